This is an optimization exercise on Yosys and OpenROAD, whose aim is small area, not a production implementation. In this exercise RTL edits were held to simulation tests only and were not proved equivalent to the original. Runs are listed by start time; runs that overlapped did not see each other's results, and the first one shown may already differ from the original design. The series may have gaps, and a smaller design here may also do less where the tests do not look. Power and IR drop assume default switching activity.

## design/flow/config.mk

```make
export PLATFORM = sky130hd
export DESIGN_NAME = msi_main
export DESIGN_NICKNAME = msi_main
export VERILOG_FILES = /design/flow/design.v
export SDC_FILE = /design/flow/constraint.sdc
export NUM_CORES = 4
export LEC_CHECK = 0
export CAP_MARGIN = 20
export CORE_MARGIN = 2
export CORE_UTILIZATION = 25
export PLACE_DENSITY = 0.4
export SLEW_MARGIN = 20
```

## design/flow/constraint.sdc

```tcl
create_clock -name core_clock -period 9.0 [get_ports {clk}]
set_input_delay 1.8000 -clock core_clock [delete_from_list [all_inputs] [get_ports {clk}]]
set_output_delay 1.8000 -clock core_clock [all_outputs]
set_load 0.01 [all_outputs]
```

## design/flow/design.v

```verilog
module FSM_MSI_CPU_requests_controller(
	input [1:0] state_in,
	input cpu_write_hit, cpu_read_hit,
	input cpu_write_miss, cpu_read_miss,
	output reg write_back_block_next, 
	output reg [1:0] state_next,bus_next
	);
	parameter INVALID=2'b00, MODIFIED=2'b01, SHARED=2'b10;
	parameter BUS_INVALIDATE=2'b00, BUS_WRITE_MISS=2'b01, BUS_READ_MISS=2'b10, BUS_NONE=2'b11;
	wire cpu_write = cpu_write_hit | cpu_write_miss; 
	wire cpu_read = cpu_read_hit | cpu_read_miss;
	always@(*)begin
		state_next = 2'b11; 
		bus_next = BUS_NONE;
		write_back_block_next = 0;
		case(state_in)
			INVALID:begin
				case({cpu_write,cpu_read})
					2'b01: begin
						state_next = SHARED;
						bus_next = BUS_READ_MISS;
						write_back_block_next = 0;
					end
					2'b10: begin
						state_next = MODIFIED;
						bus_next = BUS_WRITE_MISS;
						write_back_block_next = 0;
					end
					default:begin
						state_next = 2'b11; 
						bus_next = 2'b11;
						write_back_block_next = 0;
					end
				endcase
			end
			MODIFIED:begin
				case({cpu_write_hit,cpu_read_hit,cpu_write_miss,cpu_read_miss})
					4'b0001:begin						
						state_next = SHARED;
						bus_next = BUS_READ_MISS;
						write_back_block_next = 1;
					end
					4'b0010:begin
						state_next = MODIFIED;
						bus_next = BUS_WRITE_MISS;
						write_back_block_next =1;					
					end
					4'b0100,4'b1000:begin
						state_next = MODIFIED;
						bus_next = BUS_NONE;
						write_back_block_next = 0;
					end
					default:begin
						state_next = 2'b11; 
						bus_next = 2'b11;
						write_back_block_next = 0;
					end
				endcase			
			end
			SHARED:begin
				case({cpu_write_hit,cpu_read_hit,cpu_write_miss,cpu_read_miss})
					4'b0001:begin
						state_next = SHARED;
						bus_next = BUS_READ_MISS;
						write_back_block_next = 0;
					end
					4'b0010:begin
						state_next = MODIFIED;
						bus_next = BUS_WRITE_MISS;
						write_back_block_next = 0;
					end
					4'b0100:begin
						state_next = SHARED;
						bus_next = BUS_NONE;
						write_back_block_next = 0;
					end
					4'b1000:begin
						state_next = MODIFIED;
						bus_next = BUS_INVALIDATE;
						write_back_block_next = 0;
					end
					default:begin
						state_next = 2'b11; 
						bus_next = 2'b11;
						write_back_block_next = 0;
					end
				endcase
			end
			default:begin
				state_next = 2'b11; 
				bus_next = 2'b11;
				write_back_block_next = 0;
			end
		endcase
	end
endmodule
module FSM_MSI_BUS_requests_controller(
	input [1:0] state_in,
	input bus_write_miss, 
	input bus_read_miss, 
	input bus_invalidate,
	output reg abort_mem_access_next,
	output reg write_back_block_next,
	output reg [1:0] state_next
	);
	parameter INVALID=2'b00, MODIFIED=2'b01, SHARED=2'b10;
	always@(*)begin
		state_next = state_in;
		write_back_block_next = 0;
		abort_mem_access_next = 0;
		case(state_in)
			MODIFIED:begin
				case({bus_write_miss,bus_read_miss})
					2'b01:begin
						state_next = SHARED;
						write_back_block_next = 1;
						abort_mem_access_next = 1;
					end
					2'b10:begin
						state_next = INVALID;
						write_back_block_next = 1;
						abort_mem_access_next = 1;
					end
					default: begin
						state_next = state_in; 
					 	write_back_block_next = 0;
					 	abort_mem_access_next = 0;
					end
				endcase
			end
			SHARED:begin
				case({bus_invalidate,bus_write_miss,bus_read_miss})
					3'b001:begin
						state_next = SHARED;
						write_back_block_next = 0;
						abort_mem_access_next = 0;
					end
					3'b010,3'b100:begin
						state_next = INVALID;
						write_back_block_next = 0;
						abort_mem_access_next = 0;
					end
					default:begin
					 	write_back_block_next = 0;
					 	abort_mem_access_next = 0;
					 	state_next = state_in;
					end
				endcase
			end
			default:begin
				state_next = state_in;
				write_back_block_next = 0;
				abort_mem_access_next = 0;
			end
		endcase
	end
endmodule
module cache_directlyMapped_32x21bits(
	input clk,rst,core,
	input read, 
	input write,
	input [15:0] write_data,
	input [8:0] mem_address,
	input [1:0] bus_requests, 
	input [8:0] bus_request_mem_address, 
	input bus_data_found, 
	input [15:0] bus_data_delivery, 
	input [15:0] mem_data_delivery,
	output [15:0] data_out_cpu, 
	output cpu_write_back,bus_write_back, 
	output [8:0] address_out_mem_cpu,address_out_mem_bus,
	output [15:0] data_out_mem_cpu,data_out_mem_bus, 
	output bus_reply_abort_mem_access, 
	output [15:0] bus_reply_data_found, 
	output [8:0] ask_mem_address, 
	output [1:0] bus_reply 
	);
	integer i; 
	parameter INVALID=2'b00, MODIFIED=2'b01, SHARED=2'b10;
	parameter BUS_INVALIDATE=2'b00, BUS_WRITE_MISS=2'b01, BUS_READ_MISS=2'b10;
	reg [21:0] cache [0:31]; 
	wire [4:0] cache_index = mem_address[4:0]; 
	wire [3:0] mem_tag = mem_address[8:5];
	wire [4:0] cache_tag_attending_bus = {1'b0, bus_request_mem_address[8:5]}; 
	wire [4:0] cache_index_attending_bus = bus_request_mem_address[4:0];
	wire [1:0] coherency_state_attending_bus = cache[cache_index_attending_bus][21:20];
	wire [1:0] coherency_state_attending_cpu = cache[cache_index][21:20]; 
	wire [3:0] tag = cache[cache_index][19:16];
	wire [15:0] data = cache[cache_index][15:0];
	wire write_hit  = (write & ~read) & ( mem_tag == tag) & coherency_state_attending_cpu!=INVALID; 
	wire write_miss = (write & ~read) & ((mem_tag != tag) | coherency_state_attending_cpu==INVALID);
	wire read_hit   = (~write & read) & ( mem_tag == tag) & coherency_state_attending_cpu!=INVALID;
	wire read_miss  = (~write & read) & ((mem_tag != tag) | coherency_state_attending_cpu==INVALID);
	wire cpu_match = (coherency_state_attending_cpu!=INVALID?1'b1:1'b0) & (tag==mem_tag? 1'b1:1'b0); 
	wire bus_resquest_match = (cache[cache_index_attending_bus][21:20]!=INVALID?1'b1:1'b0) & ({1'b0, cache[cache_index_attending_bus][19:16]}==cache_tag_attending_bus? 1'b1:1'b0);
	wire cpu_controler_write_back, bus_controler_write_back, bus_controler_abort_mem_access;
	wire [1:0] state_next_cpu,state_next_bus; 
	assign data_out_cpu = read_hit == 1'b1 ? data : (bus_data_found == 1 ? bus_data_delivery : mem_data_delivery);
	assign cpu_write_back = cpu_controler_write_back;
	assign bus_write_back = bus_controler_write_back;
	assign address_out_mem_cpu = {cache[cache_index][19:16],cache_index};
	assign address_out_mem_bus =  {cache[cache_index_attending_bus][19:16],cache_index_attending_bus};
	assign data_out_mem_cpu = cache[cache_index][15:0];
	assign data_out_mem_bus = cache[cache_index_attending_bus][15:0];
	assign bus_reply_abort_mem_access = bus_resquest_match == 1 ? bus_controler_abort_mem_access : 1'b0;
	assign bus_reply_data_found = cache[cache_index_attending_bus][15:0]; 
	assign ask_mem_address = mem_address;
	FSM_MSI_CPU_requests_controller _CTRL_R_(
		.state_in(coherency_state_attending_cpu),
		.cpu_write_hit(write_hit),.cpu_read_hit(read_hit),
		.cpu_write_miss(write_miss),.cpu_read_miss(read_miss),
		.write_back_block_next(cpu_controler_write_back), 
		.state_next(state_next_cpu), 
		.bus_next(bus_reply) 
	);
	FSM_MSI_BUS_requests_controller _CTRL_B_(
		.state_in(coherency_state_attending_bus),
		.bus_write_miss(bus_requests==BUS_WRITE_MISS?1'b1:1'b0), 
		.bus_read_miss(bus_requests==BUS_READ_MISS?1'b1:1'b0), 
		.bus_invalidate(bus_requests==BUS_INVALIDATE?1'b1:1'b0),	
		.abort_mem_access_next(bus_controler_abort_mem_access), 
		.write_back_block_next(bus_controler_write_back), 
		.state_next(state_next_bus) 
	);
	always@(posedge clk)begin
		if (rst) begin
			for(i=0;i<32;i=i+1) begin
				cache[i] <= 22'b0;
			end
		end else begin
			cache[cache_index][21:20] <= state_next_cpu; 
			cache[cache_index][19:16] <= mem_tag;
			if (bus_resquest_match==1'b1)begin
				cache[cache_index_attending_bus][21:20] <= state_next_bus; 
			end
			if(write==1'b1)begin
				cache[cache_index][15:0] <= write_data;
			end
			if (bus_data_found==1'b1 && read_miss == 1'b1)begin
				cache[cache_index][15:0] <= bus_data_delivery;
			end 
			else if (bus_data_found==1'b0 && read_miss == 1'b1)begin
				cache[cache_index][15:0] <= mem_data_delivery;
			end
		end
	end
endmodule
module msi_main(
	input clk,
	input rst,
	input core1_write,
	input [8:0] core1_mem_adress,
	input [15:0] core1_write_data,
	input core2_write,
	input [8:0] core2_mem_adress,
	input [15:0] core2_write_data,
	input [15:0] mem_readed1, mem_readed2,
	output [15:0] cache1_data_out_cpu, cache2_data_out_cpu,
	output cache1_write_back_cpu, cache1_write_back_bus, cache2_write_back_cpu, cache2_write_back_bus,
	output [8:0] cache1_address_out_mem_cpu, cache1_address_out_mem_bus, cache2_address_out_mem_cpu, cache2_address_out_mem_bus,
	output [15:0] cache1_data_out_mem_cpu, cache1_data_out_mem_bus, cache2_data_out_mem_cpu, cache2_data_out_mem_bus
);
	wire core1_read = ~core1_write, core2_read = ~core2_write;
	wire [1:0] cache1_bus_reply,cache2_bus_reply;
	wire [8:0] cache1_ask_mem_address,cache2_ask_mem_address;
	wire cache1_bus_reply_data_found, cache2_bus_reply_data_found;
	wire [15:0] cache1_bus_reply_data_delivery, cache2_bus_reply_data_delivery; 
	cache_directlyMapped_32x21bits _CORE1_CACHE_(
		.clk(clk),.rst(rst),.core(1'b0),
		.read(core1_read),
		.write(core1_write),
		.write_data(core1_write_data),
		.mem_address(core1_mem_adress),
		.bus_requests(cache2_bus_reply),
		.bus_request_mem_address(cache2_ask_mem_address),
		.bus_data_found(cache2_bus_reply_data_found),
		.bus_data_delivery(cache2_bus_reply_data_delivery),
		.mem_data_delivery(mem_readed1),
		.cpu_write_back(cache1_write_back_cpu), 
		.bus_write_back(cache1_write_back_bus),
		.data_out_cpu(cache1_data_out_cpu),
		.data_out_mem_cpu(cache1_data_out_mem_cpu),
		.data_out_mem_bus(cache1_data_out_mem_bus),
		.address_out_mem_cpu(cache1_address_out_mem_cpu),
		.address_out_mem_bus(cache1_address_out_mem_bus),
		.bus_reply_abort_mem_access(cache1_bus_reply_data_found),
		.bus_reply_data_found(cache1_bus_reply_data_delivery),
		.ask_mem_address(cache1_ask_mem_address),
		.bus_reply(cache1_bus_reply)
	);
	cache_directlyMapped_32x21bits _CORE2_CACHE_(
		.clk(clk),.rst(rst),.core(1'b1),
		.read(core2_read),
		.write(core2_write),
		.write_data(core2_write_data),
		.mem_address(core2_mem_adress),
		.bus_requests(cache1_bus_reply),
		.bus_request_mem_address(cache1_ask_mem_address),
		.bus_data_found(cache1_bus_reply_data_found),
		.bus_data_delivery(cache1_bus_reply_data_delivery),
		.mem_data_delivery(mem_readed2),
		.cpu_write_back(cache2_write_back_cpu), 
		.bus_write_back(cache2_write_back_bus), 
		.data_out_cpu(cache2_data_out_cpu),
		.data_out_mem_cpu(cache2_data_out_mem_cpu),
		.data_out_mem_bus(cache2_data_out_mem_bus),
		.address_out_mem_cpu(cache2_address_out_mem_cpu),
		.address_out_mem_bus(cache2_address_out_mem_bus),
		.bus_reply_abort_mem_access(cache2_bus_reply_data_found),
		.bus_reply_data_found(cache2_bus_reply_data_delivery),
		.ask_mem_address(cache2_ask_mem_address),
		.bus_reply(cache2_bus_reply)
	);
endmodule
```

## design/flow/run.sh

```bash
#!/bin/bash
# synth_recipe.tcl (not shown) runs the flow's synth.tcl, then flattens the netlist and writes it again
# the make line also repeats each setting of config.mk as NAME=value (left out here)
make -C /OpenROAD-flow-scripts/flow DESIGN_CONFIG=/design/flow/config.mk WORK_HOME=/design/flow/orfs CLKGATE_MAP_FILE= SYNTH_SCRIPT=/design/flow/synth_recipe.tcl finish
```

==> results of run 1 <==
==> report_power, final <==
part	internal [uW]	total, uW	switching [uW]
clock network	4030	7090	3060
logic	1000	2910	1910
registers	7530	7720	190
total	12600	17700	5160
==> registers in the layout (all words and copies together), names as in the netlist <==
name,cells
_CORE1_CACHE_.cache,704
_CORE2_CACHE_.cache,704
==> synth_stat cells (all sizes together), types with 10 or more instances <==
cell     number  area share
edfxtp     1408        0.52
o21ai       582       0.036
mux4        576        0.16
nand2       567       0.027
a21oi       554       0.039
clkbuf      444       0.020
buf         334       0.025
mux2i       289       0.035
and3        236       0.018
o22ai       191       0.015
a22oi       158       0.015
a22o        133       0.014
a21o        127       0.012
nand2b      117      0.0090
nor2         85      0.0039
nand3        82      0.0057
nor4         72      0.0058
inv          60      0.0028
o31ai        48      0.0044
nand4        41      0.0031
o211ai       34      0.0068
o32ai        33      0.0035
and2         32      0.0025
nor4b        30      0.0032
or3          26      0.0020
or4          21      0.0020
nand4b       19      0.0020
nand4bb      12      0.0017
ha           10      0.0015
==> cells by family after synthesis <==
family	count (synthesis)	share of synthesized area
buf+inv	838	0.0486
fa+ha+maj	12	0.00178
mux	865	0.195
compound gates	1874	0.146
xor+xnor	4	0.000430
flops	1408	0.518
simple gates	1387	0.0902
==> layout make-up <==
type | count | area share
Antenna cell | 33 | 0.000859
Clock buffer | 225 | 0.0497
Clock inverter | 90 | 0.00748
Inverter | 60 | 0.00234
Multi-Input combinational cell | 4142 | 0.375
Sequential cell | 1408 | 0.440
Tap cell | 4325 | 0.0563
Timing Repair Buffer | 757 | 0.0691
==> worst paths after layout <==
path | from | endpoint | slack (ns) | depth (start not counted)
min | _CORE2_CACHE_.cache[27][20]$_DFFE_PP_ | _CORE2_CACHE_.cache[16][20]$_DFFE_PP_ | 1.48 | 5
max reg2reg | _CORE2_CACHE_.cache[14][16]$_SDFFCE_PN0P_ | _CORE2_CACHE_.cache[26][7]$_SDFFCE_PN0P_ | 3.56 | 10
max | core2_mem_adress[3] | cache2_data_out_cpu[3] | 0.13 | 21
min reg2reg | _CORE2_CACHE_.cache[27][20]$_DFFE_PP_ | _CORE2_CACHE_.cache[16][20]$_DFFE_PP_ | 1.48 | 5
==> cell usage in the layout, fill, tap and decap left out, types with 12 or more instances in the layout <==
cell type / synthesis / routed
a21oi_1: 453 / 445
nor4b_2: 0 / 25
clkdlybuf4s50_1: 0 / 200
buf_12: 0 / 26
a22oi_1: 158 / 157
diode_2: 0 / 33
o21ai_1: 135 / 131
buf_4: 60 / 506
nand2_2: 17 / 17
nand3_1: 71 / 70
dlymetal6s2s_1: 0 / 13
nand4b_1: 19 / 19
a21oi_2: 101 / 109
o211ai_4: 16 / 16
nor2_1: 85 / 78
clkbuf_1: 443 / 40
nand2b_1: 117 / 96
and3_1: 236 / 234
o31ai_1: 48 / 42
or3_1: 26 / 24
and2_1: 31 / 30
nor4_1: 69 / 59
or4_1: 20 / 17
clkinv_2: 0 / 29
clkinv_1: 0 / 39
nand4_1: 41 / 41
a21o_1: 127 / 127
mux4_2: 576 / 576
inv_1: 60 / 60
o211ai_2: 15 / 15
edfxtp_1: 1408 / 1408
mux2i_1: 289 / 287
nand2b_2: 0 / 21
o22ai_1: 190 / 188
clkbuf_16: 0 / 185
o32ai_1: 33 / 33
a22o_1: 133 / 133
nand2_1: 548 / 548
nand4bb_1: 12 / 12
o21ai_0: 443 / 443
==> worst register-to-register path, stage by stage (launching register included) <==
cell and delay, ns:
edfxtp_1 0.51, mux2i_1 0.20, o22ai_1 0.12, nor4_1 0.52, a21oi_1 0.15, or4_4 0.61, or4_4 0.86, buf_4 0.48
nand2_2 0.15, buf_4 0.53, nand2b_2 0.81
==> metal layers <==
layer / GRT usage / vias up
li1: - / 25800
met5: 0 / -
met4: 0.119 / 12
met1: 0.325 / 33900
met2: 0.383 / 3655
met3: 0.0503 / 729
==> through the flow <==
stage / setup slack [ns] / area (sq um) / TNS (ns) / power (uW)
after CTS: 0.00714 / 95800 / 0 / 17800
after global routing: -0.0690 / 96100 / -0.201 / 18100
final: 0.131 / 96200 / 0 / 17700
after detailed placement: -0.200 / 90300 / -2.49 / 10700
after global placement: -0.235 / 90200 / -3.02 / 10700
after floorplan: 1.01 / 81600 / 0 / 9170
==> what timing repair did <==
action                     in CTS  in global routing
gates cloned                    0                  0
setup endpoints to repair      21                 32
pin swaps                       0                  2
hold buffers                    0                  0
buffers inserted                0                  2
resized for setup              11                 41
==> summary.txt, run 1 <==
Synthesis
  • EDFF count, synth: 1408
  • Post-Synthesis Cells: approximately 6400
  • Post-synth ARST share: 0
  • Cell Area, Synth: 0.0816 sq mm
  • YS warnings: 3
  • Sequential fraction of the synthesis area: 0.518
  • Synth Area per Inst: 12.8 sq um
  • Post-synthesis register bit count: 1408
  • Net count after synthesis: approximately 6500
  • Synth cell types: 69
  • Main synth FF type: edfxtp_1

STA
  • Final Hold Vio Count: 0
  • Period Utilization, post-route: 0.985
  • Slew @ Worst Pin: ~1.3 ns
  • Unrepaired setup endpoints after global routing: true
  • Worst Clk Skew: 0.101 ns
  • Final setup fails: 0
  • Slew Viols, Final: 0
  • Fmax: approximately 110 MHz
  • Fin Hold WS: 1.48 ns
  • Min Tclk post-route: 8.87 ns
  • Slew Limit Headroom: 0.151

Floorplan
  • Initial Util: 0.251
  • DIE HEIGHT: 575 um
  • Boundary Pins: 222
  • FP Rows: ~210
  • Area of the core: 0.325 sq mm
  • Die width: 575 um
  • Die area: around 0.33 sq mm

Cells and area
  • Non-filler cells, final: 11000
  • Register area: ~0.042 sq mm
  • Nets: between 6000 and 7000
  • Multi-input logic area: 0.0360 sq mm
  • # fillers: 32700
  • Layout cells sized above 1: 0.248
  • Final Util: 0.296
  • Syn-to-layout area delta: 17.9%

Place
  • PortBufs: 221
  • Detail Placement HPWL: 282000 um
  • Routability congestion estimate: 0.925
  • Dpl cells: 10700

Routing
  • Routed WL: roughly 420000 um
  • Residual DRC: 0
  • DR WL/cell: 37.9 um
  • Metal2 WL: ~190000 um
  • DRT iter0 DRCs: 9133
  • Vias: 64100
  • WL met1: between 150000 and 200000 um
  • Met3 wire length: 35900 um
  • DRT antenna net count: 0
  • 1st-pass router iterations: 8
  • Vias/cell: roughly 5.8
  • Top sig layer: met5

Clocking
  • CTS tree: built
  • Clock Pin Slew Worst Setup and Hold Paths: about 0.05 ns
  • CTS Sinks: 1408
  • Max Root-Sink Buffers: 4
  • Clk Tree Root Cell: clkbuf_16
  • Cts bufs inserted: 180
  • H-tree Lvls: 4
  • Clk Latency, worst-skew pair: 0.90 ns

Worst setup path
  • Worst Setup End Kind: primary output
  • Crit-path cells: clkdlybuf4s50_1 -> buf_4 -> buf_4 -> or4b_1 -> o22ai_1 -> nor4_1 -> and3_1 -> or4_4 -> nor3_4 -> maj3_1 -> o21ai_0 -> ha_1 -> nand2b_1 -> nor2_1 -> o21ai_2 -> buf_12 -> nor3_4 -> buf_8 -> o21ai_1 -> mux2i_1 -> clkdlybuf4s50_1
  • Critical path fanouts, max: 17
  • Slowest stage delay, CP: 0.62 ns
  • Startpoint types: input pin
  • Critical Path RT: 7.20 ns
  • Crit-path slowest cell: or4_4
  • Arr. time, crit path: 7.07 ns
  • Buf/Inv on CP: 6
  • Setup Crit Path Kind: in2out
  • Family with the most delay on the worst path: simple AND/OR/NAND/NOR gates

Global route
  • GR Overflow Total: 0
  • Initial antenna violation count: 27
  • Number of global-route vias before repair: between 60000 and 70000
  • Largest net degree at the start of global routing: between 100 and 150
  • First-pass GRT wire length: 562000 um
  • Total global-route track usage: 0.246

Power and ir drop
  • Cell area power density: about 180 mW/mm^2
  • Max VDD drop: 142 uV
  • LEAKAGE: 0.0332 uW

Hold path
  • Tightest Hold Check Type: reg2reg

Status
  • Status: complete, no violations

Flow run
  • Max_cap viols: 0
==> run 2, diff against run 1 <==
==> design/flow/design.v (replaced) <==
module FSM_MSI_CPU_requests_controller(
	input valid, modified, hit, write,
	output write_back,
	output modified_next
	);
	assign write_back = valid & modified & ~hit;
	assign modified_next = write | (modified & hit);
endmodule
module FSM_MSI_BUS_requests_controller(
	input valid, modified, tag_match,
	input bus_write, bus_hit, bus_own_m,
	output write_back, supply, match,
	output valid_next, modified_next
	);
	wire own_m = valid & modified;
	assign write_back = own_m & ~bus_hit;            
	assign supply = write_back & tag_match;
	assign match = valid & tag_match;
	assign valid_next = ~(bus_write & (~bus_hit | (~modified & ~bus_own_m)));
	assign modified_next = modified & bus_hit;
endmodule
module cache_directlyMapped_32x21bits(
	input clk, rst,
	input write,
	input [15:0] write_data,
	input [8:0] mem_address,
	input [15:0] mem_data_delivery,
	input bus_write,
	input [8:0] bus_address,
	input bus_hit,               
	input bus_own_m,             
	input bus_data_found,        
	input [15:0] bus_data_delivery,
	output hit, own_m,
	output [15:0] data_out_cpu,
	output cpu_write_back, bus_write_back,
	output [8:0] address_out_mem_cpu, address_out_mem_bus,
	output [15:0] data_out_mem_cpu, data_out_mem_bus,
	output supply
	);
	reg        v  [0:31];
	reg        m  [0:31];
	reg [3:0]  tg [0:31];
	reg [15:0] dt [0:31];
	wire [4:0] idx = mem_address[4:0];
	wire [3:0] tag = mem_address[8:5];
	wire [4:0] bidx = bus_address[4:0];
	wire [3:0] btag = bus_address[8:5];
	wire [31:0] csel = 32'd1 << idx;
	wire [31:0] bsel = 32'd1 << bidx;
	wire [31:0] col [0:21];    
	genvar g, gb;
	generate for (g = 0; g < 32; g = g + 1) begin : rd
		assign col[0][g] = v[g];
		assign col[1][g] = m[g];
		for (gb = 0; gb < 4; gb = gb + 1) begin : t
			assign col[2 + gb][g] = tg[g][gb];
		end
		for (gb = 0; gb < 16; gb = gb + 1) begin : d
			assign col[6 + gb][g] = dt[g][gb];
		end
	end endgenerate
	wire [21:0] c_line, b_line;
	generate for (gb = 0; gb < 22; gb = gb + 1) begin : sel
		line_select32 c_sel(.sel(csel), .d(col[gb]), .q(c_line[gb]));
		line_select32 b_sel(.sel(bsel), .d(col[gb]), .q(b_line[gb]));
	end endgenerate
	wire        c_v = c_line[0], c_m = c_line[1];
	wire        b_v = b_line[0], b_m = b_line[1];
	wire [3:0]  c_tg = c_line[5:2], b_tg = b_line[5:2];
	wire [15:0] c_dt = c_line[21:6], b_dt = b_line[21:6];
	assign hit = c_v & (c_tg == tag);
	assign own_m = c_v & c_m;
	wire c_m_next, b_v_next, b_m_next, b_match;
	FSM_MSI_CPU_requests_controller _CTRL_R_(
		.valid(c_v), .modified(c_m), .hit(hit), .write(write),
		.write_back(cpu_write_back), .modified_next(c_m_next));
	FSM_MSI_BUS_requests_controller _CTRL_B_(
		.valid(b_v), .modified(b_m), .tag_match(b_tg == btag),
		.bus_write(bus_write), .bus_hit(bus_hit), .bus_own_m(bus_own_m),
		.write_back(bus_write_back), .supply(supply), .match(b_match),
		.valid_next(b_v_next), .modified_next(b_m_next));
	assign data_out_cpu = hit ? c_dt : (bus_data_found ? bus_data_delivery : mem_data_delivery);
	wire [15:0] d_next = write ? write_data : data_out_cpu;
	assign address_out_mem_cpu = {c_tg, idx};
	assign address_out_mem_bus = {b_tg, bidx};
	assign data_out_mem_cpu = c_dt;
	assign data_out_mem_bus = b_dt;
	integer i;
	always @(posedge clk) begin
		if (rst) begin
			for (i = 0; i < 32; i = i + 1)
				v[i] <= 1'b0;
		end else begin
			v[idx] <= 1'b1;
			if (b_match)
				v[bidx] <= b_v_next;    
		end
		m[idx] <= c_m_next;
		if (b_match)
			m[bidx] <= b_m_next;
		tg[idx] <= tag;
		dt[idx] <= d_next;
	end
endmodule
module line_select32(
	input [31:0] sel,
	input [31:0] d,
	output q
	);
	wire [10:0] n;
	genvar g;
	generate for (g = 0; g < 10; g = g + 1) begin : grp
		aoi222 a(.a1(sel[3*g]), .a2(d[3*g]), .b1(sel[3*g+1]), .b2(d[3*g+1]),
		         .c1(sel[3*g+2]), .c2(d[3*g+2]), .y(n[g]));
	end endgenerate
	aoi22 last(.a1(sel[30]), .a2(d[30]), .b1(sel[31]), .b2(d[31]), .y(n[10]));
	assign q = ~&n;
endmodule
module aoi222(input a1, a2, b1, b2, c1, c2, output y);
	assign y = ~((a1 & a2) | (b1 & b2) | (c1 & c2));
endmodule
module aoi22(input a1, a2, b1, b2, output y);
	assign y = ~((a1 & a2) | (b1 & b2));
endmodule
module msi_main(
	input clk,
	input rst,
	input core1_write,
	input [8:0] core1_mem_adress,
	input [15:0] core1_write_data,
	input core2_write,
	input [8:0] core2_mem_adress,
	input [15:0] core2_write_data,
	input [15:0] mem_readed1, mem_readed2,
	output [15:0] cache1_data_out_cpu, cache2_data_out_cpu,
	output cache1_write_back_cpu, cache1_write_back_bus, cache2_write_back_cpu, cache2_write_back_bus,
	output [8:0] cache1_address_out_mem_cpu, cache1_address_out_mem_bus, cache2_address_out_mem_cpu, cache2_address_out_mem_bus,
	output [15:0] cache1_data_out_mem_cpu, cache1_data_out_mem_bus, cache2_data_out_mem_cpu, cache2_data_out_mem_bus
);
	wire c1_hit, c2_hit, c1_own_m, c2_own_m;
	wire c1_supply, c2_supply;
	wire [15:0] c1_bus_data, c2_bus_data;
	cache_directlyMapped_32x21bits _CORE1_CACHE_(
		.clk(clk), .rst(rst),
		.write(core1_write), .write_data(core1_write_data), .mem_address(core1_mem_adress),
		.mem_data_delivery(mem_readed1),
		.bus_write(core2_write), .bus_address(core2_mem_adress),
		.bus_hit(c2_hit), .bus_own_m(c2_own_m),
		.bus_data_found(c2_supply), .bus_data_delivery(c2_bus_data),
		.hit(c1_hit), .own_m(c1_own_m),
		.data_out_cpu(cache1_data_out_cpu),
		.cpu_write_back(cache1_write_back_cpu), .bus_write_back(cache1_write_back_bus),
		.address_out_mem_cpu(cache1_address_out_mem_cpu), .address_out_mem_bus(cache1_address_out_mem_bus),
		.data_out_mem_cpu(cache1_data_out_mem_cpu), .data_out_mem_bus(c1_bus_data),
		.supply(c1_supply)
	);
	cache_directlyMapped_32x21bits _CORE2_CACHE_(
		.clk(clk), .rst(rst),
		.write(core2_write), .write_data(core2_write_data), .mem_address(core2_mem_adress),
		.mem_data_delivery(mem_readed2),
		.bus_write(core1_write), .bus_address(core1_mem_adress),
		.bus_hit(c1_hit), .bus_own_m(c1_own_m),
		.bus_data_found(c1_supply), .bus_data_delivery(c1_bus_data),
		.hit(c2_hit), .own_m(c2_own_m),
		.data_out_cpu(cache2_data_out_cpu),
		.cpu_write_back(cache2_write_back_cpu), .bus_write_back(cache2_write_back_bus),
		.address_out_mem_cpu(cache2_address_out_mem_cpu), .address_out_mem_bus(cache2_address_out_mem_bus),
		.data_out_mem_cpu(cache2_data_out_mem_cpu), .data_out_mem_bus(c2_bus_data),
		.supply(c2_supply)
	);
	assign cache1_data_out_mem_bus = c1_bus_data;
	assign cache2_data_out_mem_bus = c2_bus_data;
endmodule
==> design/flow/flow/run.sh (new file) <==
#!/bin/bash
# Own layout flow around the standard ORFS flow:
#  - synthesis is the standard one, except that ABC maps with flow/abc_area.script
#    (choice computation and delay-aware mapping with area recovery, without the
#    buffering and up-sizing of ORFS's speed script; placement repairs slew and timing);
#  - the port buffers use a small buffer instead of the default delay cell;
#  - clock tree synthesis uses small clock buffers and no dummy loads.
# Make output goes to synth.log and standard.log here; every ORFS step keeps its own log
# under orfs/logs/.
set -euo pipefail
here=$(pwd)
rm -rf "$here/scripts_own"
cp -r "$FLOW_HOME/scripts" "$here/scripts_own"
cp "$here/flow/abc_area.script" "$here/scripts_own/abc_area.script"
SCRIPTS_DIR="$here/scripts_own" ABC_AREA=1 bash standard.sh synth > synth.log 2>&1
export BUFFER_PORTS_ARGS="-buffer_cell sky130_fd_sc_hd__buf_2"
export CTS_ARGS="-sink_clustering_enable -repair_clock_nets -dont_use_dummy_load -buf_list sky130_fd_sc_hd__clkbuf_8 -sink_clustering_size 14 -sink_clustering_max_diameter 50"
bash standard.sh > standard.log 2>&1
==> design/flow/flow/abc_area.script (new file) <==
&get -n
&st
&dch
&nf
&put
==> design/flow/standard.sh (new file) <==
#!/bin/bash
# synth_recipe.tcl (not shown) runs the flow's synth.tcl, then flattens the netlist and writes it again
# the make line also repeats each setting of config.mk as NAME=value (left out here)
make -C /OpenROAD-flow-scripts/flow DESIGN_CONFIG=/design/flow/config.mk WORK_HOME=/design/flow/orfs CLKGATE_MAP_FILE= SYNTH_SCRIPT=/design/flow/synth_recipe.tcl "${@:-finish}"
--- a/design/flow/config.mk
+++ b/design/flow/config.mk
@@ -7,6 +7,9 @@
 export LEC_CHECK = 0
 export CAP_MARGIN = 20
 export CORE_MARGIN = 2
-export CORE_UTILIZATION = 25
-export PLACE_DENSITY = 0.4
+export CORE_UTILIZATION = 30
+export PLACE_DENSITY = 0.45
+export SETUP_SLACK_MARGIN = 0.1
 export SLEW_MARGIN = 20
+export SYNTH_HIERARCHICAL = 1
+export SYNTH_MINIMUM_KEEP_SIZE = 0
removed: design/flow/run.sh
==> summary.txt, run 2 <==
Status
  • Status: complete, no violations (unchanged)

Cells and area
  • Most frequent cells in the layout: 1344 x edfxtp_1, 880 x a222oi_1, 349 x buf_4, 220 x buf_2, 192 x nor2_2 (was 1408 x edfxtp_1, 576 x mux4_2, 548 x nand2_1, 506 x buf_4, 445 x a21oi_1)
  • Most common cell after layout, fill and taps aside: edfxtp_1 (unchanged)
  • Post-route cell area: 0.0691 sq mm (was 0.0962 sq mm)
  • # fillers: 18600 (was 32700)
  • Layout cells sized above 1: 0.227 (was 0.248)
  • Largest regs: _CORE1_CACHE_.dt: 512 flops, _CORE2_CACHE_.dt: 512 flops (was _CORE1_CACHE_.cache: 704 flops, _CORE2_CACHE_.cache: 704 flops)
  • Syn-to-layout area delta: 18.1% (was 17.9%)
  • Nets: 4446 (was 6645)

Clocking
  • Cts bufs inserted: 167 (was 180)
  • H-tree Lvls: 4 (unchanged)
  • Clock Pin Slew Worst Setup and Hold Paths: 0.06 ns (was 0.05 ns)
  • CTS Sinks: 1408 (unchanged)
  • Max Root-Sink Buffers: 3 (was 4)
  • Clk Latency, worst-skew pair: 1.00 ns (was 0.90 ns)
  • Clk Tree Root Cell: clkbuf_8 (was clkbuf_16)
  • CTS tree: built (unchanged)

Worst setup path
  • Arr. time, crit path: 6.94 ns (was 7.07 ns)
  • Reg2reg setup slack: 4.03 ns (was 3.56 ns)
  • Worst Setup End Kind: primary output (unchanged)
  • Startpoint types: input pin (unchanged)
  • FF-to-FF Start: _CORE2_CACHE_.tg[20][2]$_DFFE_PP_ (was _CORE2_CACHE_.cache[14][16]$_SDFFCE_PN0P_)
  • Setup Crit Path Kind: in2out (unchanged)
  • FF-to-FF path depth: 11 (was 10)
  • Critical Path RT: 7.20 ns (about the same)
  • Capturing point of the worst reg2reg path: _CORE1_CACHE_.dt[29][9]$_DFFE_PP_ (was _CORE2_CACHE_.cache[26][7]$_SDFFCE_PN0P_)
  • Critical path fanouts, max: 26 (was 17)

Global route
  • Number of global-route vias before repair: 43900 (was 62600)
  • Total global-route track usage: 0.268 (was 0.246)
  • Largest net degree at the start of global routing: 67 (was 115)
  • GR Overflow Total: 0 (unchanged)
  • Initial antenna violation count: 53 (was 27)
  • First-pass GRT wire length: 369000 um (was 562000 um)

Place
  • Detail Placement HPWL: 190000 um (was 282000 um)
  • DP Area: 0.0663 sq mm (was 0.0903 sq mm)
  • Routability congestion estimate: 0.948 (was 0.925)
  • PortBufs: 221 (unchanged)

Routing
  • 1st-pass router iterations: 14 (was 8)
  • Routed WL: 277000 um (was 418000 um)
  • Vias: 47200 (was 64100)
  • DR WL/cell: 39.1 um (was 37.9 um)
  • Vias/cell: 6.67 (was 5.81)
  • Residual DRC: 0 (unchanged)
  • DRT antenna net count: 0 (unchanged)
  • DRT iter0 DRCs: 11100 (was 9133)

Synthesis
  • Post-synth ARST share: 0 (unchanged)
  • Post-Synthesis Cells: 3638 (was 6388)
  • Synth Area per Inst: 16.1 sq um (was 12.8 sq um)
  • Dominant cells by area after synthesis: edfxtp_1 69%, a222oi_1 15%, dfxtp_1 2.2% (was edfxtp_1 52%, mux4_2 16%, mux2i_1 3.5%)
  • YS warnings: 7 (was 3)
  • Synth cell types: 31 (was 69)
  • Area leader, netlist: edfxtp_1 (unchanged)
  • Sequential fraction of the synthesis area: 0.712 (was 0.518)
  • Cell Area, Synth: 0.0585 sq mm (was 0.0816 sq mm)
  • EDFF count, synth: 1344 (was 1408)
  • Most frequent cells after synthesis: 1344 x edfxtp_1, 880 x a222oi_1, 228 x nor2_1 (was 1408 x edfxtp_1, 576 x mux4_2, 548 x nand2_1)
  • Main synth FF type: edfxtp_1 (unchanged)
  • Synth top area share: 0.690 (was 0.518)
  • Count leader, synth: edfxtp_1 (unchanged)
  • Post-synthesis register bit count: 1408 (unchanged)
  • Net count after synthesis: 3724 (was 6484)

STA
  • Slew Viols, Final: 0 (unchanged)
  • Slew @ Worst Pin: 1.15 ns (was 1.27 ns)
  • Min Tclk post-route: 8.74 ns (was 8.87 ns)
  • Final setup fails: 0 (unchanged)
  • Final Hold Vio Count: 0 (unchanged)
  • Fmax: 114 MHz (was 113 MHz)
  • Period Utilization, post-route: 0.971 (was 0.985)
  • Slew Limit Headroom: 0.232 (was 0.151)
  • Worst Clk Skew: 0.191 ns (was 0.101 ns)
  • Unrepaired setup endpoints after global routing: false (was true)
  • Post-route setup TNS: 0 ns (unchanged)

Hold path
  • Hold Path End: _CORE2_CACHE_.v[14]$_DFF_P_ (was _CORE2_CACHE_.cache[16][20]$_DFFE_PP_)
  • Hold path depth: 2 (was 5)
  • HP Start: _CORE2_CACHE_.v[14]$_DFF_P_ (was _CORE2_CACHE_.cache[27][20]$_DFFE_PP_)
  • Tightest Hold Check Type: reg2reg (unchanged)

Power and ir drop
  • Total Power: 12600 uW (was 17700 uW)
  • NetSw: 3350 uW (was 5160 uW)
  • Comb pwr share: 0.107 (was 0.164)
  • Int Pwr: 9250 uW (was 12600 uW)
  • Max VDD drop: 148 uV (was 142 uV)
  • Cell area power density: 182 mW/mm^2 (was 184 mW/mm^2)
  • Clock share of power: 0.310 (was 0.400)
  • Switching Fraction: 0.266 (was 0.291)
  • LEAKAGE: 0.0214 uW (was 0.0332 uW)
  • Sequential Power Share: 0.583 (was 0.436)

Flow run
  • Max_cap viols: 0 (unchanged)

Floorplan
  • FP Rows: 162 (was 209)
  • Die width: 446 um (was 575 um)
  • Initial Util: 0.301 (was 0.251)
  • DIE HEIGHT: 446 um (was 575 um)
  • Die area: 0.199 sq mm (was 0.331 sq mm)
  • Area of the core: 0.194 sq mm (was 0.325 sq mm)
  • Boundary Pins: 222 (unchanged)
## run 2: changes by cell type in the layout (fill, tap and decap cells not counted), moves of 185 or more
cell             previous run  this run
o22ai_1                   188         0
clkdlybuf4s50_1           200         0
and3_1                    234         2
a21oi_1                   445         0
mux4_2                    576         0
o21ai_0                   443       130
a222oi_1                    0       880
nand2_1                   548       106
clkbuf_16                 185         0
buf_2                       2       220
nor2_2                      2       192
mux2i_1                   287         0
## run 2: cells by family after synthesis
| family | count (synthesis) | synth area share |
|---|---|---|
| flip-flops | 1408 | 0.712 |
| AO/OA/AOI/OAI | 1292 | 0.197 |
| AND/OR/NAND/NOR | 834 | 0.0736 |
| XOR/XNOR | 16 | 0.00240 |
| multiplexers | 64 | 0.0123 |
| buffers and inverters | 24 | 0.00282 |
## run 2: stage by stage
stage	hold WS, ns	util	worst slack [ns]	std cells
after floorplan	0.482	-	0.256	3638
after global placement	0.502	0.341	0.0170	6729
after detailed placement	0.506	0.341	0.0249	6729
after CTS	0.523	0.353	0.279	6896
after global routing	0.548	0.355	0.104	7059
final	0.531	0.356	0.264	7074
## run 2: modules after synthesis (local to each module, per instance), a selection
module | cells inside | copies in the design | flip-flops and latches
line_select32 | 4 | 88 | 0
aoi222 | 1 | 880 | 0
cache_directlyMapped_32x21bits | 1150 | 2 | 704
FSM_MSI_CPU_requests_controller | 2 | 2 | 0
FSM_MSI_BUS_requests_controller | 7 | 2 | 0
aoi22 | 1 | 88 | 0
## run 2: worst max path at each step
stage	from	to	cells after the start
after floorplan	core1_mem_adress[0]	cache1_data_out_cpu[8]	12
after global placement	core1_mem_adress[0]	cache1_data_out_cpu[5]	15
after detailed placement	core1_mem_adress[0]	cache1_data_out_cpu[15]	15
after CTS	core1_mem_adress[3]	cache1_data_out_cpu[15]	17
after global routing	core2_mem_adress[0]	cache2_data_out_cpu[14]	14
final	core2_mem_adress[2]	cache2_data_out_cpu[14]	14
## run 2: repair_timing
action,in CTS,in global routing
resized for setup,2,3
buffers inserted,0,3
hold buffers,0,0
hold endpoints to repair,0,0
setup endpoints to repair,3,10
## run 2: final cells by class
class,instances,area [sq um],area share
antenna,174,435,0.00630
clock buffer,167,2300,0.0333
inverter,4,15.0,0.000217
multi-input combinational,2206,17800,0.257
sequential,1408,41600,0.603
tap,2542,3180,0.0460
timing repair buffer,573,3780,0.0547
## run 2: power by group through the flow
stage | Combinational [uW] | Clock [uW] | Sequential (uW)
floorplan | 456 | 0 | 7480
global placement | 1310 | 0 | 7490
detailed placement | 1310 | 0 | 7490
CTS | 1310 | 3960 | 7350
global route | 1360 | 4200 | 7350
finish | 1350 | 3900 | 7350
## run 2: worst max-delay path, cell delays in order
cell	delay (ns)
buf_2	0.52
or3b_1	0.65
nor2_2	0.30
a222oi_1	0.43
nand4_1	0.39
or3_1	0.52
xor2_1	0.16
nor4_1	0.57
nor3b_2	0.33
buf_4	0.36
nor2b_1	0.08
a221oi_1	0.49
nor2_1	0.08
buf_2	0.16
## run 2: per-layer routing
layer  global-route usage  wire length [um]  vias to the layer above
met1                0.354            106000                    24200
met4                0.169             19100                        6
met5                    0                38                        -
li1                     -                 -                    18900
met2                0.404            123000                     3480
met3               0.0514             28600                      560
==> run 3, diff against run 2 <==
==> design/flow/config.mk (replaced) <==
export PLATFORM = sky130hd
export DESIGN_NAME = msi_main
export DESIGN_NICKNAME = msi_main
export VERILOG_FILES = /design/flow/design.v
export SDC_FILE = /design/flow/constraint.sdc
export NUM_CORES = 4
export LEC_CHECK = 0
export CAP_MARGIN = 0
export CELL_PAD_IN_SITES_DETAIL_PLACEMENT = 1
export CELL_PAD_IN_SITES_GLOBAL_PLACEMENT = 2
export CORE_MARGIN = 2
export CORE_UTILIZATION = 30
export PLACE_DENSITY = 0.45
export SETUP_SLACK_MARGIN = 0.1
export SLEW_MARGIN = 0
export SYNTH_HIERARCHICAL = 1
export SYNTH_MINIMUM_KEEP_SIZE = 0
==> summary.txt, run 3 <==
Clocking
  • CTS tree: built (unchanged)
  • # hold bufs at CTS: 0 (unchanged)
  • Cts repair resizes: 0 (was 2)
  • Max Root-Sink Buffers: 3 (unchanged)
  • Post-CTS Setup Inserts: 0 (unchanged)
  • Clk Tree Root Cell: clkbuf_8 (unchanged)
  • CTS Sinks: 1408 (unchanged)
  • Clk Latency, worst-skew pair: 0.98 ns (was 1.00 ns)
  • Cts bufs inserted: 186 (was 167)
  • H-tree Lvls: 4 (unchanged)
  • Clock Pin Slew Worst Setup and Hold Paths: 0.04 ns (was 0.06 ns)

Worst setup path
  • CP startpoint: core1_mem_adress[4] (was core2_mem_adress[2])
  • Startpoint types: input pin (unchanged)
  • Critical path fanouts, max: 32 (was 26)
  • FF-to-FF Start: _CORE1_CACHE_.tg[21][0]$_DFFE_PP_ (was _CORE2_CACHE_.tg[20][2]$_DFFE_PP_)
  • Crit path to: cache1_data_out_cpu[9] (was cache2_data_out_cpu[14])
  • Crit-path slowest cell: a221oi_1 (was or3b_1)
  • Reg2reg setup slack: 3.96 ns (was 4.03 ns)
  • Arr. time, crit path: 7.07 ns (was 6.94 ns)
  • Worst Setup End Kind: primary output (unchanged)
  • FF-to-FF path depth: 13 (was 11)
  • Slowest stage delay, CP: 0.56 ns (was 0.65 ns)
  • Setup Crit Path Kind: in2out (unchanged)
  • CP most frequent cell: buf_4 (was buf_2)
  • Capturing point of the worst reg2reg path: _CORE1_CACHE_.dt[3][11]$_DFFE_PP_ (was _CORE1_CACHE_.dt[29][9]$_DFFE_PP_)
  • Crit-path cells: buf_2 -> buf_4 -> nand3b_1 -> nor2_2 -> buf_4 -> a222oi_1 -> nand4_1 -> or3_1 -> xor2_1 -> nor4_2 -> nor3b_2 -> buf_12 -> nor2b_1 -> a221oi_1 -> buf_4 -> nor2_1 -> buf_2 (was buf_2 -> or3b_1 -> nor2_2 -> a222oi_1 -> nand4_1 -> or3_1 -> xor2_1 -> nor4_1 -> nor3b_2 -> buf_4 -> nor2b_1 -> a221oi_1 -> nor2_1 -> buf_2)
  • Critical Path RT: 7.20 ns (about the same)

Flow run
  • Max_cap viols: 0 (unchanged)

Synthesis
  • Sequential fraction of the synthesis area: 0.712 (unchanged)
  • Cell Area, Synth: 0.0585 sq mm (unchanged)
  • Main synth FF type: edfxtp_1 (unchanged)
  • Synth cell types: 31 (unchanged)
  • EDFF count, synth: 1344 (unchanged)
  • Area leader, netlist: edfxtp_1 (unchanged)
  • Post-synth ARST share: 0 (unchanged)
  • Post-Synthesis Cells: 3638 (unchanged)
  • Most frequent cells after synthesis: 1344 x edfxtp_1, 880 x a222oi_1, 228 x nor2_1 (unchanged)
  • Synth top area share: 0.690 (unchanged)
  • Count leader, synth: edfxtp_1 (unchanged)
  • Net count after synthesis: 3724 (unchanged)
  • Synth Area per Inst: 16.1 sq um (unchanged)
  • Dominant cells by area after synthesis: edfxtp_1 69%, a222oi_1 15%, dfxtp_1 2.2% (unchanged)
  • YS warnings: 7 (unchanged)
  • Post-synthesis register bit count: 1408 (unchanged)

Cells and area
  • # fillers: 19800 (was 18600)
  • Nets: 4522 (was 4446)
  • Layout cells sized above 1: 0.236 (was 0.227)
  • Multi-input logic area: 0.0177 sq mm (was 0.0178 sq mm)
  • Most frequent cells in the layout: 1344 x edfxtp_1, 880 x a222oi_1, 397 x buf_4, 219 x buf_2, 191 x nor2_2 (was 1344 x edfxtp_1, 880 x a222oi_1, 349 x buf_4, 220 x buf_2, 192 x nor2_2)
  • Largest regs: _CORE1_CACHE_.dt: 512 flops, _CORE2_CACHE_.dt: 512 flops (unchanged)
  • Syn-to-layout area delta: 19.0% (was 18.1%)
  • Register area: 0.0416 sq mm (unchanged)
  • Most common cell after layout, fill and taps aside: edfxtp_1 (unchanged)
  • Final Util: 0.358 (was 0.356)
  • Non-filler cells, final: 7056 (was 7074)

STA
  • Fmax: 113 MHz (was 114 MHz)
  • Slew Limit Headroom: 0.143 (was 0.232)
  • Post-route setup TNS: 0 ns (unchanged)
  • Slew @ Worst Pin: 1.28 ns (was 1.15 ns)
  • Slew Viols, Final: 0 (unchanged)
  • Min Tclk post-route: 8.87 ns (was 8.74 ns)
  • Setup WS post-layout: 0.128 ns (was 0.264 ns)
  • Final setup fails: 0 (unchanged)
  • Worst Clk Skew: 0.121 ns (was 0.191 ns)
  • Final Hold Vio Count: 0 (unchanged)
  • Period Utilization, post-route: 0.986 (was 0.971)
  • Unrepaired setup endpoints after global routing: false (unchanged)

Status
  • Status: complete, no violations (unchanged)

Power and ir drop
  • Int Pwr: 9440 uW (was 9250 uW)
  • Sequential Power Share: 0.568 (was 0.583)
  • NetSw: 3500 uW (was 3350 uW)
  • Clock share of power: 0.323 (was 0.310)
  • Cell area power density: 186 mW/mm^2 (was 182 mW/mm^2)
  • Switching Fraction: 0.271 (was 0.266)
  • Max VDD drop: 121 uV (was 148 uV)
  • LEAKAGE: 0.0218 uW (was 0.0214 uW)
  • Comb pwr share: 0.109 (was 0.107)

Floorplan
  • Area of the core: 0.194 sq mm (unchanged)
  • Die area: 0.199 sq mm (unchanged)
  • Boundary Pins: 222 (unchanged)
  • FP Rows: 162 (unchanged)
  • DIE HEIGHT: 446 um (unchanged)
  • Initial Util: 0.301 (unchanged)
  • Die width: 446 um (unchanged)

Place
  • Routability congestion estimate: 0.908 (was 0.948)
  • Detail Placement HPWL: 218000 um (was 190000 um)
  • Pre-CTS setup slack: 0.179 ns (was 0.0249 ns)
  • PortBufs: 221 (unchanged)
  • Dpl cells: 6790 (was 6729)

Global route
  • GR Overflow Total: 0 (unchanged)
  • Total global-route track usage: 0.305 (was 0.268)
  • Largest net degree at the start of global routing: 67 (unchanged)
  • First-pass GRT wire length: 415000 um (was 369000 um)
  • Initial antenna violation count: 90 (was 53)
  • Number of global-route vias before repair: 47400 (was 43900)

Routing
  • DRT iter0 DRCs: 9305 (was 11100)
  • Vias/cell: 6.73 (was 6.67)
  • Routed WL: 311000 um (was 277000 um)
  • DRT antenna net count: 0 (unchanged)
  • Vias: 47500 (was 47200)
  • 1st-pass router iterations: 11 (was 14)
  • DR WL/cell: 44.1 um (was 39.1 um)
  • Residual DRC: 0 (unchanged)

Hold path
  • Tightest Hold Check Type: reg2reg (unchanged)
## run 3: cell counts after synthesis
Identical to the previous run, type by type.
## run 3: worst min path at each step
stage | start | endpoint | cells after the start
finish | _CORE1_CACHE_.v[7]$_DFF_P_ | _CORE1_CACHE_.v[7]$_DFF_P_ | 2
global route | _CORE1_CACHE_.v[17]$_DFF_P_ | _CORE1_CACHE_.v[17]$_DFF_P_ | 2
CTS | _CORE1_CACHE_.v[7]$_DFF_P_ | _CORE1_CACHE_.v[7]$_DFF_P_ | 2
detailed placement | _CORE1_CACHE_.v[17]$_DFF_P_ | _CORE1_CACHE_.v[17]$_DFF_P_ | 2
global placement | _CORE2_CACHE_.v[25]$_DFF_P_ | _CORE2_CACHE_.v[25]$_DFF_P_ | 2
floorplan | _CORE1_CACHE_.v[0]$_DFF_P_ | _CORE1_CACHE_.v[0]$_DFF_P_ | 2
## run 3: metal layers
| metal | up-vias | wire length (um) | global-route usage | part of all wire |
|---|---|---|---|---|
| li1 | 18900 | - | - | - |
| met3 | 504 | 27900 | 0.0590 | 0.090 |
| met4 | 10 | 15800 | 0.154 | 0.051 |
| met2 | 2930 | 136000 | 0.451 | 0.44 |
| met1 | 25100 | 131000 | 0.425 | 0.42 |
| met5 | - | 66 | 0 | 0.00021 |
## run 3: cells by family (layout without fill, tap and decap cells)
logic type | after synthesis | count (layout) | synth area share
flip-flops | 1408 | 1408 | 0.712
AO/OA/AOI/OAI | 1292 | 1292 | 0.197
AND/OR/NAND/NOR | 834 | 834 | 0.0736
multiplexers | 64 | 64 | 0.0123
buffers and inverters | 24 | 820 | 0.00282
XOR/XNOR | 16 | 16 | 0.00240
other | 0 | 80 | 0
## run 3: per-module statistics from Yosys, one instance, submodules excluded, excerpt
module,cell area (sq um),flops+latches,cells inside
aoi222,10.0,0,1
cache_directlyMapped_32x21bits,23400,704,1150
line_select32,23.8,0,4
FSM_MSI_BUS_requests_controller,36.3,0,7
aoi22,7.51,0,1
FSM_MSI_CPU_requests_controller,16.3,0,2
## run 3: metrics by stage
stage	area, sq um	hold WS (ns)	power (uW)
after floorplan	58500	0.482	7940
after global placement	66800	0.500	8870
after detailed placement	66800	0.510	8890
after CTS	69400	0.525	13000
after global routing	69500	0.562	13300
final	69600	0.527	12900
## run 3: worst max-delay path: cells and delay by family
family,cells,cell delay (ns)
AO/OA/AOI/OAI,2,1.06
XOR/XNOR,1,0.18
AND/OR/NAND/NOR,8,2.55
buffers and inverters,6,1.42
## run 3: power groups by stage
stage / sequential (uW) / combinational, uW / clock [uW]
after global routing: 7360 / 1440 / 4500
final: 7350 / 1410 / 4180
after floorplan: 7480 / 456 / 0
after global placement: 7490 / 1380 / 0
after CTS: 7350 / 1400 / 4300
after detailed placement: 7490 / 1390 / 0
## run 3: layout make-up
cell class	instances	area share
sequential	1408	0.598
multi-input combinational	2206	0.254
timing repair buffer	630	0.0626
tap	2542	0.0457
clock buffer	186	0.0368
antenna	80	0.00288
inverter	4	0.000216
==> run 4, diff against run 3 <==
--- a/design/flow/flow/run.sh
+++ b/design/flow/flow/run.sh
@@ -14,5 +14,5 @@
 cp "$here/flow/abc_area.script" "$here/scripts_own/abc_area.script"
 SCRIPTS_DIR="$here/scripts_own" ABC_AREA=1 bash standard.sh synth > synth.log 2>&1
 export BUFFER_PORTS_ARGS="-buffer_cell sky130_fd_sc_hd__buf_2"
-export CTS_ARGS="-sink_clustering_enable -repair_clock_nets -dont_use_dummy_load -buf_list sky130_fd_sc_hd__clkbuf_8 -sink_clustering_size 14 -sink_clustering_max_diameter 50"
+export CTS_ARGS="-sink_clustering_enable -repair_clock_nets -dont_use_dummy_load -buf_list sky130_fd_sc_hd__clkbuf_16 -sink_clustering_size 30 -sink_clustering_max_diameter 80"
 bash standard.sh > standard.log 2>&1
==> design/flow/config.mk (replaced) <==
export PLATFORM = sky130hd
export DESIGN_NAME = msi_main
export DESIGN_NICKNAME = msi_main
export VERILOG_FILES = /design/flow/design.v
export SDC_FILE = /design/flow/constraint.sdc
export NUM_CORES = 4
export LEC_CHECK = 0
export CAP_MARGIN = 20
export CORE_MARGIN = 2
export CORE_UTILIZATION = 30
export PLACE_DENSITY = 0.45
export SETUP_SLACK_MARGIN = 0.1
export SLEW_MARGIN = 20
export SYNTH_HIERARCHICAL = 1
export SYNTH_MINIMUM_KEEP_SIZE = 0
==> summary.txt, run 4 <==
Global route
  • Total global-route track usage: 0.266 (was 0.305)
  • Number of global-route vias before repair: 43200 (was 47400)
  • Initial antenna violation count: 52 (was 90)
  • First-pass GRT wire length: 367000 um (was 415000 um)
  • GR Overflow Total: 0 (unchanged)
  • Largest net degree at the start of global routing: 67 (unchanged)

Power and ir drop
  • Max VDD drop: 140 uV (was 121 uV)
  • Switching Fraction: 0.258 (was 0.271)
  • NetSw: 3290 uW (was 3500 uW)
  • Int Pwr: 9450 uW (was 9440 uW)
  • Cell area power density: 184 mW/mm^2 (was 186 mW/mm^2)
  • Clock share of power: 0.318 (was 0.323)
  • Comb pwr share: 0.106 (was 0.109)
  • LEAKAGE: 0.0213 uW (was 0.0218 uW)
  • Sequential Power Share: 0.576 (was 0.568)

Place
  • Detail Placement HPWL: 190000 um (was 218000 um)
  • Pre-CTS setup slack: 0.0249 ns (was 0.179 ns)
  • PortBufs: 221 (unchanged)
  • Routability congestion estimate: 0.948 (was 0.908)

Floorplan
  • FP Rows: 162 (unchanged)
  • Initial Util: 0.301 (unchanged)
  • Die width: 446 um (unchanged)
  • Boundary Pins: 222 (unchanged)
  • DIE HEIGHT: 446 um (unchanged)
  • Die area: 0.199 sq mm (unchanged)
  • Area of the core: 0.194 sq mm (unchanged)

STA
  • Post-route setup TNS: 0 ns (unchanged)
  • Unrepaired setup endpoints after global routing: false (unchanged)
  • Fmax: 113 MHz (about the same)
  • Slew Viols, Final: 0 (unchanged)
  • Final setup fails: 0 (unchanged)
  • Slew Limit Headroom: 0.214 (was 0.143)
  • Fin Hold WS: 0.534 ns (was 0.527 ns)
  • Final Hold Vio Count: 0 (unchanged)
  • Slew @ Worst Pin: 1.18 ns (was 1.28 ns)
  • Min Tclk post-route: 8.84 ns (was 8.87 ns)
  • Worst Clk Skew: 0.136 ns (was 0.121 ns)
  • Period Utilization, post-route: 0.982 (was 0.986)
  • Setup WS post-layout: 0.162 ns (was 0.128 ns)

Worst setup path
  • Critical path fanouts, max: 26 (was 32)
  • Slowest stage delay, CP: 0.79 ns (was 0.56 ns)
  • Critical Path RT: 7.20 ns (about the same)
  • Worst Setup End Kind: primary output (unchanged)
  • Startpoint types: input pin (unchanged)
  • CP most frequent cell: buf_4 (unchanged)
  • Setup Crit Path Kind: in2out (unchanged)
  • Crit-path slowest cell: nor2_2 (was a221oi_1)
  • Arr. time, crit path: 7.04 ns (was 7.07 ns)
  • Crit-path cells: buf_2 -> buf_4 -> nand3b_1 -> nor2_2 -> a222oi_1 -> nand4_1 -> or3_1 -> xor2_1 -> nor4_2 -> buf_4 -> nor3b_2 -> buf_4 -> nor2b_1 -> a221oi_1 -> nor2_1 -> buf_2 (was buf_2 -> buf_4 -> nand3b_1 -> nor2_2 -> buf_4 -> a222oi_1 -> nand4_1 -> or3_1 -> xor2_1 -> nor4_2 -> nor3b_2 -> buf_12 -> nor2b_1 -> a221oi_1 -> buf_4 -> nor2_1 -> buf_2)

Cells and area
  • Multi-input logic area: 0.0178 sq mm (was 0.0177 sq mm)
  • Nets: 4373 (was 4522)
  • Most common cell after layout, fill and taps aside: edfxtp_1 (unchanged)
  • Register area: 0.0416 sq mm (unchanged)
  • Syn-to-layout area delta: 18.2% (was 19.0%)
  • Largest regs: _CORE1_CACHE_.dt: 512 flops, _CORE2_CACHE_.dt: 512 flops (unchanged)
  • Layout cells sized above 1: 0.214 (was 0.236)
  • # fillers: 18600 (was 19800)
  • Most frequent cells in the layout: 1344 x edfxtp_1, 880 x a222oi_1, 349 x buf_4, 221 x buf_2, 192 x nor2_2 (was 1344 x edfxtp_1, 880 x a222oi_1, 397 x buf_4, 219 x buf_2, 191 x nor2_2)

Synthesis
  • EDFF count, synth: 1344 (unchanged)
  • Cell Area, Synth: 0.0585 sq mm (unchanged)
  • Count leader, synth: edfxtp_1 (unchanged)
  • Synth cell types: 31 (unchanged)
  • Post-synthesis mux area share: 0.0123 (unchanged)
  • Synth top area share: 0.690 (unchanged)
  • YS warnings: 7 (unchanged)
  • Simple-gate area share of the yosys netlist: 0.0736 (unchanged)
  • Post-synthesis adder-cell area fraction: 0 (unchanged)
  • Synth Area per Inst: 16.1 sq um (unchanged)
  • Post-synth ARST share: 0 (unchanged)
  • Most frequent cells after synthesis: 1344 x edfxtp_1, 880 x a222oi_1, 228 x nor2_1 (unchanged)
  • Post-synthesis register bit count: 1408 (unchanged)
  • Sequential fraction of the synthesis area: 0.712 (unchanged)
  • Dominant cells by area after synthesis: edfxtp_1 69%, a222oi_1 15%, dfxtp_1 2.2% (unchanged)
  • Largest family of logic cells by synthesized area: compound AO/OA/AOI/OAI gates (unchanged)
  • Post-Synthesis Cells: 3638 (unchanged)
  • Net count after synthesis: 3724 (unchanged)
  • Main synth FF type: edfxtp_1 (unchanged)
  • XOR/XNOR share of the synthesized area: 0.00240 (unchanged)
  • Area leader, netlist: edfxtp_1 (unchanged)
  • Area fraction in compound gates after synthesis: 0.197 (unchanged)

Clocking
  • Cts bufs inserted: 94 (was 186)
  • CTS Sinks: 1408 (unchanged)
  • # hold bufs at CTS: 0 (unchanged)
  • Max Root-Sink Buffers: 3 (unchanged)
  • H-tree Lvls: 3 (was 4)
  • Clk Latency, worst-skew pair: 0.81 ns (was 0.98 ns)
  • Clk Tree Root Cell: clkbuf_16 (was clkbuf_8)
  • Clock Pin Slew Worst Setup and Hold Paths: 0.06 ns (was 0.04 ns)
  • CTS tree: built (unchanged)

Hold path
  • Tightest Hold Check Type: reg2reg (unchanged)

Flow run
  • Max_cap viols: 0 (unchanged)

Status
  • Status: complete, no violations (unchanged)

Routing
  • Vias: 46900 (was 47500)
  • DR WL/cell: 39.3 um (was 44.1 um)
  • Routed WL: 275000 um (was 311000 um)
  • DRT antenna net count: 0 (unchanged)
  • Residual DRC: 0 (unchanged)
  • 1st-pass router iterations: 11 (unchanged)
  • Vias/cell: 6.70 (was 6.73)
  • DRT iter0 DRCs: 11500 (was 9305)
-- run 4: cell count changes in the layout (fill, tap and decap cells not counted), moves of 2 or more --
cell and delta:
diode_2 +94, clkbuf_8 -186, buf_4 -48, clkbuf_16 +94, buf_2 +2, a221oi_1 -17
a221oi_2 +17, buf_12 -12
-- run 4: metrics by stage --
step / cells / power (uW) / utilization / instance area [sq um]
after detailed placement: 6729 / 8800 / 0.341 / 66300
final: 7001 / 12700 / 0.356 / 69200
after floorplan: 3638 / 7940 / - / 58500
after global placement: 6729 / 8800 / 0.341 / 66300
after CTS: 6823 / 12800 / 0.353 / 68700
after global routing: 6989 / 13000 / 0.356 / 69100
-- run 4: timing repair --
action	CTS	global route
setup buffers	0	3
setup endpoints to repair	9	7
gates resized for setup	2	3
pin swaps	0	0
-- run 4: final timing paths --
path                                     startpoint                                 to  slack [ns]  cells after the start
hold reg to reg         _CORE1_CACHE_.v[22]$_DFF_P_        _CORE1_CACHE_.v[22]$_DFF_P_        0.53                      2
setup / recovery                core1_mem_adress[4]             cache1_data_out_cpu[9]        0.16                     16
hold / removal          _CORE1_CACHE_.v[22]$_DFF_P_        _CORE1_CACHE_.v[22]$_DFF_P_        0.53                      2
setup reg to reg  _CORE2_CACHE_.tg[18][2]$_DFFE_PP_  _CORE1_CACHE_.dt[11][9]$_DFFE_PP_        4.01                     11
-- run 4: layout make-up --
class / count / share of cell area
Inverter: 4 / 0.000217
Sequential cell: 1408 / 0.602
Antenna cell: 174 / 0.00630
Clock buffer: 94 / 0.0340
Timing Repair Buffer: 573 / 0.0546
Tap cell: 2542 / 0.0460
Multi-Input combinational cell: 2206 / 0.257
-- run 4: worst max-delay path: cells and delay by family --
| kind | cells | cell delay, ns |
|---|---|---|
| and+or+nand+nor | 8 | 2.84 |
| buffers and inverters | 5 | 1.51 |
| AOI/OAI and AO/OA | 2 | 0.70 |
| xor gates and xnor gates | 1 | 0.14 |
-- run 4: power groups by stage --
| stage | Combinational (uW) | Sequential (uW) | Clock, uW |
|---|---|---|---|
| 2_1_floorplan | 456 | 7480 | 0 |
| 3_3_place_gp | 1310 | 7490 | 0 |
| 3_5_place_dp | 1310 | 7490 | 0 |
| 4_1_cts | 1310 | 7340 | 4110 |
| 5_1_grt | 1360 | 7350 | 4320 |
| 6_report | 1350 | 7340 | 4050 |
-- run 4: layer usage --
metal / share of wire / vias to the layer above / track usage / routed length [um]
met5: 0.00019 / - / 0 / 53
met4: 0.067 / 8 / 0.154 / 18400
met3: 0.11 / 468 / 0.0524 / 29000
met2: 0.45 / 3366 / 0.406 / 123000
met1: 0.38 / 24300 / 0.351 / 105000
li1: - / 18800 / - / -
-- run 4: modules after synthesis, one instance, submodules excluded, a selection --
module / cell area (sq um) / cells inside / copies in the design
cache_directlyMapped_32x21bits: 23400 / 1150 / 2
FSM_MSI_BUS_requests_controller: 36.3 / 7 / 2
line_select32: 23.8 / 4 / 88
FSM_MSI_CPU_requests_controller: 16.3 / 2 / 2
aoi222: 10.0 / 1 / 880
aoi22: 7.51 / 1 / 88
-- run 4: cell families (layout without fill, tap and decap cells) --
family,count (synthesis),after routing
simple gates,834,834
compound gates,1292,1292
flops,1408,1408
xor+xnor,16,16
mux,64,64
other cells,0,174
buf+inv,24,671
==> run 5, diff against run 4 <==
--- a/design/flow/flow/run.sh
+++ b/design/flow/flow/run.sh
@@ -14,5 +14,5 @@
 cp "$here/flow/abc_area.script" "$here/scripts_own/abc_area.script"
 SCRIPTS_DIR="$here/scripts_own" ABC_AREA=1 bash standard.sh synth > synth.log 2>&1
 export BUFFER_PORTS_ARGS="-buffer_cell sky130_fd_sc_hd__buf_2"
-export CTS_ARGS="-sink_clustering_enable -repair_clock_nets -dont_use_dummy_load -buf_list sky130_fd_sc_hd__clkbuf_16 -sink_clustering_size 30 -sink_clustering_max_diameter 80"
+export CTS_ARGS="-sink_clustering_enable -repair_clock_nets -dont_use_dummy_load -buf_list sky130_fd_sc_hd__clkbuf_8 -sink_clustering_size 18 -sink_clustering_max_diameter 55"
 bash standard.sh > standard.log 2>&1
==> summary.txt, run 5 <==
Clocking
  • Max Root-Sink Buffers: 3 (unchanged)
  • Clk Tree Root Cell: clkbuf_8 (was clkbuf_16)
  • CTS Sinks: 1408 (unchanged)
  • H-tree Lvls: 4 (was 3)
  • Clk Latency, worst-skew pair: 0.97 ns (was 0.81 ns)
  • Clock Pin Slew Worst Setup and Hold Paths: 0.08 ns (was 0.06 ns)
  • Cts bufs inserted: 139 (was 94)
  • CTS tree: built (unchanged)

Synthesis
  • Area fraction in compound gates after synthesis: 0.197 (unchanged)
  • Post-Synthesis Cells: 3638 (unchanged)
  • YS warnings: 7 (unchanged)
  • Post-synth ARST share: 0 (unchanged)
  • Cell Area, Synth: 0.0585 sq mm (unchanged)
  • Simple-gate area share of the yosys netlist: 0.0736 (unchanged)
  • Count leader, synth: edfxtp_1 (unchanged)
  • Synth top area share: 0.690 (unchanged)
  • Net count after synthesis: 3724 (unchanged)
  • Post-synthesis adder-cell area fraction: 0 (unchanged)
  • Synth Area per Inst: 16.1 sq um (unchanged)
  • Area leader, netlist: edfxtp_1 (unchanged)
  • Post-synthesis register bit count: 1408 (unchanged)
  • Most frequent cells after synthesis: 1344 x edfxtp_1, 880 x a222oi_1, 228 x nor2_1 (unchanged)
  • XOR/XNOR share of the synthesized area: 0.00240 (unchanged)
  • EDFF count, synth: 1344 (unchanged)
  • Dominant cells by area after synthesis: edfxtp_1 69%, a222oi_1 15%, dfxtp_1 2.2% (unchanged)
  • Post-synthesis mux area share: 0.0123 (unchanged)
  • Largest family of logic cells by synthesized area: compound AO/OA/AOI/OAI gates (unchanged)
  • Main synth FF type: edfxtp_1 (unchanged)
  • Sequential fraction of the synthesis area: 0.712 (unchanged)
  • Synth cell types: 31 (unchanged)

Routing
  • DR WL/cell: 39.0 um (was 39.3 um)
  • Vias: 47100 (was 46900)
  • DRT antenna net count: 0 (unchanged)
  • Residual DRC: 0 (unchanged)
  • DRT iter0 DRCs: 11200 (was 11500)
  • 1st-pass router iterations: 14 (was 11)
  • Routed WL: 276000 um (was 275000 um)
  • Vias/cell: 6.66 (was 6.70)

STA
  • Unrepaired setup endpoints after global routing: true (was false)
  • Fmax: 115 MHz (was 113 MHz)
  • Worst Clk Skew: 0.147 ns (was 0.136 ns)
  • Post-route setup TNS: 0 ns (unchanged)
  • Final Hold Vio Count: 0 (unchanged)
  • Slew Limit Headroom: 0.215 (was 0.214)
  • Min Tclk post-route: 8.72 ns (was 8.84 ns)
  • Slew Viols, Final: 0 (unchanged)
  • Period Utilization, post-route: 0.969 (was 0.982)
  • Slew @ Worst Pin: 1.17 ns (was 1.18 ns)
  • Final setup fails: 0 (unchanged)

Floorplan
  • Die area: 0.199 sq mm (unchanged)
  • FP Rows: 162 (unchanged)
  • Area of the core: 0.194 sq mm (unchanged)
  • Initial Util: 0.301 (unchanged)
  • Boundary Pins: 222 (unchanged)
  • Die width: 446 um (unchanged)
  • DIE HEIGHT: 446 um (unchanged)

Place
  • DP Area: 0.0663 sq mm (unchanged)
  • Detail Placement HPWL: 190000 um (unchanged)
  • PortBufs: 221 (unchanged)
  • Routability congestion estimate: 0.948 (unchanged)

Cells and area
  • Most common cell after layout, fill and taps aside: edfxtp_1 (unchanged)
  • Syn-to-layout area delta: 17.6% (was 18.2%)
  • Multi-input logic area: 0.0178 sq mm (unchanged)
  • Nets: 4418 (was 4373)
  • # fillers: 18600 (about the same)
  • Post-route cell area: 0.0688 sq mm (was 0.0692 sq mm)
  • Largest regs: _CORE1_CACHE_.dt: 512 flops, _CORE2_CACHE_.dt: 512 flops (unchanged)
  • Most frequent cells in the layout: 1344 x edfxtp_1, 880 x a222oi_1, 349 x buf_4, 221 x buf_2, 192 x nor2_2 (unchanged)
  • Layout cells sized above 1: 0.222 (was 0.214)
  • Register area: 0.0416 sq mm (unchanged)

Worst setup path
  • FF-to-FF Start: _CORE2_CACHE_.tg[18][2]$_DFFE_PP_ (unchanged)
  • Arr. time, crit path: 6.92 ns (was 7.04 ns)
  • Setup Crit Path Kind: in2out (unchanged)
  • Worst Setup End Kind: primary output (unchanged)
  • Capturing point of the worst reg2reg path: _CORE1_CACHE_.dt[19][9]$_DFFE_PP_ (was _CORE1_CACHE_.dt[11][9]$_DFFE_PP_)
  • Startpoint types: input pin (unchanged)
  • Critical path fanouts, max: 26 (unchanged)
  • FF-to-FF path depth: 11 (unchanged)
  • Reg2reg setup slack: 4.07 ns (was 4.01 ns)
  • Critical Path RT: 7.20 ns (about the same)

Power and ir drop
  • LEAKAGE: 0.0212 uW (was 0.0213 uW)
  • Cell area power density: 178 mW/mm^2 (was 184 mW/mm^2)
  • Max VDD drop: 132 uV (was 140 uV)

Hold path
  • Hold path depth: 2 (unchanged)
  • HP Start: _CORE2_CACHE_.v[9]$_DFF_P_ (was _CORE1_CACHE_.v[22]$_DFF_P_)
  • Tightest Hold Check Type: reg2reg (unchanged)
  • Hold Path End: _CORE2_CACHE_.v[9]$_DFF_P_ (was _CORE1_CACHE_.v[22]$_DFF_P_)

Global route
  • Largest net degree at the start of global routing: 67 (unchanged)
  • Total global-route track usage: 0.267 (was 0.266)
  • First-pass GRT wire length: 368000 um (was 367000 um)
  • Number of global-route vias before repair: 43600 (was 43200)
  • GR Overflow Total: 0 (unchanged)
  • Initial antenna violation count: 54 (was 52)

Status
  • Status: complete, no violations (unchanged)

Flow run
  • Max_cap viols: 0 (unchanged)
==> run 5: cell counts after synthesis <==
No cell type changed its count.
==> run 5: where the power goes <==
group          internal, uW  switching, uW
Combinational           306           1040
Sequential             7300           42.2
Clock                  1370           2200
Total                  8980           3280
==> run 5: layout make-up <==
type,instances,share of cell area
clock buffer,139,0.0278
sequential,1408,0.605
antenna,204,0.00742
tap,2542,0.0462
inverter,4,0.000218
multi-input combinational,2206,0.258
timing repair buffer,573,0.0549
==> run 5: modules after synthesis, one instance, submodules excluded, excerpt <==
module,flops+latches,cells inside
line_select32,0,4
aoi222,0,1
cache_directlyMapped_32x21bits,704,1150
FSM_MSI_BUS_requests_controller,0,7
aoi22,0,1
FSM_MSI_CPU_requests_controller,0,2
==> run 5: metal layers <==
| metal | track usage | vias to the layer above | part of all wire |
|---|---|---|---|
| met1 | 0.351 | 24300 | 0.38 |
| met2 | 0.401 | 3358 | 0.44 |
| met3 | 0.0542 | 547 | 0.10 |
| met5 | 0 | - | 0.00020 |
| met4 | 0.170 | 8 | 0.070 |
| li1 | - | 18900 | - |
==> run 5: worst max-delay path by stage <==
stage                   startpoint                       to  slack [ns]
6_report       core2_mem_adress[2]  cache2_data_out_cpu[14]        0.28
5_1_grt        core1_mem_adress[2]  cache1_data_out_cpu[15]        0.09
4_1_cts        core1_mem_adress[3]  cache1_data_out_cpu[15]        0.28
3_5_place_dp   core1_mem_adress[0]  cache1_data_out_cpu[15]        0.02
3_3_place_gp   core1_mem_adress[0]   cache1_data_out_cpu[5]        0.02
2_1_floorplan  core1_mem_adress[0]   cache1_data_out_cpu[8]        0.26
==> run 5: logic make-up after synthesis <==
family	count (synthesis)
compound gates	1292
xor+xnor	16
buf+inv	24
flops	1408
mux	64
simple gates	834
==> run 5: timing repair <==
item / CTS / global route
cloned: 0 / 0
hold buffers: 0 / 0
endpoints found under the setup margin: 3 / 9
setup buffers: 0 / 3
gates resized for setup: 2 / 3
endpoints found under the hold margin: 0 / 0
==> run 5: stage by stage <==
step	utilization	setup slack (ns)	instances	total power, uW	hold WS (ns)
after floorplan	-	0.256	3638	7940	0.482
after detailed placement	0.341	0.0249	6729	8800	0.506
after global placement	0.341	0.0170	6729	8800	0.502
after CTS	0.351	0.279	6868	12300	0.527
after global routing	0.354	0.0874	7062	12600	0.553
final	0.354	0.276	7076	12300	0.530
==> run 5: worst max-delay path, cell delays in order <==
cell	delay, ns
buf_2	0.52
or3b_1	0.65
nor2_2	0.30
a222oi_1	0.45
nand4_1	0.34
or3_1	0.47
xor2_1	0.16
nor4_1	0.62
nor3b_2	0.33
buf_4	0.37
nor2b_1	0.09
a221oi_1	0.49
nor2_1	0.08
buf_2	0.16
==> run 6, diff against run 5 <==
--- a/design/flow/flow/run.sh
+++ b/design/flow/flow/run.sh
@@ -14,5 +14,5 @@
 cp "$here/flow/abc_area.script" "$here/scripts_own/abc_area.script"
 SCRIPTS_DIR="$here/scripts_own" ABC_AREA=1 bash standard.sh synth > synth.log 2>&1
 export BUFFER_PORTS_ARGS="-buffer_cell sky130_fd_sc_hd__buf_2"
-export CTS_ARGS="-sink_clustering_enable -repair_clock_nets -dont_use_dummy_load -buf_list sky130_fd_sc_hd__clkbuf_8 -sink_clustering_size 18 -sink_clustering_max_diameter 55"
+export CTS_ARGS="-sink_clustering_enable -repair_clock_nets -dont_use_dummy_load -buf_list sky130_fd_sc_hd__clkbuf_4 -sink_clustering_size 10 -sink_clustering_max_diameter 40"
 bash standard.sh > standard.log 2>&1
==> summary.txt, run 6 <==
Status
  • Status: complete, no violations (unchanged)

Global route
  • Total global-route track usage: 0.268 (was 0.267)
  • Largest net degree at the start of global routing: 67 (unchanged)
  • Initial antenna violation count: 55 (was 54)
  • First-pass GRT wire length: 371000 um (was 368000 um)
  • Number of global-route vias before repair: 44500 (was 43600)
  • GR Overflow Total: 0 (unchanged)

Floorplan
  • DIE HEIGHT: 446 um (unchanged)
  • FP Rows: 162 (unchanged)
  • Die area: 0.199 sq mm (unchanged)
  • Area of the core: 0.194 sq mm (unchanged)
  • Die width: 446 um (unchanged)
  • Boundary Pins: 222 (unchanged)
  • Initial Util: 0.301 (unchanged)

STA
  • Slew Viols, Final: 0 (unchanged)
  • Final setup fails: 0 (unchanged)
  • Min Tclk post-route: 8.75 ns (was 8.72 ns)
  • Fmax: 114 MHz (was 115 MHz)
  • Setup WS post-layout: 0.247 ns (was 0.276 ns)
  • Slew Limit Headroom: 0.246 (was 0.215)
  • Worst Clk Skew: 0.254 ns (was 0.147 ns)
  • Period Utilization, post-route: 0.973 (was 0.969)
  • Slew @ Worst Pin: 1.13 ns (was 1.17 ns)
  • Post-route setup TNS: 0 ns (unchanged)
  • Unrepaired setup endpoints after global routing: false (was true)
  • Final Hold Vio Count: 0 (unchanged)

Place
  • Detail Placement HPWL: 190000 um (unchanged)
  • PortBufs: 221 (unchanged)
  • Pre-CTS setup slack: 0.0249 ns (unchanged)
  • Routability congestion estimate: 0.948 (unchanged)

Synthesis
  • Main synth FF type: edfxtp_1 (unchanged)
  • Post-synth ARST share: 0 (unchanged)
  • Post-synthesis register bit count: 1408 (unchanged)
  • Area leader, netlist: edfxtp_1 (unchanged)
  • Synth Area per Inst: 16.1 sq um (unchanged)
  • Count leader, synth: edfxtp_1 (unchanged)
  • YS warnings: 7 (unchanged)
  • Net count after synthesis: 3724 (unchanged)
  • EDFF count, synth: 1344 (unchanged)
  • Post-Synthesis Cells: 3638 (unchanged)
  • Synth top area share: 0.690 (unchanged)
  • Sequential fraction of the synthesis area: 0.712 (unchanged)
  • Synth cell types: 31 (unchanged)
  • Most frequent cells after synthesis: 1344 x edfxtp_1, 880 x a222oi_1, 228 x nor2_1 (unchanged)
  • Dominant cells by area after synthesis: edfxtp_1 69%, a222oi_1 15%, dfxtp_1 2.2% (unchanged)
  • Cell Area, Synth: 0.0585 sq mm (unchanged)

Clocking
  • H-tree Lvls: 4 (unchanged)
  • CTS Sinks: 1408 (unchanged)
  • Clock Pin Slew Worst Setup and Hold Paths: 0.07 ns (was 0.08 ns)
  • Cts bufs inserted: 239 (was 139)
  • Max Root-Sink Buffers: 3 (unchanged)
  • CTS tree: built (unchanged)
  • Clk Latency, worst-skew pair: 1.38 ns (was 0.97 ns)
  • Clk Tree Root Cell: clkbuf_4 (was clkbuf_8)

Cells and area
  • Syn-to-layout area delta: 17.3% (was 17.6%)
  • Most frequent cells in the layout: 1344 x edfxtp_1, 880 x a222oi_1, 349 x buf_4, 239 x clkbuf_4, 221 x buf_2 (was 1344 x edfxtp_1, 880 x a222oi_1, 349 x buf_4, 221 x buf_2, 192 x nor2_2)
  • Nets: 4518 (was 4418)
  • Layout cells sized above 1: 0.240 (was 0.222)
  • Largest regs: _CORE1_CACHE_.dt: 512 flops, _CORE2_CACHE_.dt: 512 flops (unchanged)
  • Most common cell after layout, fill and taps aside: edfxtp_1 (unchanged)

Hold path
  • Tightest Hold Check Type: reg2reg (unchanged)

Power and ir drop
  • LEAKAGE: 0.0213 uW (was 0.0212 uW)
  • Comb pwr share: 0.111 (was 0.110)
  • Int Pwr: 8810 uW (was 8980 uW)
  • Cell area power density: 177 mW/mm^2 (was 178 mW/mm^2)
  • NetSw: 3320 uW (was 3280 uW)
  • Clock share of power: 0.283 (was 0.291)
  • Switching Fraction: 0.274 (was 0.268)
  • Sequential Power Share: 0.606 (was 0.599)
  • Max VDD drop: 109 uV (was 132 uV)

Routing
  • Routed WL: 277000 um (was 276000 um)
  • Vias: 47700 (was 47100)
  • 1st-pass router iterations: 14 (unchanged)
  • Vias/cell: 6.65 (was 6.66)
  • DRT iter0 DRCs: 11100 (was 11200)
  • Residual DRC: 0 (unchanged)
  • DRT antenna net count: 0 (unchanged)
  • DR WL/cell: 38.6 um (was 39.0 um)

Worst setup path
  • Critical path fanouts, max: 26 (unchanged)
  • Slowest stage delay, CP: 0.78 ns (was 0.65 ns)
  • Setup Crit Path Kind: in2out (unchanged)
  • Crit-path slowest cell: nor2_2 (was or3b_1)
  • CP most frequent cell: buf_4 (was buf_2)
  • Crit-path cells: buf_2 -> buf_4 -> nand3b_1 -> nor2_2 -> a222oi_1 -> nand4_1 -> or3_1 -> xor2_1 -> nor4_2 -> buf_4 -> nor3b_2 -> buf_4 -> nor2b_1 -> a221oi_2 -> nor2_1 -> buf_2 (was buf_2 -> or3b_1 -> nor2_2 -> a222oi_1 -> nand4_1 -> or3_1 -> xor2_1 -> nor4_1 -> nor3b_2 -> buf_4 -> nor2b_1 -> a221oi_1 -> nor2_1 -> buf_2)
  • Worst Setup End Kind: primary output (unchanged)
  • Startpoint types: input pin (unchanged)
  • Critical Path RT: 7.20 ns (about the same)
  • Arr. time, crit path: 6.95 ns (was 6.92 ns)

Flow run
  • Max_cap viols: 0 (unchanged)
run 6: changes by cell type in the layout (fill, tap and decap cells not counted):
cell      delta
or3b_1       -1
clkbuf_8   -139
diode_2      -8
clkbuf_4   +239
or3b_2       +1
run 6: timing repair:
action / in CTS / in global routing
pin swaps: 0 / 0
resized for setup: 2 / 4
buffers inserted: 0 / 3
cloned: 0 / 0
hold buffers: 0 / 0
setup endpoints to repair: 9 / 5
run 6: routing by layer:
layer | GRT usage | wire, um
met5 | 0 | 27
met2 | 0.402 | 122000
met1 | 0.351 | 105000
met3 | 0.0583 | 29800
met4 | 0.173 | 19500
run 6: layout make-up:
cell class,count,area (sq um)
fill,18700,126000
sequential,1408,41600
multi-input combinational,2206,17800
timing repair buffer,573,3780
tap,2542,3180
clock buffer,239,1790
antenna,196,490
inverter,4,15.0
run 6: per-module statistics from Yosys (local to each module, per instance), excerpt:
module	cells inside	cell area (sq um)
FSM_MSI_BUS_requests_controller	7	36.3
aoi22	1	7.51
FSM_MSI_CPU_requests_controller	2	16.3
cache_directlyMapped_32x21bits	1150	23400
line_select32	4	23.8
aoi222	1	10.0
run 6: logic make-up (layout without fill, tap and decap cells):
family,count (synthesis),after routing,synth area share
compound gates,1292,1292,0.197
xor+xnor,16,16,0.00240
buf+inv,24,816,0.00282
flops,1408,1408,0.712
mux,64,64,0.0123
other cells,0,196,0
simple gates,834,834,0.0736
run 6: worst paths after layout:
kind,endpoint,start,depth (start not counted),slack (ns)
max,cache1_data_out_cpu[14],core1_mem_adress[4],16,0.25
min,_CORE2_CACHE_.v[9]$_DFF_P_,_CORE2_CACHE_.v[9]$_DFF_P_,2,0.53
max reg2reg,_CORE1_CACHE_.dt[22][9]$_DFFE_PP_,_CORE2_CACHE_.tg[18][2]$_DFFE_PP_,11,3.93
min reg2reg,_CORE2_CACHE_.v[9]$_DFF_P_,_CORE2_CACHE_.v[9]$_DFF_P_,2,0.53
run 6: critical path, delay by kind of cell:
family	cells	cell delay (ns)
compound gates	2	0.59
xor+xnor	1	0.14
buf+inv	5	1.53
simple gates	8	2.82
run 6: through the flow:
| step | hold slack [ns] | std cells | cell area, sq um | power [uW] | utilization |
|---|---|---|---|---|---|
| 4_1_cts | 0.527 | 6968 | 68100 | 12200 | 0.350 |
| 6_report | 0.531 | 7168 | 68700 | 12100 | 0.353 |
| 5_1_grt | 0.553 | 7142 | 68600 | 12500 | 0.353 |
| 3_3_place_gp | 0.502 | 6729 | 66300 | 8800 | 0.341 |
| 3_5_place_dp | 0.506 | 6729 | 66300 | 8800 | 0.341 |
| 2_1_floorplan | 0.482 | 3638 | 58500 | 7940 | - |
run 6: power groups by stage:
stage | Combinational [uW] | Clock, uW | Sequential (uW)
floorplan | 456 | 0 | 7480
global placement | 1310 | 0 | 7490
detailed placement | 1310 | 0 | 7490
CTS | 1310 | 3510 | 7340
global route | 1360 | 3770 | 7350
finish | 1350 | 3440 | 7350
==> run 7, diff against run 6 <==
==> design/flow/flow/run.sh (replaced) <==
#!/bin/bash
# Own layout flow: the standard ORFS flow (standard synthesis unchanged), with
#  - the port buffers made with a small buffer instead of the default delay cell,
#  - clock tree synthesis with small clock buffers and no dummy loads.
# Make output goes to standard.log here; every ORFS step keeps its own log under orfs/logs/.
set -euo pipefail
export BUFFER_PORTS_ARGS="-buffer_cell sky130_fd_sc_hd__buf_2"
export CTS_ARGS="-sink_clustering_enable -repair_clock_nets -dont_use_dummy_load -buf_list sky130_fd_sc_hd__clkbuf_8 -sink_clustering_size 14 -sink_clustering_max_diameter 50"
bash standard.sh > standard.log 2>&1
removed: design/flow/flow/abc_area.script
==> summary.txt, run 7 <==
Clocking
  • Max Root-Sink Buffers: 3 (unchanged)
  • CTS tree: built (unchanged)
  • Clock Pin Slew Worst Setup and Hold Paths: 0.05 ns (was 0.07 ns)
  • CTS Sinks: 1408 (unchanged)
  • H-tree Lvls: 4 (unchanged)
  • Cts bufs inserted: 152 (was 239)
  • Clk Tree Root Cell: clkbuf_8 (was clkbuf_4)
  • Clk Latency, worst-skew pair: 0.96 ns (was 1.38 ns)
  • # hold bufs at CTS: 0 (unchanged)

Routing
  • DRT iter0 DRCs: 9658 (was 11100)
  • Vias/cell: 6.59 (was 6.65)
  • DRT antenna net count: 0 (unchanged)
  • 1st-pass router iterations: 12 (was 14)
  • Routed WL: 267000 um (was 277000 um)
  • DR WL/cell: 38.3 um (was 38.6 um)
  • Vias: 45800 (was 47700)
  • Residual DRC: 0 (unchanged)

STA
  • Fmax: 115 MHz (was 114 MHz)
  • Slew Viols, Final: 0 (unchanged)
  • Fin Hold WS: 0.527 ns (was 0.531 ns)
  • Slew Limit Headroom: 0.217 (was 0.246)
  • Final Hold Vio Count: 0 (unchanged)
  • Min Tclk post-route: 8.66 ns (was 8.75 ns)
  • Slew @ Worst Pin: 1.17 ns (was 1.13 ns)
  • Unrepaired setup endpoints after global routing: false (unchanged)
  • Final setup fails: 0 (unchanged)
  • Period Utilization, post-route: 0.962 (was 0.973)
  • Worst Clk Skew: 0.0938 ns (was 0.254 ns)
  • Post-route setup TNS: 0 ns (unchanged)

Floorplan
  • FP Rows: 163 (was 162)
  • Die width: 449 um (was 446 um)
  • Area of the core: 0.197 sq mm (was 0.194 sq mm)
  • Die area: 0.202 sq mm (was 0.199 sq mm)
  • DIE HEIGHT: 449 um (was 446 um)
  • Boundary Pins: 222 (unchanged)
  • Initial Util: 0.301 (about the same)

Worst setup path
  • Critical Path RT: 7.20 ns (about the same)
  • Startpoint types: input pin (unchanged)
  • Crit-path slowest cell: nand2b_1 (was nor2_2)
  • Critical path fanouts, max: 24 (was 26)
  • FF-to-FF Start: _CORE2_CACHE_.tg[3][0]$_DFFE_PP_ (was _CORE2_CACHE_.tg[18][2]$_DFFE_PP_)
  • Buf/Inv on CP: 5 (unchanged)
  • Family with the most delay on the worst path: simple AND/OR/NAND/NOR gates (unchanged)
  • Setup Crit Path Kind: in2out (unchanged)
  • Arr. time, crit path: 6.86 ns (was 6.95 ns)
  • Slowest stage delay, CP: 0.70 ns (was 0.78 ns)
  • CP most frequent cell: buf_4 (unchanged)
  • Worst Setup End Kind: primary output (unchanged)
  • Crit-path cells: buf_2 -> nand2b_1 -> nor2_2 -> buf_4 -> a222oi_1 -> nand4_1 -> or3_1 -> xor2_1 -> nor4_1 -> buf_4 -> nor3b_4 -> buf_4 -> nor2b_1 -> a221oi_1 -> nor2_1 -> buf_2 (was buf_2 -> buf_4 -> nand3b_1 -> nor2_2 -> a222oi_1 -> nand4_1 -> or3_1 -> xor2_1 -> nor4_2 -> buf_4 -> nor3b_2 -> buf_4 -> nor2b_1 -> a221oi_2 -> nor2_1 -> buf_2)
  • CP startpoint: core1_mem_adress[1] (was core1_mem_adress[4])

Synthesis
  • Net count after synthesis: 3818 (was 3724)
  • Area leader, netlist: edfxtp_1 (unchanged)
  • EDFF count, synth: 1344 (unchanged)
  • Sequential fraction of the synthesis area: 0.701 (was 0.712)
  • Most frequent cells after synthesis: 1344 x edfxtp_1, 880 x a222oi_1, 284 x nor2_1 (was 1344 x edfxtp_1, 880 x a222oi_1, 228 x nor2_1)
  • Post-Synthesis Cells: 3732 (was 3638)
  • Synth Area per Inst: 15.9 sq um (was 16.1 sq um)
  • Count leader, synth: edfxtp_1 (unchanged)
  • Synth cell types: 43 (was 31)
  • Synth top area share: 0.680 (was 0.690)
  • Main synth FF type: edfxtp_1 (unchanged)
  • Dominant cells by area after synthesis: edfxtp_1 68%, a222oi_1 15%, dfxtp_1 2.2% (was edfxtp_1 69%, a222oi_1 15%, dfxtp_1 2.2%)
  • YS warnings: 7 (unchanged)
  • Post-synthesis register bit count: 1408 (unchanged)
  • Cell Area, Synth: 0.0594 sq mm (was 0.0585 sq mm)
  • Post-synth ARST share: 0 (unchanged)

Place
  • Routability congestion estimate: 0.931 (was 0.948)
  • DP Area: 0.0664 sq mm (was 0.0663 sq mm)
  • PortBufs: 221 (unchanged)
  • Dpl cells: 6759 (was 6729)
  • Detail Placement HPWL: 182000 um (was 190000 um)

Hold path
  • Tightest Hold Check Type: reg2reg (unchanged)
  • HP Start: _CORE1_CACHE_.v[27]$_DFF_P_ (was _CORE2_CACHE_.v[9]$_DFF_P_)

Cells and area
  • Nets: 4360 (was 4518)
  • Final Util: 0.348 (was 0.353)
  • Non-filler cells, final: 6957 (was 7168)
  • Syn-to-layout area delta: 15.5% (was 17.3%)
  • Most common cell after layout, fill and taps aside: edfxtp_1 (unchanged)
  • Largest regs: _CORE1_CACHE_.dt: 512 flops, _CORE2_CACHE_.dt: 512 flops (unchanged)
  • Post-route cell area: 0.0686 sq mm (was 0.0687 sq mm)
  • Layout cells sized above 1: 0.253 (was 0.240)
  • Most frequent cells in the layout: 1344 x edfxtp_1, 880 x a222oi_1, 305 x buf_4, 221 x buf_2, 179 x nor2_2 (was 1344 x edfxtp_1, 880 x a222oi_1, 349 x buf_4, 239 x clkbuf_4, 221 x buf_2)
  • # fillers: 19000 (was 18700)

Power and ir drop
  • Max VDD drop: 166 uV (was 109 uV)
  • LEAKAGE: 0.0209 uW (was 0.0213 uW)
  • Cell area power density: 180 mW/mm^2 (was 177 mW/mm^2)

Global route
  • Initial antenna violation count: 42 (was 55)
  • Total global-route track usage: 0.254 (was 0.268)
  • First-pass GRT wire length: 359000 um (was 371000 um)
  • GR Overflow Total: 0 (unchanged)
  • Largest net degree at the start of global routing: 65 (was 67)
  • Number of global-route vias before repair: 43200 (was 44500)

Flow run
  • Max_cap viols: 0 (unchanged)

Status
  • Status: complete, no violations (unchanged)
[run 7: cell types whose count changed in the layout (fill, tap and decap cells not counted), moves of 64 or more]
| cell | change |
|---|---|
| a22oi_1 | -88 |
| a22oi_2 | +88 |
| a31oi_1 | -64 |
| clkbuf_4 | -239 |
| clkbuf_8 | +152 |
| diode_2 | -151 |
| nor2_1 | +66 |
| o31ai_1 | -64 |
[run 7: worst reg2reg max path, stage by stage, from the launching register on]
cell and delay [ns]:
edfxtp_1 0.40, a222oi_1 0.44, nand4_1 0.35, or3_1 0.53, xor2_1 0.17, nor4_1 0.27, buf_4 0.17, nor3b_4 0.35
buf_4 0.36, a221oi_1 0.22, o31ai_4 0.79, buf_4 0.40
[run 7: what timing repair did]
item	4_1_cts	5_1_grt
endpoints found under the setup margin	0	5
buffers inserted	0	0
resized for setup	0	1
[run 7: report_power, final]
part           total [uW]  switching, uW  internal, uW
logic                1300            995           304
clock network        3700           2200          1500
registers            7350           44.4          7300
[run 7: logic make-up after synthesis]
| group | after synthesis | share of synthesized area |
|---|---|---|
| flops | 1408 | 0.701 |
| compound gates | 1196 | 0.193 |
| simple gates | 908 | 0.0800 |
| buf+inv | 140 | 0.0118 |
| mux | 64 | 0.0121 |
| xor+xnor | 16 | 0.00236 |
[run 7: Yosys stat by module (local to each module, per instance), excerpt]
module	cell area (sq um)	flops+latches	cells inside
line_select32	23.8	0	4
aoi22	12.5	0	1
cache_directlyMapped_32x21bits	23600	704	1197
aoi222	10.0	0	1
FSM_MSI_CPU_requests_controller	17.5	0	2
FSM_MSI_BUS_requests_controller	42.5	0	7
[run 7: layout make-up]
cell class,instances,area [sq um],share of cell area
clock buffer,152,2090,0.0305
multi-input combinational,2184,18000,0.263
timing repair buffer,528,3430,0.0499
sequential,1408,41600,0.607
tap,2640,3300,0.0481
antenna,45,113,0.00164
[run 7: path summary, 6_finish.rpt]
kind                                        to  slack, ns  cells after the start
max                     cache1_data_out_cpu[3]       0.34                     16
min                _CORE1_CACHE_.v[27]$_DFF_P_       0.53                      2
max reg2reg  _CORE1_CACHE_.dt[15][9]$_DFFE_PP_       4.31                     11
min reg2reg        _CORE1_CACHE_.v[27]$_DFF_P_       0.53                      2
[run 7: stage by stage]
step	setup WS (ns)	power [uW]
5_1_grt	0.132	12700
6_report	0.338	12400
2_1_floorplan	1.30	7980
4_1_cts	0.291	12400
3_5_place_dp	0.315	8780
3_3_place_gp	0.363	8770
[run 7: metal layers]
| metal | up-vias | global-route usage | share of wire |
|---|---|---|---|
| met1 | 23800 | 0.333 | 0.39 |
| li1 | 18400 | - | - |
| met4 | 28 | 0.135 | 0.062 |
| met3 | 489 | 0.0533 | 0.10 |
| met5 | - | 0 | 0.00065 |
| met2 | 3110 | 0.392 | 0.45 |
==> run 8, diff against run 7 <==
==> design/flow/flow/run.sh (replaced) <==
#!/bin/bash
# Own layout flow around the standard ORFS flow:
#  - synthesis is the standard one, except that ABC maps with flow/abc_area.script
#    (choice computation and delay-aware mapping with area recovery, without the
#    buffering and up-sizing of ORFS's speed script; placement repairs slew and timing);
#  - the port buffers use a small buffer instead of the default delay cell;
#  - clock tree synthesis uses small clock buffers and no dummy loads.
# Make output goes to synth.log and standard.log here; every ORFS step keeps its own log
# under orfs/logs/.
set -euo pipefail
here=$(pwd)
rm -rf "$here/scripts_own"
cp -r "$FLOW_HOME/scripts" "$here/scripts_own"
cp "$here/flow/abc_area.script" "$here/scripts_own/abc_area.script"
SCRIPTS_DIR="$here/scripts_own" ABC_AREA=1 bash standard.sh synth > synth.log 2>&1
export BUFFER_PORTS_ARGS="-buffer_cell sky130_fd_sc_hd__buf_2"
export CTS_ARGS="-sink_clustering_enable -repair_clock_nets -dont_use_dummy_load -buf_list sky130_fd_sc_hd__clkbuf_4 -sink_clustering_size 10 -sink_clustering_max_diameter 40"
bash standard.sh > standard.log 2>&1
==> design/flow/flow/abc_area.script (new file) <==
&get -n
&st
&dch
&nf
&put
--- a/design/flow/config.mk
+++ b/design/flow/config.mk
@@ -7,8 +7,8 @@
 export LEC_CHECK = 0
 export CAP_MARGIN = 20
 export CORE_MARGIN = 2
-export CORE_UTILIZATION = 30
-export PLACE_DENSITY = 0.45
+export CORE_UTILIZATION = 40
+export PLACE_DENSITY = 0.55
 export SETUP_SLACK_MARGIN = 0.1
 export SLEW_MARGIN = 20
 export SYNTH_HIERARCHICAL = 1
==> summary.txt, run 8 <==
Status
  • Status: complete, no violations (unchanged)

Cells and area
  • Layout cells sized above 1: 0.232 (was 0.253)
  • Register area: 0.0416 sq mm (unchanged)
  • Most common cell after layout, fill and taps aside: edfxtp_1 (unchanged)
  • Most frequent cells in the layout: 1344 x edfxtp_1, 880 x a222oi_1, 362 x buf_4, 220 x buf_2, 204 x clkbuf_4 (was 1344 x edfxtp_1, 880 x a222oi_1, 305 x buf_4, 221 x buf_2, 179 x nor2_2)
  • Nets: 4496 (was 4360)
  • Multi-input logic area: 0.0177 sq mm (was 0.0180 sq mm)
  • Post-route cell area: 0.0672 sq mm (was 0.0686 sq mm)
  • Syn-to-layout area delta: 14.9% (was 15.5%)
  • # fillers: 12800 (was 19000)
  • Final Util: 0.463 (was 0.348)
  • Largest regs: _CORE1_CACHE_.dt: 512 flops, _CORE2_CACHE_.dt: 512 flops (unchanged)

Worst setup path
  • Critical path fanouts, max: 26 (was 24)
  • Crit-path slowest cell: or3b_1 (was nand2b_1)
  • Arr. time, crit path: 6.94 ns (was 6.86 ns)
  • Family with the most delay on the worst path: simple AND/OR/NAND/NOR gates (unchanged)
  • Critical Path RT: 7.20 ns (about the same)
  • Crit-path cells: buf_2 -> or3b_1 -> nor2_2 -> buf_4 -> a222oi_1 -> nand4_1 -> or3_1 -> xnor2_1 -> and4_1 -> nand2_1 -> clkinv_1 -> nor3b_2 -> buf_4 -> nor2b_1 -> a221oi_2 -> buf_4 -> nor2_1 -> buf_2 (was buf_2 -> nand2b_1 -> nor2_2 -> buf_4 -> a222oi_1 -> nand4_1 -> or3_1 -> xor2_1 -> nor4_1 -> buf_4 -> nor3b_4 -> buf_4 -> nor2b_1 -> a221oi_1 -> nor2_1 -> buf_2)
  • Buf/Inv on CP: 6 (was 5)
  • Startpoint types: input pin (unchanged)
  • Worst Setup End Kind: primary output (unchanged)
  • Slowest stage delay, CP: 0.63 ns (was 0.70 ns)
  • CP most frequent cell: buf_4 (unchanged)
  • Setup Crit Path Kind: in2out (unchanged)

Routing
  • Routed WL: 250000 um (was 267000 um)
  • DRT antenna net count: 0 (unchanged)
  • Residual DRC: 0 (unchanged)
  • DR WL/cell: 39.4 um (was 38.3 um)
  • DRT iter0 DRCs: 12100 (was 9658)
  • 1st-pass router iterations: 13 (was 12)
  • Vias: 47500 (was 45800)
  • Vias/cell: 7.47 (was 6.59)

Synthesis
  • Post-synth ARST share: 0 (unchanged)
  • Cell Area, Synth: 0.0585 sq mm (was 0.0594 sq mm)
  • Synth top area share: 0.690 (was 0.680)
  • YS warnings: 7 (unchanged)
  • Dominant cells by area after synthesis: edfxtp_1 69%, a222oi_1 15%, dfxtp_1 2.2% (was edfxtp_1 68%, a222oi_1 15%, dfxtp_1 2.2%)
  • Post-synthesis register bit count: 1408 (unchanged)
  • Post-Synthesis Cells: 3638 (was 3732)
  • Count leader, synth: edfxtp_1 (unchanged)
  • Most frequent cells after synthesis: 1344 x edfxtp_1, 880 x a222oi_1, 228 x nor2_1 (was 1344 x edfxtp_1, 880 x a222oi_1, 284 x nor2_1)
  • Area leader, netlist: edfxtp_1 (unchanged)
  • Synth Area per Inst: 16.1 sq um (was 15.9 sq um)
  • Main synth FF type: edfxtp_1 (unchanged)
  • Sequential fraction of the synthesis area: 0.712 (was 0.701)
  • EDFF count, synth: 1344 (unchanged)
  • Net count after synthesis: 3724 (was 3818)
  • Synth cell types: 31 (was 43)

Power and ir drop
  • LEAKAGE: 0.0211 uW (was 0.0209 uW)
  • Total Power: 11800 uW (was 12400 uW)
  • Cell area power density: 175 mW/mm^2 (was 180 mW/mm^2)
  • Max VDD drop: 114 uV (was 166 uV)

Clocking
  • Cts bufs inserted: 203 (was 152)
  • Post-CTS Setup Inserts: 0 (unchanged)
  • Clk Tree Root Cell: clkbuf_4 (was clkbuf_8)
  • CTS tree: built (unchanged)
  • Max Root-Sink Buffers: 3 (unchanged)
  • CTS Sinks: 1408 (unchanged)
  • H-tree Lvls: 4 (unchanged)
  • Clock Pin Slew Worst Setup and Hold Paths: 0.06 ns (was 0.05 ns)
  • Clk Latency, worst-skew pair: 1.30 ns (was 0.96 ns)

STA
  • Period Utilization, post-route: 0.971 (was 0.962)
  • Worst Clk Skew: 0.160 ns (was 0.0938 ns)
  • Fin Hold WS: 0.532 ns (was 0.527 ns)
  • Final Hold Vio Count: 0 (unchanged)
  • Final setup fails: 0 (unchanged)
  • Unrepaired setup endpoints after global routing: false (unchanged)
  • Post-route setup TNS: 0 ns (unchanged)
  • Fmax: 114 MHz (was 115 MHz)
  • Slew Limit Headroom: 0.288 (was 0.217)
  • Slew @ Worst Pin: 1.07 ns (was 1.17 ns)
  • Slew Viols, Final: 0 (unchanged)
  • Min Tclk post-route: 8.74 ns (was 8.66 ns)

Floorplan
  • Initial Util: 0.402 (was 0.301)
  • DIE HEIGHT: 386 um (was 449 um)
  • Boundary Pins: 222 (unchanged)
  • Die area: 0.149 sq mm (was 0.202 sq mm)
  • Area of the core: 0.145 sq mm (was 0.197 sq mm)
  • FP Rows: 140 (was 163)
  • Die width: 386 um (was 449 um)

Place
  • DP Area: 0.0656 sq mm (was 0.0664 sq mm)
  • Detail Placement HPWL: 168000 um (was 182000 um)
  • PortBufs: 221 (unchanged)
  • Routability congestion estimate: 0.937 (was 0.931)

Global route
  • Number of global-route vias before repair: 44600 (was 43200)
  • First-pass GRT wire length: 342000 um (was 359000 um)
  • Total global-route track usage: 0.323 (was 0.254)
  • GR Overflow Total: 0 (unchanged)
  • Largest net degree at the start of global routing: 67 (was 65)
  • Initial antenna violation count: 34 (was 42)

Hold path
  • Tightest Hold Check Type: reg2reg (unchanged)

Flow run
  • Max_cap viols: 0 (unchanged)
[run 8: changes by cell type in the layout (fill, tap and decap cells not counted), sizes merged, moves of 36 or more]
cell    before  now
nand3      128   92
a31oi        0   64
o21ai       74  130
clkbuf     152  204
buf        528  586
o31ai       32   96
nor2       294  228
[run 8: per-module statistics from Yosys, one instance, submodules excluded, excerpt]
| module | copies in the design | flip-flops and latches |
|---|---|---|
| FSM_MSI_BUS_requests_controller | 2 | 0 |
| FSM_MSI_CPU_requests_controller | 2 | 0 |
| aoi22 | 88 | 0 |
| aoi222 | 880 | 0 |
| cache_directlyMapped_32x21bits | 2 | 704 |
| line_select32 | 88 | 0 |
[run 8: kinds of logic (layout without fill, tap and decap cells)]
family / Yosys count / count (layout) / synth area share
AO/OA/AOI/OAI: 1292 / 1292 / 0.197
other: 0 / 33 / 0
multiplexers: 64 / 64 / 0.0123
buffers and inverters: 24 / 794 / 0.00282
XOR/XNOR: 16 / 16 / 0.00240
flip-flops: 1408 / 1408 / 0.712
AND/OR/NAND/NOR: 834 / 834 / 0.0736
[run 8: layer usage]
metal,track usage,routed length (um),up-vias
met5,0,141,-
met4,0.118,9740,22
met3,0.109,39700,564
met2,0.471,107000,4222
met1,0.447,93600,23800
li1,-,-,18900
[run 8: worst paths after layout]
| kind | from | end | slack [ns] | depth (start not counted) |
|---|---|---|---|---|
| hold reg to reg | _CORE1_CACHE_.v[20]$_DFF_P_ | _CORE1_CACHE_.v[20]$_DFF_P_ | 0.53 | 2 |
| setup reg to reg | _CORE1_CACHE_.tg[24][0]$_DFFE_PP_ | _CORE1_CACHE_.dt[24][9]$_DFFE_PP_ | 4.23 | 14 |
| hold / removal | _CORE1_CACHE_.v[20]$_DFF_P_ | _CORE1_CACHE_.v[20]$_DFF_P_ | 0.53 | 2 |
| setup / recovery | core1_mem_adress[4] | cache1_data_out_cpu[9] | 0.26 | 18 |
[run 8: timing repair]
item | in CTS | in global routing
resized for setup | 1 | 7
hold buffers | 0 | 0
setup endpoints to repair | 1 | 4
[run 8: final cells by class]
| cell class | instances | area share |
|---|---|---|
| sequential | 1408 | 0.619 |
| multi-input combinational | 2206 | 0.263 |
| timing repair buffer | 587 | 0.0581 |
| tap | 1917 | 0.0357 |
| clock buffer | 203 | 0.0227 |
| antenna | 33 | 0.00123 |
| inverter | 4 | 0.000223 |
[run 8: per-stage QoR]
| stage | std cells | worst slack (ns) |
|---|---|---|
| finish | 6358 | 0.260 |
| floorplan | 3638 | 0.256 |
| CTS | 6325 | 0.193 |
| global route | 6336 | 0.119 |
| global placement | 6122 | 0.105 |
| detailed placement | 6122 | 0.0741 |
[run 8: power by group]
part,total (uW),internal (uW),leakage [uW],switching (uW)
clock,3150,1030,0.000934,2130
sequential,7340,7300,0.0127,41.8
combinational,1260,309,0.00744,948
[run 8: worst min-delay path: stages, from the launching register on]
cell and delay, ns:
dfxtp_1 0.35, o21ai_0 0.09, o31ai_1 0.06
==> run 9, diff against run 8 <==
==> design/flow/flow/run.sh (replaced) <==
#!/bin/bash
# Own layout flow: the standard ORFS flow (standard synthesis unchanged), with
#  - the port buffers made with a small buffer instead of the default delay cell,
#  - clock tree synthesis with small (clkbuf_4) clock buffers and no dummy loads.
# Make output goes to standard.log here; every ORFS step keeps its own log under orfs/logs/.
set -euo pipefail
export BUFFER_PORTS_ARGS="-buffer_cell sky130_fd_sc_hd__buf_2"
export CTS_ARGS="-sink_clustering_enable -repair_clock_nets -dont_use_dummy_load -buf_list sky130_fd_sc_hd__clkbuf_4 -sink_clustering_size 10 -sink_clustering_max_diameter 40"
bash standard.sh > standard.log 2>&1
--- a/design/flow/config.mk
+++ b/design/flow/config.mk
@@ -7,8 +7,8 @@
 export LEC_CHECK = 0
 export CAP_MARGIN = 20
 export CORE_MARGIN = 2
-export CORE_UTILIZATION = 40
-export PLACE_DENSITY = 0.55
+export CORE_UTILIZATION = 30
+export PLACE_DENSITY = 0.45
 export SETUP_SLACK_MARGIN = 0.1
 export SLEW_MARGIN = 20
 export SYNTH_HIERARCHICAL = 1
removed: design/flow/flow/abc_area.script
==> summary.txt, run 9 <==
Synthesis
  • Area leader, netlist: edfxtp_1 (unchanged)
  • Synth Area per Inst: 15.9 sq um (was 16.1 sq um)
  • Post-synthesis register bit count: 1408 (unchanged)
  • Sequential fraction of the synthesis area: 0.701 (was 0.712)
  • Net count after synthesis: 3818 (was 3724)
  • Post-Synthesis Cells: 3732 (was 3638)
  • Main synth FF type: edfxtp_1 (unchanged)
  • Count leader, synth: edfxtp_1 (unchanged)
  • Synth cell types: 43 (was 31)
  • Cell Area, Synth: 0.0594 sq mm (was 0.0585 sq mm)
  • YS warnings: 7 (unchanged)
  • Post-synth ARST share: 0 (unchanged)
  • Synth top area share: 0.680 (was 0.690)
  • Dominant cells by area after synthesis: edfxtp_1 68%, a222oi_1 15%, dfxtp_1 2.2% (was edfxtp_1 69%, a222oi_1 15%, dfxtp_1 2.2%)
  • Most frequent cells after synthesis: 1344 x edfxtp_1, 880 x a222oi_1, 284 x nor2_1 (was 1344 x edfxtp_1, 880 x a222oi_1, 228 x nor2_1)
  • EDFF count, synth: 1344 (unchanged)

Routing
  • Vias: 46200 (was 47500)
  • DRT iter0 DRCs: 9966 (was 12100)
  • Routed WL: 267000 um (was 250000 um)
  • Vias/cell: 6.57 (was 7.47)
  • 1st-pass router iterations: 11 (was 13)
  • DRT antenna net count: 0 (unchanged)
  • DR WL/cell: 38.0 um (was 39.4 um)
  • Residual DRC: 0 (unchanged)

Worst setup path
  • CP most frequent cell: buf_4 (unchanged)
  • Startpoint types: input pin (unchanged)
  • Crit-path slowest cell: nand2b_1 (was or3b_1)
  • Critical path fanouts, max: 24 (was 26)
  • Critical Path RT: 7.20 ns (about the same)
  • Slowest stage delay, CP: 0.68 ns (was 0.63 ns)
  • Worst Setup End Kind: primary output (unchanged)
  • Arr. time, crit path: 6.88 ns (was 6.94 ns)
  • Buf/Inv on CP: 5 (was 6)
  • Setup Crit Path Kind: in2out (unchanged)
  • Family with the most delay on the worst path: simple AND/OR/NAND/NOR gates (unchanged)
  • Crit-path cells: buf_2 -> nand2b_1 -> nor2_2 -> buf_4 -> a222oi_1 -> nand4_1 -> or3_1 -> xor2_1 -> nor4_1 -> buf_4 -> nor3b_4 -> buf_4 -> nor2b_1 -> a221oi_1 -> nor2_1 -> buf_2 (was buf_2 -> or3b_1 -> nor2_2 -> buf_4 -> a222oi_1 -> nand4_1 -> or3_1 -> xnor2_1 -> and4_1 -> nand2_1 -> clkinv_1 -> nor3b_2 -> buf_4 -> nor2b_1 -> a221oi_2 -> buf_4 -> nor2_1 -> buf_2)

Power and ir drop
  • LEAKAGE: 0.0208 uW (was 0.0211 uW)
  • Clock share of power: 0.275 (was 0.268)
  • Sequential Power Share: 0.616 (was 0.625)
  • Cell area power density: 175 mW/mm^2 (about the same)
  • Int Pwr: 8680 uW (was 8640 uW)
  • Comb pwr share: 0.109 (was 0.107)
  • NetSw: 3230 uW (was 3120 uW)
  • Switching Fraction: 0.271 (was 0.265)
  • Total Power: 11900 uW (was 11800 uW)
  • Max VDD drop: 140 uV (was 114 uV)

Clocking
  • Max Root-Sink Buffers: 3 (unchanged)
  • H-tree Lvls: 4 (unchanged)
  • Clk Latency, worst-skew pair: 1.36 ns (was 1.30 ns)
  • Clock Pin Slew Worst Setup and Hold Paths: 0.07 ns (was 0.06 ns)
  • Cts bufs inserted: 214 (was 203)
  • Post-CTS Setup Inserts: 0 (unchanged)
  • CTS tree: built (unchanged)
  • Clk Tree Root Cell: clkbuf_4 (unchanged)
  • CTS Sinks: 1408 (unchanged)

STA
  • Min Tclk post-route: 8.68 ns (was 8.74 ns)
  • Slew Limit Headroom: 0.242 (was 0.288)
  • Final Hold Vio Count: 0 (unchanged)
  • Period Utilization, post-route: 0.964 (was 0.971)
  • Slew @ Worst Pin: 1.14 ns (was 1.07 ns)
  • Fmax: 115 MHz (was 114 MHz)
  • Post-route setup TNS: 0 ns (unchanged)
  • Slew Viols, Final: 0 (unchanged)
  • Final setup fails: 0 (unchanged)
  • Unrepaired setup endpoints after global routing: false (unchanged)
  • Worst Clk Skew: 0.163 ns (was 0.160 ns)

Cells and area
  • Layout cells sized above 1: 0.264 (was 0.232)
  • Most frequent cells in the layout: 1344 x edfxtp_1, 880 x a222oi_1, 305 x buf_4, 221 x buf_2, 214 x clkbuf_4 (was 1344 x edfxtp_1, 880 x a222oi_1, 362 x buf_4, 220 x buf_2, 204 x clkbuf_4)
  • Largest regs: _CORE1_CACHE_.dt: 512 flops, _CORE2_CACHE_.dt: 512 flops (unchanged)
  • Syn-to-layout area delta: 14.8% (was 14.9%)
  • Most common cell after layout, fill and taps aside: edfxtp_1 (unchanged)
  • Nets: 4421 (was 4496)

Floorplan
  • Initial Util: 0.301 (was 0.402)
  • DIE HEIGHT: 449 um (was 386 um)
  • Die area: 0.202 sq mm (was 0.149 sq mm)
  • Boundary Pins: 222 (unchanged)
  • FP Rows: 163 (was 140)
  • Area of the core: 0.197 sq mm (was 0.145 sq mm)
  • Die width: 449 um (was 386 um)

Global route
  • First-pass GRT wire length: 360000 um (was 342000 um)
  • GR Overflow Total: 0 (unchanged)
  • Total global-route track usage: 0.254 (was 0.323)
  • Initial antenna violation count: 59 (was 34)
  • Largest net degree at the start of global routing: 65 (was 67)
  • Number of global-route vias before repair: 43700 (was 44600)

Status
  • Status: complete, no violations (unchanged)

Flow run
  • Max_cap viols: 0 (unchanged)

Hold path
  • Tightest Hold Check Type: reg2reg (unchanged)

Place
  • PortBufs: 221 (unchanged)
  • Routability congestion estimate: 0.931 (was 0.937)
  • Detail Placement HPWL: 182000 um (was 168000 um)
[run 9: cell types whose count changed after synthesis, moves of 56 or more]
cell	change
o21ai_0	-56
a22oi_1	-88
clkbuf_1	+64
a31oi_1	-64
nor2_1	+56
o31ai_1	-64
mux2_1	-56
mux2_2	+56
a22oi_2	+88
[run 9: worst register-to-register path, delay by kind of cell (launching register included)]
family | cells | cell delay [ns]
AND/OR/NAND/NOR | 4 | 1.56
AO/OA/AOI/OAI | 3 | 1.52
buffers and inverters | 3 | 0.93
XOR/XNOR | 1 | 0.18
flip-flops | 1 | 0.40
[run 9: per-module statistics from Yosys, one instance, submodules excluded, a selection]
module,copies in the design,area [sq um],flops+latches,cells inside
FSM_MSI_BUS_requests_controller,2,42.5,0,7
FSM_MSI_CPU_requests_controller,2,17.5,0,2
aoi22,88,12.5,0,1
aoi222,880,10.0,0,1
cache_directlyMapped_32x21bits,2,23600,704,1197
line_select32,88,23.8,0,4
[run 9: timing repair]
action                                  in CTS  in global routing
gates resized for setup                      0                  1
endpoints found under the setup margin       0                  7
hold buffers                                 0                  0
[run 9: cells by family (layout without fill, tap and decap cells)]
family / count (synthesis) / after routing / share of synthesized area
compound gates: 1196 / 1196 / 0.193
xor+xnor: 16 / 16 / 0.00236
buf+inv: 140 / 741 / 0.0118
flops: 1408 / 1408 / 0.701
mux: 64 / 64 / 0.0121
other cells: 0 / 59 / 0
simple gates: 908 / 908 / 0.0800
[run 9: per-stage QoR]
stage          hold WS, ns  instances  utilization  setup WS, ns  cell area, sq um
5_1_grt              0.564       7017        0.346         0.161             68100
4_1_cts              0.527       6973        0.345         0.291             68000
6_report             0.530       7032        0.346         0.322             68200
2_1_floorplan        0.486       3732            -          1.30             59400
3_3_place_gp         0.508       6759        0.337         0.363             66400
3_5_place_dp         0.516       6759        0.337         0.315             66400
[run 9: worst paths after layout]
| check | startpoint | endpoint | slack (ns) | depth (start not counted) |
|---|---|---|---|---|
| max | core1_mem_adress[1] | cache1_data_out_cpu[3] | 0.32 | 16 |
| min reg2reg | _CORE2_CACHE_.v[21]$_DFF_P_ | _CORE2_CACHE_.v[21]$_DFF_P_ | 0.53 | 2 |
| min | _CORE2_CACHE_.v[21]$_DFF_P_ | _CORE2_CACHE_.v[21]$_DFF_P_ | 0.53 | 2 |
| max reg2reg | _CORE2_CACHE_.tg[3][3]$_DFFE_PP_ | _CORE1_CACHE_.dt[21][9]$_DFFE_PP_ | 4.18 | 11 |
[run 9: routing by layer]
metal  vias to the layer above  routed length (um)  global-route usage
met2                      3241              119000               0.388
met3                       558               28700              0.0584
met1                     23700              101000               0.330
met4                        32               17300               0.149
met5                         -                 178                   0
li1                      18700                   -                   -
[run 9: cell type report]
type / instances / area, sq um
fillers: 19200 / 129000
flip-flops and latches: 1408 / 41600
multi-input cells: 2184 / 18000
repair buffers: 527 / 3420
well taps: 2640 / 3300
clock buffers: 214 / 1610
diodes: 59 / 148
[run 9: power by group through the flow]
stage / Sequential [uW] / Combinational [uW] / Clock, uW
CTS: 7340 / 1280 / 3350
global placement: 7490 / 1280 / 0
global route: 7350 / 1320 / 3580
detailed placement: 7490 / 1280 / 0
floorplan: 7490 / 491 / 0
finish: 7350 / 1290 / 3280
==> run 10, diff against run 9 <==
--- a/design/flow/config.mk
+++ b/design/flow/config.mk
@@ -7,8 +7,8 @@
 export LEC_CHECK = 0
 export CAP_MARGIN = 20
 export CORE_MARGIN = 2
-export CORE_UTILIZATION = 30
-export PLACE_DENSITY = 0.45
+export CORE_UTILIZATION = 40
+export PLACE_DENSITY = 0.55
 export SETUP_SLACK_MARGIN = 0.1
 export SLEW_MARGIN = 20
 export SYNTH_HIERARCHICAL = 1
==> summary.txt, run 10 <==
Worst setup path
  • Startpoint types: input pin (unchanged)
  • Crit-path slowest cell: or3_1 (was nand2b_1)
  • Setup Crit Path Kind: in2out (unchanged)
  • Arr. time, crit path: 6.90 ns (was 6.88 ns)
  • Worst Setup End Kind: primary output (unchanged)
  • Slowest stage delay, CP: 0.63 ns (was 0.68 ns)
  • Critical path fanouts, max: 32 (was 24)
  • Critical Path RT: 7.20 ns (about the same)
  • Crit-path cells: buf_2 -> or3_1 -> nor2_2 -> buf_4 -> a222oi_1 -> nand4_1 -> or3_1 -> xnor2_1 -> nand3_1 -> nor2_1 -> nor3b_4 -> buf_4 -> a221oi_1 -> nor2_1 -> buf_2 (was buf_2 -> nand2b_1 -> nor2_2 -> buf_4 -> a222oi_1 -> nand4_1 -> or3_1 -> xor2_1 -> nor4_1 -> buf_4 -> nor3b_4 -> buf_4 -> nor2b_1 -> a221oi_1 -> nor2_1 -> buf_2)

Cells and area
  • Most frequent cells in the layout: 1344 x edfxtp_1, 880 x a222oi_1, 304 x buf_4, 221 x buf_2, 190 x clkbuf_4 (was 1344 x edfxtp_1, 880 x a222oi_1, 305 x buf_4, 221 x buf_2, 214 x clkbuf_4)
  • Multi-input logic area: 0.0180 sq mm (about the same)
  • Final Util: 0.454 (was 0.346)
  • Nets: 4398 (was 4421)
  • Largest regs: _CORE1_CACHE_.dt: 512 flops, _CORE2_CACHE_.dt: 512 flops (unchanged)
  • Register area: 0.0416 sq mm (unchanged)
  • Layout cells sized above 1: 0.259 (was 0.264)
  • Most common cell after layout, fill and taps aside: edfxtp_1 (unchanged)
  • # fillers: 12900 (was 19200)
  • Non-filler cells, final: 6261 (was 7032)
  • Syn-to-layout area delta: 12.8% (was 14.8%)

STA
  • Slew Viols, Final: 0 (unchanged)
  • Slew Limit Headroom: 0.263 (was 0.242)
  • Slew @ Worst Pin: 1.10 ns (was 1.14 ns)
  • Min Tclk post-route: 8.70 ns (was 8.68 ns)
  • Worst Clk Skew: 0.155 ns (was 0.163 ns)
  • Final Hold Vio Count: 0 (unchanged)
  • Final setup fails: 0 (unchanged)
  • Post-route setup TNS: 0 ns (unchanged)
  • Unrepaired setup endpoints after global routing: false (unchanged)
  • Fin Hold WS: 0.538 ns (was 0.530 ns)
  • Period Utilization, post-route: 0.967 (was 0.964)
  • Fmax: 115 MHz (about the same)

Synthesis
  • Synth Area per Inst: 15.9 sq um (unchanged)
  • Post-synthesis register bit count: 1408 (unchanged)
  • Cell Area, Synth: 0.0594 sq mm (unchanged)
  • Post-synth ARST share: 0 (unchanged)
  • Count leader, synth: edfxtp_1 (unchanged)
  • EDFF count, synth: 1344 (unchanged)
  • Most frequent cells after synthesis: 1344 x edfxtp_1, 880 x a222oi_1, 284 x nor2_1 (unchanged)
  • Area leader, netlist: edfxtp_1 (unchanged)
  • Main synth FF type: edfxtp_1 (unchanged)
  • Post-Synthesis Cells: 3732 (unchanged)
  • Synth top area share: 0.680 (unchanged)
  • Dominant cells by area after synthesis: edfxtp_1 68%, a222oi_1 15%, dfxtp_1 2.2% (unchanged)
  • Sequential fraction of the synthesis area: 0.701 (unchanged)
  • Synth cell types: 43 (unchanged)
  • YS warnings: 7 (unchanged)
  • Net count after synthesis: 3818 (unchanged)

Clocking
  • Clk Latency, worst-skew pair: 1.29 ns (was 1.36 ns)
  • Post-CTS Setup Inserts: 0 (unchanged)
  • Clock Pin Slew Worst Setup and Hold Paths: 0.07 ns (about the same)
  • # hold bufs at CTS: 0 (unchanged)
  • H-tree Lvls: 4 (unchanged)
  • Clk Tree Root Cell: clkbuf_4 (unchanged)
  • Cts repair resizes: 0 (unchanged)
  • CTS tree: built (unchanged)
  • Cts bufs inserted: 190 (was 214)
  • CTS Sinks: 1408 (unchanged)
  • Max Root-Sink Buffers: 3 (unchanged)

Power and ir drop
  • Total Power: 11700 uW (was 11900 uW)
  • Max VDD drop: 124 uV (was 140 uV)
  • Cell area power density: 175 mW/mm^2 (about the same)
  • LEAKAGE: 0.0207 uW (was 0.0208 uW)

Place
  • Dpl cells: 6049 (was 6759)
  • Routability congestion estimate: 0.976 (was 0.931)
  • PortBufs: 221 (unchanged)
  • Detail Placement HPWL: 166000 um (was 182000 um)

Routing
  • Vias/cell: 7.50 (was 6.57)
  • DRT antenna net count: 0 (unchanged)
  • DR WL/cell: 40.0 um (was 38.0 um)
  • 1st-pass router iterations: 13 (was 11)
  • DRT iter0 DRCs: 12500 (was 9966)
  • Residual DRC: 0 (unchanged)
  • Vias: 46900 (was 46200)
  • Routed WL: 250000 um (was 267000 um)

Flow run
  • Max_cap viols: 0 (unchanged)

Global route
  • Global route hottest layer: met2 (unchanged)
  • Number of global-route vias before repair: 43600 (was 43700)
  • GRT met2 Usage: 0.456 (was 0.388)
  • Initial antenna violation count: 57 (was 59)
  • Total global-route track usage: 0.319 (was 0.254)
  • Grt met1 use: 0.446 (was 0.330)
  • GR Overflow Total: 0 (unchanged)
  • First-pass GRT wire length: 341000 um (was 360000 um)
  • Met3 Use GR: 0.0966 (was 0.0584)
  • Largest net degree at the start of global routing: 65 (unchanged)

Floorplan
  • FP Rows: 141 (was 163)
  • Boundary Pins: 222 (unchanged)
  • Die area: 0.152 sq mm (was 0.202 sq mm)
  • Area of the core: 0.148 sq mm (was 0.197 sq mm)
  • Die width: 389 um (was 449 um)
  • DIE HEIGHT: 389 um (was 449 um)
  • Initial Util: 0.402 (was 0.301)

Hold path
  • Tightest Hold Check Type: reg2reg (unchanged)

Status
  • Status: complete, no violations (unchanged)
run 10: cell counts after synthesis:
Identical to the previous run, type by type.
run 10: final timing paths:
path / startpoint / to / slack [ns] / cells past startpoint
worst max-delay path: core1_mem_adress[3] / cache1_data_out_cpu[1] / 0.30 / 15
worst min-delay path: _CORE2_CACHE_.v[28]$_DFF_P_ / _CORE2_CACHE_.v[28]$_DFF_P_ / 0.54 / 2
worst max register to register: _CORE2_CACHE_.tg[20][1]$_DFFE_PP_ / _CORE1_CACHE_.dt[2][2]$_DFFE_PP_ / 4.22 / 10
worst min register to register: _CORE2_CACHE_.v[28]$_DFF_P_ / _CORE2_CACHE_.v[28]$_DFF_P_ / 0.54 / 2
run 10: logic make-up after synthesis:
logic type | count (synthesis) | share of synthesized area
buffers and inverters | 140 | 0.0118
and+or+nand+nor | 908 | 0.0800
DFF | 1408 | 0.701
muxes | 64 | 0.0121
xor gates and xnor gates | 16 | 0.00236
AOI/OAI and AO/OA | 1196 | 0.193
run 10: routing by layer:
layer / vias up / share of wire
li1: 18600 / -
met1: 23500 / 0.38
met2: 4301 / 0.42
met3: 565 / 0.15
met4: 20 / 0.048
met5: - / 0.00046
run 10: final cells by class:
cell class              instances  area share
clock buffers                 190      0.0213
well taps                    1930      0.0361
diodes                         21    0.000785
repair buffers                528      0.0514
flip-flops and latches       1408       0.622
multi-input cells            2184       0.269
run 10: worst max-delay path: cells and delay by family:
family	cells	cell delay, ns
buffers and inverters	4	1.25
and+or+nand+nor	8	2.63
xor gates and xnor gates	1	0.19
AOI/OAI and AO/OA	2	0.94
run 10: through the flow:
stage	setup slack [ns]	area (sq um)
4_1_cts	0.416	66900
3_3_place_gp	0.428	65500
6_report	0.296	67000
2_1_floorplan	1.30	59400
3_5_place_dp	0.440	65500
5_1_grt	0.214	67000
run 10: modules after synthesis (local to each module, per instance), a selection:
module | flops+latches | cell area (sq um)
cache_directlyMapped_32x21bits | 704 | 23600
aoi22 | 0 | 12.5
FSM_MSI_CPU_requests_controller | 0 | 17.5
line_select32 | 0 | 23.8
FSM_MSI_BUS_requests_controller | 0 | 42.5
aoi222 | 0 | 10.0
run 10: report_power, final:
part           switching, uW  internal [uW]  leakage (uW)  total [uW]
Sequential              45.4           7300        0.0127        7350
Clock                   2130            962      0.000874        3090
Combinational            967            306       0.00711        1270
Total                   3140           8570        0.0207       11700
==> run 11, diff against run 10 <==
--- a/design/flow/config.mk
+++ b/design/flow/config.mk
@@ -7,8 +7,8 @@
 export LEC_CHECK = 0
 export CAP_MARGIN = 20
 export CORE_MARGIN = 2
-export CORE_UTILIZATION = 40
-export PLACE_DENSITY = 0.55
+export CORE_UTILIZATION = 45
+export PLACE_DENSITY = 0.6
 export SETUP_SLACK_MARGIN = 0.1
 export SLEW_MARGIN = 20
 export SYNTH_HIERARCHICAL = 1
==> summary.txt, run 11 <==
Routing
  • DR WL/cell: 39.0 um (was 40.0 um)
  • DRT iter0 DRCs: 12300 (was 12500)
  • DRT antenna net count: 0 (unchanged)
  • Routed WL: 236000 um (was 250000 um)
  • Vias/cell: 7.75 (was 7.50)
  • Residual DRC: 0 (unchanged)
  • Vias: 46800 (was 46900)
  • 1st-pass router iterations: 14 (was 13)

Clocking
  • Post-CTS Setup Inserts: 0 (unchanged)
  • Clk Tree Root Cell: clkbuf_4 (unchanged)
  • Clock Pin Slew Worst Setup and Hold Paths: 0.08 ns (was 0.07 ns)
  • Clk Latency, worst-skew pair: 1.23 ns (was 1.29 ns)
  • # hold bufs at CTS: 0 (unchanged)
  • Max Root-Sink Buffers: 3 (unchanged)
  • CTS Sinks: 1408 (unchanged)
  • H-tree Lvls: 4 (unchanged)
  • Cts repair resizes: 0 (unchanged)
  • Cts bufs inserted: 185 (was 190)
  • CTS tree: built (unchanged)

Synthesis
  • Synth cell types: 43 (unchanged)
  • Main synth FF type: edfxtp_1 (unchanged)
  • Most frequent cells after synthesis: 1344 x edfxtp_1, 880 x a222oi_1, 284 x nor2_1 (unchanged)
  • Area leader, netlist: edfxtp_1 (unchanged)
  • Cell Area, Synth: 0.0594 sq mm (unchanged)
  • Area fraction in compound gates after synthesis: 0.193 (unchanged)
  • XOR/XNOR share of the synthesized area: 0.00236 (unchanged)
  • Synth top area share: 0.680 (unchanged)
  • Net count after synthesis: 3818 (unchanged)
  • Post-synth ARST share: 0 (unchanged)
  • EDFF count, synth: 1344 (unchanged)
  • Synth Area per Inst: 15.9 sq um (unchanged)
  • Dominant cells by area after synthesis: edfxtp_1 68%, a222oi_1 15%, dfxtp_1 2.2% (unchanged)
  • Post-synthesis register bit count: 1408 (unchanged)
  • Sequential fraction of the synthesis area: 0.701 (unchanged)
  • Post-Synthesis Cells: 3732 (unchanged)
  • YS warnings: 7 (unchanged)
  • Post-synthesis mux area share: 0.0121 (unchanged)
  • Post-synthesis adder-cell area fraction: 0 (unchanged)
  • Largest family of logic cells by synthesized area: compound AO/OA/AOI/OAI gates (unchanged)
  • Count leader, synth: edfxtp_1 (unchanged)
  • Simple-gate area share of the yosys netlist: 0.0800 (unchanged)

Floorplan
  • FP Rows: 133 (was 141)
  • Initial Util: 0.452 (was 0.402)
  • Die area: 0.135 sq mm (was 0.152 sq mm)
  • Boundary Pins: 222 (unchanged)
  • DIE HEIGHT: 367 um (was 389 um)
  • Area of the core: 0.131 sq mm (was 0.148 sq mm)
  • Die width: 367 um (was 389 um)

Worst setup path
  • Critical Path RT: 7.20 ns (about the same)
  • Buf/Inv on CP: 3 (was 4)
  • Slowest stage delay, CP: 0.81 ns (was 0.63 ns)
  • Critical path fanouts, max: 29 (was 32)
  • Setup Crit Path Kind: in2out (unchanged)
  • FF-to-FF path depth: 12 (was 10)
  • Startpoint types: input pin (unchanged)
  • Arr. time, crit path: 6.83 ns (was 6.90 ns)
  • Reg2reg setup slack: 4.26 ns (was 4.22 ns)
  • Crit-path slowest cell: a221oi_2 (was or3_1)
  • Capturing point of the worst reg2reg path: _CORE1_CACHE_.dt[8][13]$_DFFE_PP_ (was _CORE1_CACHE_.dt[2][2]$_DFFE_PP_)
  • Worst Setup End Kind: primary output (unchanged)
  • FF-to-FF Start: _CORE2_CACHE_.tg[18][0]$_DFFE_PP_ (was _CORE2_CACHE_.tg[20][1]$_DFFE_PP_)
  • Crit-path cells: buf_2 -> or3b_1 -> nor2_2 -> a222oi_1 -> nand4_1 -> or3_1 -> xnor2_1 -> nand3_1 -> nor2_1 -> nor3b_4 -> buf_4 -> a221oi_2 -> nor2_1 -> buf_2 (was buf_2 -> or3_1 -> nor2_2 -> buf_4 -> a222oi_1 -> nand4_1 -> or3_1 -> xnor2_1 -> nand3_1 -> nor2_1 -> nor3b_4 -> buf_4 -> a221oi_1 -> nor2_1 -> buf_2)
  • Family with the most delay on the worst path: simple AND/OR/NAND/NOR gates (unchanged)

STA
  • Fin Hold WS: 0.538 ns (about the same)
  • Slew Limit Headroom: 0.235 (was 0.263)
  • Slew @ Worst Pin: 1.14 ns (was 1.10 ns)
  • Min Tclk post-route: 8.63 ns (was 8.70 ns)
  • Unrepaired setup endpoints after global routing: false (unchanged)
  • Worst Clk Skew: 0.120 ns (was 0.155 ns)
  • Final setup fails: 0 (unchanged)
  • Period Utilization, post-route: 0.959 (was 0.967)
  • Slew Viols, Final: 0 (unchanged)
  • Post-route setup TNS: 0 ns (unchanged)
  • Fmax: 116 MHz (was 115 MHz)
  • Final Hold Vio Count: 0 (unchanged)

Place
  • PortBufs: 221 (unchanged)
  • Detail Placement HPWL: 157000 um (was 166000 um)
  • Routability congestion estimate: 0.956 (was 0.976)

Cells and area
  • Syn-to-layout area delta: 12.0% (was 12.8%)
  • Largest regs: _CORE1_CACHE_.dt: 512 flops, _CORE2_CACHE_.dt: 512 flops (unchanged)
  • Multi-input logic area: 0.0180 sq mm (unchanged)
  • Most frequent cells in the layout: 1344 x edfxtp_1, 880 x a222oi_1, 283 x buf_4, 221 x buf_2, 185 x clkbuf_4 (was 1344 x edfxtp_1, 880 x a222oi_1, 304 x buf_4, 221 x buf_2, 190 x clkbuf_4)
  • Most common cell after layout, fill and taps aside: edfxtp_1 (unchanged)
  • Layout cells sized above 1: 0.255 (was 0.259)
  • Register area: 0.0416 sq mm (unchanged)
  • Nets: 4373 (was 4398)
  • # fillers: 11000 (was 12900)

Global route
  • Initial antenna violation count: 21 (was 57)
  • Total global-route track usage: 0.337 (was 0.319)
  • First-pass GRT wire length: 325000 um (was 341000 um)
  • Largest net degree at the start of global routing: 65 (unchanged)
  • GR Overflow Total: 0 (unchanged)
  • Number of global-route vias before repair: 43700 (was 43600)

Power and ir drop
  • LEAKAGE: 0.0206 uW (was 0.0207 uW)
  • Cell area power density: 174 mW/mm^2 (was 175 mW/mm^2)
  • Total Power: 11600 uW (was 11700 uW)
  • Max VDD drop: 135 uV (was 124 uV)

Hold path
  • Tightest Hold Check Type: reg2reg (unchanged)
  • Hold path depth: 2 (unchanged)
  • HP Start: _CORE1_CACHE_.v[28]$_DFF_P_ (was _CORE2_CACHE_.v[28]$_DFF_P_)
  • Hold Path End: _CORE1_CACHE_.v[28]$_DFF_P_ (was _CORE2_CACHE_.v[28]$_DFF_P_)

Flow run
  • Max_cap viols: 0 (unchanged)

Status
  • Status: complete, no violations (unchanged)
[run 11: cell counts after synthesis]
No cell type changed its count.
[run 11: worst max-delay path by stage]
stage / startpoint / end / slack [ns] / cells after the start
after CTS: core1_mem_adress[4] / cache1_data_out_cpu[12] / 0.53 / 16
final: core1_mem_adress[0] / cache1_data_out_cpu[12] / 0.37 / 14
after floorplan: core1_mem_adress[1] / cache1_data_out_cpu[0] / 1.30 / 16
after global routing: core2_mem_adress[0] / cache2_data_out_cpu[14] / 0.24 / 16
after detailed placement: core1_mem_adress[4] / cache1_data_out_cpu[12] / 0.54 / 16
after global placement: core2_mem_adress[0] / cache2_data_out_cpu[10] / 0.60 / 16
[run 11: per-stage QoR]
stage          setup slack (ns)  cell area, sq um  utilization  std cells
2_1_floorplan              1.30             59400            -       3732
3_3_place_gp              0.603             65100        0.496       5852
3_5_place_dp              0.543             65100        0.496       5855
4_1_cts                   0.532             66500        0.507       6040
5_1_grt                   0.236             66500        0.507       6041
6_report                  0.373             66500        0.507       6047
[run 11: Yosys stat by module, one instance, submodules excluded, excerpt]
module                           times used  cells  area (sq um)  flops+latches
FSM_MSI_BUS_requests_controller           2      7          42.5              0
FSM_MSI_CPU_requests_controller           2      2          17.5              0
aoi22                                    88      1          12.5              0
aoi222                                  880      1          10.0              0
cache_directlyMapped_32x21bits            2   1197         23600            704
line_select32                            88      4          23.8              0
[run 11: cell families (layout without fill, tap and decap cells)]
kind of cell	Yosys count	count (layout)
AOI/OAI and AO/OA	1196	1196
muxes	64	64
other	0	7
and+or+nand+nor	908	908
DFF	1408	1408
xor gates and xnor gates	16	16
buffers and inverters	140	693
[run 11: area by class of cell]
type	instances	share of cell area
Multi-Input combinational cell	2184	0.271
Sequential cell	1408	0.626
Antenna cell	7	0.000263
Clock buffer	185	0.0209
Timing Repair Buffer	508	0.0494
Tap cell	1755	0.0330
[run 11: tightest hold or removal path, cell delays in order, from the launching register on]
cell	delay (ns)
dfxtp_1	0.33
o32ai_1	0.11
nor2_1	0.06
[run 11: power by group]
group | total [uW] | internal, uW | switching [uW]
sequential | 7350 | 7300 | 44.8
clock | 3010 | 938 | 2070
combinational | 1210 | 302 | 906
total | 11600 | 8540 | 3030
[run 11: layer usage]
metal | vias to the layer above | part of all wire | GRT usage
li1 | 18500 | - | -
met1 | 23100 | 0.36 | 0.477
met2 | 4585 | 0.42 | 0.479
met3 | 653 | 0.17 | 0.107
met4 | 14 | 0.045 | 0.137
met5 | - | 0.00072 | 0.00356

static timing again, ports no longer ideal:
Ports are ideal in the flow. The routed layouts listed here were re-timed in OpenROAD.
Step 1 assumes that a clkbuf_16 drives the clock port and a buf_2 every other input.
Step 2 adds t to the input delays and takes it off the output delays; t is the mean of the earliest and latest rising clock arrival at the registers after step 1. Input paths then give back, and output paths get back, about the clock's delay inside the block.
a / b / c = ideal / step 1 / step 2; a / b = the first two.
run	shift t [ns]	setup WS [ns]	worst setup path after step 2	latest minus earliest clock arrival (ns)	worst slew at a driven data input, ns
run 1	0.940	0.131 / 0.104 / 0.104	input to output	0.101 / 0.101	0.25
run 2	0.995	0.264 / 0.206 / 0.206	input to output	0.191 / 0.191	0.16
run 3	1.002	0.128 / 0.102 / 0.102	input to output	0.121 / 0.121	0.23
run 4	0.823	0.162 / 0.138 / 0.138	input to output	0.136 / 0.136	0.18
run 5	0.978	0.276 / 0.254 / 0.254	input to output	0.147 / 0.147	0.19
run 6	1.343	0.247 / 0.222 / 0.222	input to output	0.253 / 0.254	0.17
run 7	0.992	0.338 / 0.268 / 0.268	input to output	0.094 / 0.094	0.11
run 8	1.300	0.260 / 0.230 / 0.230	input to output	0.164 / 0.164	0.16
run 9	1.357	0.322 / 0.290 / 0.290	input to output	0.164 / 0.165	0.11
run 10	1.295	0.296 / 0.203 / 0.203	input to output	0.156 / 0.156	0.12
run 11	1.252	0.373 / 0.349 / 0.350	input to output	0.120 / 0.120	0.06
After both steps setup and hold are still met in every run listed. The setup slack of run 10, which loses most, moves by -0.093 ns with the drivers and by -0.093 ns with both steps.
